Source: an optimization exercise on an open RTL-to-GDS flow (aim: small area). Production flows keep margins and buffers that such runs may drop. RTL that was checked went through simulation tests only; none was proved equivalent to the original. Order is by start time. A run may have started before the one above it ended, and the first run may already hold edits. Some runs may be left out. An edit can pass the tests and still lose a function that they never use. Function not checked in runs 2 and 6 to 8: the RTL went through the layout flow alone. The clock port is modelled as an ideal driver; clocking choices that lean on that would not hold on a real chip.

==> flow/design.v <==
module dec2_7seg(display, num);
	input [3:0] num;
	output[6:0] display;
	assign display =
			num	== 0 ? 7'b1000000 :
			num	== 1 ? 7'b1111001 :
			num	== 2 ? 7'b0100100 :
			num	== 3 ? 7'b0110000 :
			num	== 4 ? 7'b0011001 :
			num	== 5 ? 7'b0010010 :
			num	== 6 ? 7'b0000010 :
			num	== 7 ? 7'b1111000 :
			num	== 8 ? 7'b0000000 :
			num	== 9 ? 7'b0010000 :
			7'b0010000;			 
endmodule
module nBit2InputMux(out, sel, in0, in1);
	parameter n = 8;
	input sel;
	input [(n - 1):0] in0, in1;
	output [(n - 1):0] out;
	reg [(n - 1):0] rOut;
	assign out = rOut;
	always@(*) begin
		if (sel) begin
			rOut = in1;
		end
		else begin
			rOut = in0;		
		end
	end 
endmodule
module divideClock(clk_in, clk_out, rst);
	parameter freq = 1'd1;	 
	input clk_in, rst;
	output clk_out;
	reg[31:0] ct;
	reg clk_out;
	always @(posedge clk_in) begin
		if (rst) begin
			clk_out <= 1'b0;
			ct <= 32'b0;
		end else begin
		clk_out <= 0;
		if (ct % (32'd100000000 / (freq * 2)) == 0) begin
			clk_out <= ~clk_out;
			ct <= 32'b0;
		end		
		ct <= ct + 1'd1;
		end
	end
endmodule
module TimerController(state, key, clk, finishBit);
	parameter [3:0]	RESET		= 4'b0100,	 
					SET_SEC 	= 4'b0000,	 
					SET_MIN		= 4'b0001,	 
					READY		= 4'b0011, 	 
					TIMER		= 4'b0010,	 
					FLASH		= 4'b0101,	 
					SEC_MIN 	= 4'b0111,	 
					READY_TIMER	= 4'b1001,
					TIMER_READY	= 4'b1011,
					MIN_READY	= 4'b1010;
	input [2:0] key;
	input clk, finishBit;
	output [3:0] state;
	reg [3:0] state;
	always@(posedge clk) begin
		case (state)
			FLASH:
				state <= FLASH;	 
			TIMER:
				if (~key[2])
					state <= TIMER_READY;
				else if (finishBit)
					state <= FLASH;   
			TIMER_READY:
				if (key[2])
					state <= READY;
			READY_TIMER:
				if (key[2])
					state <= TIMER;
			READY:
				if (~key[2])
					state <= READY_TIMER;
			MIN_READY:
				if (key[1])
					state <= READY;
			SET_MIN:
				if (~key[1])
					state <= MIN_READY;
			SEC_MIN:
				if (key[1])
					state <= SET_MIN;
			SET_SEC:
				if (~key[1])
					state <= SEC_MIN;
			RESET:
				if (key[0])
					state <= SET_SEC;
		endcase
		if (!key[0])	 
			state <= RESET;
	end
endmodule
module OnBoard(LEDR, HEX3, HEX2, HEX1, HEX0, SW, KEY, CLOCK_50);
	parameter [3:0]	RESET		= 4'b0100,	 
					SET_SEC 	= 4'b0000,	 
					SET_MIN		= 4'b0001,	 
					READY		= 4'b0011, 	 
					TIMER		= 4'b0010,	 
					FLASH		= 4'b0101,	 
					SEC_MIN 	= 4'b0111,	 
					READY_TIMER	= 4'b1001,
					TIMER_READY	= 4'b1011,
					MIN_READY	= 4'b1010;
	input [7:0] SW;
	input [2:0] KEY;
	input CLOCK_50;
	output [9:0] LEDR;
	output [6:0] HEX3, HEX2, HEX1, HEX0;
	wire timeoutBit, clk0;	
	wire [3:0] wSTATE;
	TimerController fsm(wSTATE, KEY, CLOCK_50, timeoutBit);	
	divideClock #(500000) dvd(CLOCK_50, clk0, ~KEY[0]);
	wire [3:0] out3, out2, out1, out0;
	dec2_7seg disp3(HEX3, out3);
	dec2_7seg disp2(HEX2, out2);
	dec2_7seg disp1(HEX1, out1);
	dec2_7seg disp0(HEX0, out0);
	reg [3:0] r0, r1, r2, r3;
	reg [15:0] timeStore;
	reg sel;
	nBit2InputMux #(4) mux3(out3, sel, timeStore[15:12], r3);
	nBit2InputMux #(4) mux2(out2, sel, timeStore[11:8], r2);
	nBit2InputMux #(4) mux1(out1, sel, timeStore[7:4], r1);
	nBit2InputMux #(4) mux0(out0, sel, timeStore[3:0], r0);
	assign timeoutBit = ({r3, r2, r1, r0} == 0) ? 1 : 0;
	reg [9:0] LEDR;
	wire CLK500ms;
	divideClock #(1000000) ledrclock(CLOCK_50, CLK500ms, ~KEY[0]);
	always@(posedge CLOCK_50) begin
		if (CLK500ms)
		case(wSTATE)		
			FLASH: begin
				LEDR[9:0] <= ~LEDR[9:0];
			end
			default: begin
				LEDR[9:0] <= 10'b0;
			end
		endcase
	end
	always @(posedge CLOCK_50) begin
		if (clk0)
		case(wSTATE)
			FLASH: begin end
			TIMER: begin
				r0 <= r0 - 1;
				if (r0 == 0) begin
					r0 <= 9;
					r1 <= r1 - 1;
					if (r1 == 0) begin
						r1 <= 5;
						r2 <= r2 - 1;
						if (r2 == 0) begin
							r2 <= 9;
							r3 <= r3 - 1;
						end
					end
				end
			end
			TIMER_READY: begin end
			READY_TIMER: begin end
			READY: begin end	
			default:
				{r3, r2, r1, r0} <= timeStore;	
		endcase
	end
	always@(posedge CLOCK_50) begin
		case(wSTATE)
			MIN_READY:
				sel <= 1;
			SET_MIN: begin
				timeStore[15:12] <= (SW[7:4] <= 4'd5) ? SW[7:4] : 4'd5;
				timeStore[11:8] <= (SW[3:0] <= 4'd9) ? SW[3:0] : 4'd9;
			end
			SEC_MIN: begin
				timeStore[7:4] <= (SW[7:4] <= 4'd5) ? SW[7:4] : 4'd5;
				timeStore[3:0] <= (SW[3:0] <= 4'd9) ? SW[3:0] : 4'd9;
			end
			SET_SEC: begin
				timeStore[7:4] <= (SW[7:4] <= 4'd5) ? SW[7:4] : 4'd5;
				timeStore[3:0] <= (SW[3:0] <= 4'd9) ? SW[3:0] : 4'd9;
			end
			RESET: begin
				sel <= 0;
				timeStore <= 16'b0;
			end
		endcase
	end
endmodule
==> flow/run.sh <==
#!/bin/bash
# synth_recipe.tcl (not shown) runs the flow's synth.tcl, then flattens the netlist and writes it again
# the make line also repeats each setting of config.mk as NAME=value (left out here)
make -C /OpenROAD-flow-scripts/flow DESIGN_CONFIG=/design/flow/config.mk WORK_HOME=/design/flow/orfs CLKGATE_MAP_FILE= SYNTH_SCRIPT=/design/flow/synth_recipe.tcl finish
==> flow/config.mk <==
export PLATFORM = sky130hd
export DESIGN_NAME = OnBoard
export DESIGN_NICKNAME = OnBoard
export VERILOG_FILES = /design/flow/design.v
export SDC_FILE = /design/flow/constraint.sdc
export NUM_CORES = 4
export LEC_CHECK = 0
export CAP_MARGIN = 20
export CORE_MARGIN = 2
export CORE_UTILIZATION = 40
export SLEW_MARGIN = 20
==> flow/constraint.sdc <==
create_clock -name core_clock -period 25.0 [get_ports {CLOCK_50}]
set_input_delay 5.0000 -clock core_clock [delete_from_list [all_inputs] [get_ports {CLOCK_50}]]
set_output_delay 5.0000 -clock core_clock [all_outputs]
set_load 0.01 [all_outputs]
==> results_dict.tcl, run 1 <==
set metrics [dict create \
    dieArea_mm2 0.0534 \
    yosysMostFrequentCell "nor2_1" \
    nets 2612 \
    hold_class "register to register" \
    synth.top_cell.area_share_pct 6.79 \
    grt_pass1_vias 19375 \
    synthMuxAreaShare_pct 4.18 \
    dr.pass1.iters 6 \
    fin_worst_skew_ns 0.0179 \
    ctsResizeCount 0 \
    seq_area_mm2 0.00269 \
    crit_required_ns 25.34 \
    cts-buffers-inserted 17 \
    post-cts-setup-buffer-count 0 \
    clk_latency_ns 0.45 \
    cts_tree "done" \
    cts_max_level 4 \
    setup-tns-final_ns 0 \
    rsz0062_at_grt "no" \
    critPathLaunchType "register" \
    clock.fmax_mhz 54.1 \
    layout-drive-gt1-share_pct 14.0 \
    die_h_um 231 \
    drv_slew 0 \
    syn_area_mm2 0.0206 \
    synth-main-ff-cell "dfxtp_1" \
    vias 20932 \
    slowest_stage "dfxtp_1" \
    syn-instance-count 2681 \
    syn_to_final_growth_pct 4.18 \
    ys_seq_elements 113 \
    place_hpwl_mm 40.5 \
    synth_async_sr_flop_share_pct 0 \
    synth_edf_count 43 \
    initial_core_util_pct 40.3 \
    end_kind "register" \
    hold_buffers 0 \
    synthDistinctLibCells 180 \
    drtIter0Drc 1483 \
    final_cells 3284 \
    grt_pass1_wl_mm 92.9 \
    syn_avg_cell_area_um2 7.70 \
    period_share_pct 73.9 \
    grt_use_met3_pct 1.86 \
    synthXorXnorAreaFrac_pct 5.36 \
    slew_headroom_pct 30.1 \
    finalHoldViolCount 0 \
    worst-path-buf-inv 1 \
    synth_area_leader_cell "dfxtp_1" \
    synth_top_family_by_area "compound AO/OA/AOI/OAI gates" \
    grt_max_degree 63 \
    crit_fanout 28 \
    criticalPathCategory "register to register" \
    status "no timing/DRC/antenna violations" \
    fin_crit_ns 18.48 \
    setup_viol 0 \
    path_delay_family "compound AO/OA/AOI/OAI gates" \
    gr-total-overflow 0 \
    met2_usage_pct 33.9 \
    fp.coreArea_mm2 0.0512 \
    n_antenna_cell 0 \
    max_stage_delay_ns 0.91 \
    viasPerCell 6.37 \
    drtAntennaViolNets 0 \
    grt-busiest-layer "met2" \
    use_met1_pct 26.6 \
    seq_area_frac_synth_pct 13.0 \
    yosys.area_share.simple_pct 27.4 \
    antenna_found_initial 0 \
    clock_sinks 113 \
    track_usage_pct 19.8 \
    wl_per_cell_um 16.7 \
    synth_compound_area_share_pct 41.8 \
    dpl.cell_count 3252 \
    cap_violations 0 \
    tightestPinTransition_ns 1.05 \
    multiInputGateArea_mm2 0.0165 \
    place_congestion 0.895 \
    die_w_um 231 \
    cp.arrival_ns 18.82 \
    clockBufferDepth 2 \
    n_fill_cell 5159 \
    ios 50 \
    fp-row-count 83 \
    synth-adder-area-share_pct 1.23 \
    port_buffers 49 \
    drc_errors 0 \
    synthTopCellsByArea "dfxtp_1 (6.8%), edfxtp_1 (6.3%), nor2_1 (4.3%), xnor2_1 (4.2%), a21oi_1 (4.1%)" \
    routed_wl_mm 54.9 \
    clkTransAtPathRegs_ns 0.06 \
    ys_warn_count 5 \
    root_buffer "clkbuf_16" \
    synthTopCellsByCount "nor2_1 (234), nand2_1 (197), a21oi_1 (168)" \
]
[worst paths after layout]
check | start | end | slack, ns | cells after the start
min reg2reg | dvd.ct[0] | dvd.ct[0] | 0.48 | 1
max | dvd.ct[31] | dvd.clk_out | 6.52 | 55
max reg2reg | dvd.ct[31] | dvd.clk_out | 6.52 | 55
min | dvd.ct[0] | dvd.ct[0] | 0.48 | 1
[state kept, by name (all words and copies together) (netlist names)]
signal and count:
dvd.ct 32, ledrclock.ct 32, timeStore 16, LEDR 10
fsm.state 4, r0 4, r1 4, r2 4
r3 4, dvd.clk_out 1, ledrclock.clk_out 1, sel 1
[through the flow]
step / util (%) / hold slack (ns) / setup slack [ns] / instance area (um2)
after global placement: 40.8 / 0.447 / 6.91 / 20900
after floorplan: - / 0.437 / 9.94 / 20600
final: 42.0 / 0.480 / 6.52 / 21500
after detailed placement: 40.8 / 0.468 / 6.84 / 20900
after CTS: 42.0 / 0.486 / 6.80 / 21500
after global routing: 42.0 / 0.530 / 4.98 / 21500
[cell usage in the layout, fill, tap and decap left out, types with 22 or more instances in the layout]
cell             count
o31ai_1             27
and3_1              25
o211ai_1            50
nor2_1             234
a31oi_1             38
nand2_1            197
o21ai_1             44
nand2b_1            22
mux2i_1             44
or3_1               42
nor3_1              95
a211oi_1            42
inv_1               71
clkdlybuf4s50_1     48
a21o_1              38
nor4_1              24
o2111ai_1           23
nand4_1             36
nand3_1            107
a21boi_0            27
and2_1              80
xnor2_1             98
a21oi_1            168
o21a_1              36
dfxtp_1             70
edfxtp_1            43
o21ai_0             97
[per-layer routing]
metal | vias to the layer above | routed length [um]
met5 | - | 0
met4 | 0 | 661
met3 | 73 | 2230
met2 | 611 | 26400
met1 | 9947 | 25700
li1 | 10301 | -
[worst register-to-register path, delay by kind of cell (launching register included)]
family / cells / cell delay, ns
muxes: 1 / 0.33
buffers and inverters: 1 / 0.37
xor gates and xnor gates: 3 / 0.75
and+or+nand+nor: 14 / 4.10
AOI/OAI and AO/OA: 36 / 11.95
DFF: 1 / 0.91
[cell type report]
| cell class | instances | area share, % |
|---|---|---|
| flip-flops and latches | 113 | 12.5 |
| multi-input cells | 2325 | 76.8 |
| repair buffers | 55 | 2.47 |
| clock buffers | 17 | 1.98 |
| well taps | 680 | 3.96 |
| clock inverters | 15 | 0.873 |
| inverters | 79 | 1.38 |
[logic make-up (layout without fill, tap and decap cells)]
group,Yosys count,in the layout
adders and majority gates,23,23
and+or+nand+nor,1050,1050
AOI/OAI and AO/OA,1058,1058
other,1,2
xor gates and xnor gates,116,116
buffers and inverters,244,166
DFF,113,113
muxes,76,76
Power of run 1 is not shown: the default activity estimate is doubtful for this run.
==> run 2: changes to the inputs <==
==> flow/design.v (replaced) <==
module OnBoard(LEDR, HEX3, HEX2, HEX1, HEX0, SW, KEY, CLOCK_50);
	input [7:0] SW;
	input [2:0] KEY;
	input CLOCK_50;
	output [9:0] LEDR;
	output [6:0] HEX3, HEX2, HEX1, HEX0;
	localparam [3:0] RESET=4'd4, SET_SEC=4'd0, SET_MIN=4'd1, READY=4'd3, TIMER=4'd2,
		FLASH=4'd5, SEC_MIN=4'd7, READY_TIMER=4'd9, TIMER_READY=4'd11, MIN_READY=4'd10,
		RESET1=4'd12, MIN_READY1=4'd14;
	reg [6:0] p;
	always @(posedge CLOCK_50)
		if (!KEY[0]) p <= 7'd0;
		else p <= (p == 7'd99) ? 7'd0 : p + 7'd1;
	wire tick = (p == 7'd1);
	wire tickL = (p == 7'd1) | (p == 7'd51);
	reg [3:0] st;
	reg [3:0] r0, r2, r3;
	reg [2:0] r1;
	reg [3:0] t0, t2;
	reg [2:0] t1, t3;
	reg led;
	wire zero = ({r3, r2, r1, r0} == 15'd0);
	wire sel = (st == READY) | (st == TIMER) | (st == FLASH) | (st == READY_TIMER) |
		(st == TIMER_READY) | (st == RESET1) | (st == MIN_READY1);
	always @(posedge CLOCK_50) begin
		case (st)
			FLASH: st <= FLASH;
			TIMER: if (~KEY[2]) st <= TIMER_READY; else if (zero) st <= FLASH;
			TIMER_READY: if (KEY[2]) st <= READY;
			READY_TIMER: if (KEY[2]) st <= TIMER;
			READY: if (~KEY[2]) st <= READY_TIMER;
			MIN_READY: st <= KEY[1] ? READY : MIN_READY1;
			MIN_READY1: if (KEY[1]) st <= READY;
			SET_MIN: if (~KEY[1]) st <= MIN_READY;
			SEC_MIN: if (KEY[1]) st <= SET_MIN;
			SET_SEC: if (~KEY[1]) st <= SEC_MIN;
			default: st <= SET_SEC;  
		endcase
		if (!KEY[0]) st <= (sel && st != RESET1 || st == MIN_READY) ? RESET1 : RESET;
	end
	wire [2:0] ct = (SW[7] | (SW[6] & SW[5] & SW[4]) | (SW[6] & SW[5])) ? 3'd5 : SW[6:4];
	wire [3:0] co = (SW[3] & (SW[2] | SW[1])) ? 4'd9 : SW[3:0];
	always @(posedge CLOCK_50) begin
		case (st)
			RESET, RESET1: begin t3 <= 0; t2 <= 0; t1 <= 0; t0 <= 0; end
			SET_SEC, SEC_MIN: begin t1 <= ct; t0 <= co; end
			SET_MIN: begin t3 <= ct; t2 <= co; end
			default: ;
		endcase
	end
	always @(posedge CLOCK_50) begin
		if (tick) case (st)
			TIMER: begin
				r0 <= (r0 == 0) ? 4'd9 : r0 - 4'd1;
				if (r0 == 0) begin
					r1 <= (r1 == 0) ? 3'd5 : r1 - 3'd1;
					if (r1 == 0) begin
						r2 <= (r2 == 0) ? 4'd9 : r2 - 4'd1;
						if (r2 == 0) r3 <= r3 - 4'd1;
					end
				end
			end
			READY, READY_TIMER, TIMER_READY, FLASH: ;
			default: begin r3 <= {1'b0, t3}; r2 <= t2; r1 <= t1; r0 <= t0; end
		endcase
	end
	always @(posedge CLOCK_50)
		if (tickL) led <= (st == FLASH) & ~led;
	assign LEDR = {10{led}};
	wire [3:0] d3 = sel ? r3 : {1'b0, t3};
	wire [3:0] d2 = sel ? r2 : t2;
	wire [2:0] d1 = sel ? r1 : t1;
	wire [3:0] d0 = sel ? r0 : t0;
	assign HEX3 = seg(d3);
	assign HEX2 = seg(d2);
	assign HEX1 = seg({1'b0, d1});
	assign HEX0 = seg(d0);
	function [6:0] seg(input [3:0] n);
		case (n)
			4'd0: seg = 7'b1000000;
			4'd1: seg = 7'b1111001;
			4'd2: seg = 7'b0100100;
			4'd3: seg = 7'b0110000;
			4'd4: seg = 7'b0011001;
			4'd5: seg = 7'b0010010;
			4'd6: seg = 7'b0000010;
			4'd7: seg = 7'b1111000;
			4'd8: seg = 7'b0000000;
			default: seg = 7'b0010000;
		endcase
	endfunction
endmodule
--- a/flow/config.mk
+++ b/flow/config.mk
@@ -6,4 +6,5 @@
 export NUM_CORES = 4
 export LEC_CHECK = 0
+export ABC_AREA = 1
 export CAP_MARGIN = 20
 export CORE_MARGIN = 2
==> run 2 against run 1 <==
Still clean on timing, DRC and antenna. First-iteration DRC count down 92%. Die area down 84%. Register-to-register slack better by 16 ns. Worst setup slack better by 10 ns. Count of clock-buffer cells in the layout down 11. Critical path type is now register to primary output. Largest cell class unchanged. Highest routed layer unchanged.
==> results_dict.tcl, run 2 <==
set metrics [dict create \
    status "no timing/DRC/antenna violations" \
    finalHoldViolCount 0 \
    stdcell_area_mm2 0.00366 \
    fin_ws_ns 16.76 \
    holdPathEnd "p[0]" \
    setup_viol 0 \
    cp.arrival_ns 3.24 \
    r2r_slack_ns 22.51 \
    largest_reg_flops 7 \
    top_register "p" \
    drtAntennaViolNets 0 \
    grt_pass1_wl_mm 10.6 \
    viasPerCell 4.75 \
    crit_required_ns 20.00 \
    syn_to_final_growth_pct 18.1 \
    seq_area_frac_synth_pct 37.5 \
    syn_area_mm2 0.00310 \
    layout-drive-gt1-share_pct 10.6 \
    grt_pass1_vias 2408 \
    placed_cell_area_mm2 0.00357 \
    fp-row-count 32 \
    ys_seq_elements 41 \
    layout_commonest_cell "nand2_1" \
    tightestPinTransition_ns 0.964 \
    gr-total-overflow 0 \
    clockBufferDepth 2 \
    min_from "p[0]" \
    drc_errors 0 \
    clk_latency_ns 0.29 \
    hold_buffers 0 \
    place_congestion 0.895 \
    ios 50 \
    synthDistinctLibCells 40 \
    syn_avg_cell_area_um2 7.46 \
    antenna_found_initial 0 \
    clock.fmax_mhz 121 \
    grt_max_degree 23 \
    die_w_um 92.0 \
    slew_headroom_pct 35.1 \
    drtIter0Drc 118 \
    initial_core_util_pct 40.7 \
    synth_edf_count 34 \
    track_usage_pct 15.3 \
    fin_worst_skew_ns 0.00365 \
    cts_max_level 2 \
    end_kind "primary output" \
    fp.coreArea_mm2 0.00761 \
    cap_violations 0 \
    vias 2641 \
    n_antenna_cell 0 \
    synth_async_sr_flop_share_pct 0 \
    ff2ff_path_depth 7 \
    grt_use_met3_pct 2.63 \
    drv_slew 0 \
    crit_fanout 22 \
    synthTopCellsByArea "edfxtp_1 (33%), nand2_1 (11%), nor2_1 (7.0%), inv_1 (6.9%), nand3_1 (5.2%)" \
    reg2reg_to "r3[3]" \
    clock_sinks 41 \
    grt-busiest-layer "met2" \
    ctsResizeCount 0 \
    dr.pass1.iters 4 \
    post-cts-setup-buffer-count 0 \
    nets 474 \
    port_buffers 49 \
    cts-buffers-inserted 5 \
    criticalPathCategory "register to primary output" \
    holdPathStages 1 \
    wl_per_cell_um 11.2 \
    met2_usage_pct 26.7 \
    pre_cts_ws_ns 17.08 \
    die_h_um 92.0 \
    layout_common_cells "nand2_1 (94), nor2_1 (58), inv_1 (57)" \
    synth.top_cell.area_share_pct 33.0 \
    ys_warn_count 1 \
    critPathLaunchType "register" \
    period_share_pct 33.0 \
    routed_wl_mm 6.25 \
    synthTopCellsByCount "nand2_1 (94), nor2_1 (58), inv_1 (57)" \
    dieArea_mm2 0.00846 \
    setup-tns-final_ns 0 \
    syn-instance-count 415 \
    hold_class "register to register" \
    clkTransAtPathRegs_ns 0.08 \
    use_met1_pct 20.1 \
    synth-main-ff-cell "edfxtp_1" \
    fin_crit_ns 8.24 \
    root_buffer "clkbuf_8" \
    cts_tree "done" \
    yosysMostFrequentCell "nand2_1" \
    place_hpwl_mm 5.01 \
    rsz0062_at_grt "no" \
    r2r-start "st[0]" \
    synth_area_leader_cell "edfxtp_1" \
]
==> run 2: changes by cell type after synthesis, moves of 63 or more <==
cell,delta
nand2_1,-103
nor2_1,-176
nor3_1,-91
dfxtp_1,-63
nand3_1,-75
o21ai_0,-69
a21oi_1,-162
and2_1,-78
xnor2_1,-97
==> run 2: worst max path at each step <==
stage | slack (ns) | to | start | depth (start not counted)
after floorplan | 18.15 | HEX0[0] | st[3] | 13
after global placement | 17.17 | HEX0[0] | st[0] | 14
after detailed placement | 17.08 | HEX0[0] | st[0] | 14
after CTS | 16.75 | HEX0[3] | st[0] | 14
after global routing | 16.47 | HEX0[3] | st[0] | 14
final | 16.76 | HEX0[0] | st[0] | 14
==> run 2: cells by family (layout without fill, tap and decap cells) <==
logic type / Yosys count / count (layout) / synth area share (%)
AO/OA/AOI/OAI: 51 / 51 / 9.66
XOR/XNOR: 4 / 4 / 1.13
adder cells (fa/ha/maj): 9 / 9 / 3.64
buffers and inverters: 84 / 123 / 12.9
flip-flops: 41 / 41 / 37.5
AND/OR/NAND/NOR: 226 / 226 / 35.2
==> run 2: worst max-delay path, cell delays in order (launching register included) <==
cell and delay [ns]:
edfxtp_1 0.53, nand2_1 0.13, clkinv_1 0.09, nand2_1 0.09
nand2_2 0.06, nor2_4 0.47, nand2_4 0.29, nand2_1 0.16
nand2_2 0.09, inv_1 0.08, ha_1 0.13, nand3b_1 0.10
nand2_1 0.09, a21oi_2 0.10, clkdlybuf4s50_1 0.54
==> run 2: final cells by class <==
| type | count | area [um2] |
|---|---|---|
| clock buffer | 6 | 72.6 |
| clock inverter | 2 | 12.5 |
| fill | 767 | 3950 |
| inverter | 66 | 250 |
| multi-input combinational | 290 | 1540 |
| sequential | 41 | 1160 |
| tap | 102 | 128 |
| timing repair buffer | 49 | 490 |
==> run 2: stage by stage <==
step           util [%]  hold slack, ns  instances
2_1_floorplan         -           0.433        415
3_3_place_gp       46.9           0.452        548
3_5_place_dp       47.0           0.461        548
4_1_cts            48.1           0.479        556
5_1_grt            48.1           0.494        556
6_report           48.1           0.471        556
==> run 2: per-layer routing <==
layer / routed length, um / part of all wire [%]
met1: 3010 / 48
met2: 2940 / 47
met3: 277 / 4.4
met4: 19 / 0.30
met5: 0 / 0
Power of run 2 is not shown: the default activity estimate is doubtful for this run.
==> run 3: changes to the inputs <==
==> flow/design.v (replaced) <==
module OnBoard(LEDR, HEX3, HEX2, HEX1, HEX0, SW, KEY, CLOCK_50);
	input [7:0] SW;
	input [2:0] KEY;
	input CLOCK_50;
	output [9:0] LEDR;
	output [6:0] HEX3, HEX2, HEX1, HEX0;
	localparam [3:0] RST=4'd0, SS=4'd1, SM=4'd2, SMIN=4'd3, MR0=4'd4, MR1=4'd5,
		RDY=4'd6, RT=4'd7, TMR=4'd8, TR=4'd9, FL=4'd10;
	reg [6:0] p;
	wire fb = ((p[0] & ~p[4]) ^ p[1]) ^ p[6];
	always @(posedge CLOCK_50)
		p <= KEY[0] ? {p[5:0], fb} : 7'd3;
	wire tick = ~p[0] & p[1] & p[2] & ~p[3] & ~p[6];
	wire tickL = ~p[0] & p[1] & ~p[3] & ~p[5] & ~p[6];
	reg [3:0] st;
	reg [3:0] d0, d2, d3;
	reg [2:0] d1;
	reg [3:0] o0, o2;
	reg [2:0] o1, o3;
	reg led;
	wire b0 = (d0 == 4'd0);
	wire b1 = b0 & (d1 == 3'd0);
	wire b2 = b1 & (d2 == 4'd0);
	wire zero = b2 & (d3 == 4'd0);
	always @(posedge CLOCK_50) begin
		case (st)
			SS: if (~KEY[1]) st <= SM;
			SM: if (KEY[1]) st <= SMIN;
			SMIN: if (~KEY[1]) st <= MR0;
			MR0: st <= KEY[1] ? RDY : MR1;
			MR1: if (KEY[1]) st <= RDY;
			RDY: if (~KEY[2]) st <= RT;
			RT: if (KEY[2]) st <= TMR;
			TMR: if (~KEY[2]) st <= TR; else if (zero) st <= FL;
			TR: if (KEY[2]) st <= RDY;
			FL: ;
			default: st <= SS;
		endcase
		if (!KEY[0]) st <= RST;
	end
	wire setting = (st == RST) | (st == SS) | (st == SM) | (st == SMIN);
	wire [2:0] ct = (SW[7] | (SW[6] & SW[5])) ? 3'd5 : SW[6:4];
	wire [3:0] co = (SW[3] & (SW[2] | SW[1])) ? 4'd9 : SW[3:0];
	always @(posedge CLOCK_50)
		if ((tick & st != MR1) | st == MR0) begin
			o3 <= d3[2:0]; o2 <= d2; o1 <= d1; o0 <= d0;
		end
	wire ldo = (st == MR0 & ~tick) | (st == MR1 & tick);
	wire dec = (st == TMR) & tick;
	always @(posedge CLOCK_50) begin
		if (st == RST) begin
			d3 <= 0; d2 <= 0; d1 <= 0; d0 <= 0;
		end else if (ldo) begin
			d3 <= {1'b0, o3}; d2 <= o2; d1 <= o1; d0 <= o0;
		end else begin
			if (st == SS | st == SM) begin d1 <= ct; d0 <= co; end
			if (st == SMIN) begin d3 <= {1'b0, ct}; d2 <= co; end
			if (dec) begin
				d0 <= b0 ? 4'd9 : d0 - 4'd1;
				if (b0) d1 <= (d1 == 3'd0) ? 3'd5 : d1 - 3'd1;
				if (b1) d2 <= (d2 == 4'd0) ? 4'd9 : d2 - 4'd1;
				if (b2) d3 <= d3 - 4'd1;
			end
		end
	end
	always @(posedge CLOCK_50)
		if (tickL) led <= (st == FL) & ~led;
	assign LEDR = {10{led}};
	assign HEX3 = seg(d3);
	assign HEX2 = seg(d2);
	assign HEX1 = seg({1'b0, d1});
	assign HEX0 = seg(d0);
	function [6:0] seg(input [3:0] n);
		seg = n == 4'd0 ? 7'b1000000 :
			n == 4'd1 ? 7'b1111001 :
			n == 4'd2 ? 7'b0100100 :
			n == 4'd3 ? 7'b0110000 :
			n == 4'd4 ? 7'b0011001 :
			n == 4'd5 ? 7'b0010010 :
			n == 4'd6 ? 7'b0000010 :
			n == 4'd7 ? 7'b1111000 :
			n == 4'd8 ? 7'b0000000 : 7'b0010000;
	endfunction
endmodule
==> run 3 against run 2 <==
Worst setup slack better by 0.84 ns. Cell count decreased by 5.2%. Global-route usage increased by 2.6 points.
==> results_dict.tcl, run 3 <==
set metrics [dict create \
    layout_common_cells "nand2_1 (115), inv_1 (58), nor2_1 (50)" \
    synthTopCellsByCount "nand2_1 (115), inv_1 (58), nor2_1 (50)" \
    place_congestion 0.894 \
    synth_async_sr_flop_share_pct 0 \
    cp_cell_sequence "inv_1 > ha_1 > o21ai_0 > nand2_1 > nor2_1 > nand2_1 > a41oi_1 > clkdlybuf4s50_1" \
    slowest_stage "clkdlybuf4s50_1" \
    finalHoldViolCount 0 \
    dieArea_mm2 0.00738 \
    ys_warn_count 1 \
    crit_fanout 6 \
    multiInputGateArea_mm2 0.00137 \
    cts_max_level 2 \
    fp.coreArea_mm2 0.00642 \
    fp-row-count 29 \
    cts_tree "done" \
    grt_max_degree 16 \
    clk_latency_ns 0.29 \
    ctsResizeCount 0 \
    setup-tns-final_ns 0 \
    hold_class "register to register" \
    die_w_um 85.9 \
    initial_core_util_pct 41.8 \
    antenna_found_initial 0 \
    cp_common_cell "nand2_1" \
    die_h_um 85.9 \
    critPathLaunchType "register" \
    vias 2530 \
    end_kind "primary output" \
    yosysMostFrequentCell "nand2_1" \
    synthTopCellsByArea "dfxtp_1 (19%), edfxtp_1 (17%), nand2_1 (16%), inv_1 (8.1%), nor2_1 (7.0%)" \
    max_stage_delay_ns 0.56 \
    port_buffers 49 \
    clockBufferDepth 2 \
    cts-buffers-inserted 5 \
    period_share_pct 29.6 \
    synth.top_cell.area_share_pct 19.4 \
    dr.pass1.iters 4 \
    drtAntennaViolNets 0 \
    grt_pass1_wl_mm 10.6 \
    synthDistinctLibCells 29 \
    routed_wl_mm 6.23 \
    drtIter0Drc 124 \
    root_buffer "clkbuf_8" \
    place_hpwl_mm 4.80 \
    nets 466 \
    syn_to_final_growth_pct 22.3 \
    fin_worst_skew_ns 0.00639 \
    slew_headroom_pct 51.0 \
    n_fill_cell 634 \
    setup_viol 0 \
    drv_slew 0 \
    hold_buffers 0 \
    seq_area_um2 971 \
    syn-instance-count 406 \
    criticalPathCategory "register to primary output" \
    n_antenna_cell 0 \
    track_usage_pct 17.9 \
    tightestPinTransition_ns 0.734 \
    drc_errors 0 \
    wl_per_cell_um 11.8 \
    clock_sinks 41 \
    ys_seq_elements 41 \
    fin_crit_ns 7.40 \
    post-cts-setup-buffer-count 0 \
    layout_commonest_cell "nand2_1" \
    cp.arrival_ns 2.40 \
    clkTransAtPathRegs_ns 0.08 \
    viasPerCell 4.80 \
    synth_area_leader_cell "dfxtp_1" \
    syn_avg_cell_area_um2 6.61 \
    top_register "p" \
    grt_pass1_vias 2328 \
    crit_required_ns 20.00 \
    layout-drive-gt1-share_pct 7.78 \
    clock.fmax_mhz 135 \
    ios 50 \
    rsz0062_at_grt "no" \
    synth_edf_count 15 \
    largest_reg_flops 7 \
    gr-total-overflow 0 \
    synth-main-ff-cell "dfxtp_1" \
    cap_violations 0 \
    syn_area_mm2 0.00268 \
    seq_area_frac_synth_pct 36.2 \
    status "no timing/DRC/antenna violations" \
]
run 3: worst max-delay path, delay by kind of cell, from the launching register on:
kind / cells / cell delay (ns)
AND/OR/NAND/NOR: 3 / 0.32
AO/OA/AOI/OAI: 2 / 0.41
flip-flops: 1 / 0.44
buffers and inverters: 2 / 0.68
adder cells (fa/ha/maj): 1 / 0.24
run 3: worst paths after layout:
path	to	start	cells past startpoint	slack (ns)
min	p[4]	p[3]	2	0.43
min reg2reg	p[4]	p[3]	2	0.43
max	HEX3[5]	d3[0]	8	17.60
max reg2reg	o1[2]	p[0]	5	23.21
run 3: layer usage:
layer	global-route usage, %	vias up	share of wire (%)
li1	-	1363	-
met1	25.2	1104	51
met2	27.8	57	45
met3	3.18	6	3.9
met4	5.77	0	0.98
met5	0	-	0
run 3: cell type report:
class                   count  share of cell area, %
inverters                  65                   7.43
clock inverters             2                   1.07
clock buffers               6                   2.21
repair buffers             49                   14.9
multi-input cells         287                   41.8
flip-flops and latches     41                   29.6
well taps                  77                   2.93
run 3: metrics by stage:
step / hold WS, ns / worst slack [ns] / std cells / cell area [um2] / util [%]
floorplan: 0.407 / 18.62 / 406 / 2680 / -
global placement: 0.414 / 18.06 / 519 / 3180 / 49.4
detailed placement: 0.419 / 17.97 / 519 / 3180 / 49.4
CTS: 0.432 / 17.64 / 527 / 3280 / 51.1
global route: 0.447 / 17.46 / 527 / 3280 / 51.1
finish: 0.429 / 17.60 / 527 / 3280 / 51.1
run 3: cells by family (layout without fill, tap and decap cells):
family	after synthesis	in the layout	share of synthesized area [%]
buf+inv	78	122	12.6
flops	41	41	36.2
fa+ha+maj	5	5	2.33
simple gates	220	220	35.2
xor+xnor	3	3	0.979
compound gates	59	59	12.6
Power of run 3 is not shown: the default activity estimate is doubtful for this run.
==> run 4: changes to the inputs <==
==> flow/flow/run.sh (new file) <==
#!/bin/bash
# Own layout flow: the standard ORFS flow (standard.sh, unchanged synthesis), with
# - one buf_1 per input/output port instead of the default port buffer,
# - combinational cells downsized to their smallest drive after floorplan (timing is loose),
# - CTS with small clock buffers and no dummy loads.
# Each step's full output goes to a log file in this folder; ORFS's own logs are under orfs/logs.
set -euo pipefail
HERE=$(pwd)
export BUFFER_PORTS_ARGS="-buffer_cell sky130_fd_sc_hd__buf_1"
export POST_FLOORPLAN_TCL="$HERE/flow/downsize.tcl"
export CTS_ARGS="-sink_clustering_enable -repair_clock_nets -buf_list sky130_fd_sc_hd__clkbuf_4 -dont_use_dummy_load"
bash standard.sh synth > "$HERE/log_synth.txt" 2>&1
bash standard.sh finish > "$HERE/log_layout.txt" 2>&1
==> flow/flow/downsize.tcl (new file) <==
# Swap every combinational cell to the smallest-area drive strength of the same function.
set db [ord::get_db]
set block [ord::get_db_block]
set n 0
foreach inst [$block getInsts] {
  set mname [[$inst getMaster] getName]
  if {![regexp {^(sky130_fd_sc_hd__[a-z0-9]+)_([0-9]+)$} $mname -> base drive]} { continue }
  if {[regexp {df|dl|tap|fill|decap|conb|clk} $base]} { continue }
  set best ""
  set barea 1e9
  foreach d {0 1 2 3 4 6 8 12 16} {
    set m [$db findMaster ${base}_$d]
    if {$m == "NULL"} { continue }
    if {[lsearch -exact $::env(DONT_USE_CELLS) ${base}_$d] >= 0} { continue }
    set a [expr {[$m getWidth] * [$m getHeight]}]
    if {$a < $barea} { set barea $a; set best ${base}_$d }
  }
  if {$best ne "" && $best ne $mname} {
    replace_cell [$inst getName] $best
    incr n
  }
}
puts "downsize: replaced $n cells"
==> flow/standard.sh (new file) <==
#!/bin/bash
# synth_recipe.tcl (not shown) runs the flow's synth.tcl, then flattens the netlist and writes it again
# the make line also repeats each setting of config.mk as NAME=value (left out here)
make -C /OpenROAD-flow-scripts/flow DESIGN_CONFIG=/design/flow/config.mk WORK_HOME=/design/flow/orfs CLKGATE_MAP_FILE= SYNTH_SCRIPT=/design/flow/synth_recipe.tcl "${@:-finish}"
removed: flow/run.sh
==> run 4 against run 3 <==
Area after synthesis stayed put. Register-to-register slack worse by 0.17 ns. First-iteration DRC count is 8.9% lower. Final area is 14% lower. Sequential share of layout area is 4.7 points higher. Critical path type unchanged.
==> results_dict.tcl, run 4 <==
set metrics [dict create \
    layout-drive-gt1-share_pct 1.12 \
    grt_pass1_wl_mm 10.4 \
    hold_buffers 0 \
    initial_core_util_pct 41.8 \
    clockBufferDepth 2 \
    synth-main-ff-cell "dfxtp_1" \
    min_from "p[3]" \
    layout_commonest_cell "nand2_1" \
    cp.arrival_ns 2.04 \
    synthTopCellsByCount "nand2_1 (115), inv_1 (58), nor2_1 (50)" \
    final_util_pct 44.1 \
    clock_sinks 41 \
    clk_latency_ns 0.35 \
    period_share_pct 28.1 \
    cts-buffers-inserted 5 \
    drc_errors 0 \
    dieArea_mm2 0.00738 \
    die_h_um 85.9 \
    ios 50 \
    place_congestion 0.895 \
    nets 466 \
    holdPathStages 2 \
    reg2reg_to "d1[1]" \
    drtAntennaViolNets 0 \
    grt_max_degree 16 \
    ff2ff_path_depth 9 \
    fin_crit_ns 7.04 \
    place_hpwl_mm 4.68 \
    setup-tns-final_ns 0 \
    fp-row-count 29 \
    fin_worst_skew_ns 0.0204 \
    layout_common_cells "nand2_1 (122), inv_1 (65), nor2_1 (62)" \
    wl_per_cell_um 11.7 \
    drtIter0Drc 113 \
    post-cts-setup-buffer-count 0 \
    holdPathEnd "p[4]" \
    largest_reg_flops 7 \
    synth.top_cell.area_share_pct 19.4 \
    n_antenna_cell 0 \
    r2r_slack_ns 23.04 \
    dr.pass1.iters 4 \
    synth_edf_count 15 \
    track_usage_pct 17.6 \
    seq_area_frac_synth_pct 36.2 \
    cp_cell_sequence "inv_1 > ha_1 > o21ai_0 > nand2_1 > nor2_1 > nand2_1 > a41oi_1 > buf_1" \
    slowest_stage "dfxtp_1" \
    cts_tree "done" \
    clkTransAtPathRegs_ns 0.11 \
    synth_async_sr_flop_share_pct 0 \
    r2r-start "st[2]" \
    status "no timing/DRC/antenna violations" \
    syn_area_mm2 0.00268 \
    hold_class "register to register" \
    ys_warn_count 1 \
    crit_fanout 6 \
    cp_common_cell "nand2_1" \
    root_buffer "clkbuf_4" \
    fp.coreArea_mm2 0.00642 \
    finalHoldViolCount 0 \
    top_register "p" \
    port_buffers 49 \
    clock.fmax_mhz 142 \
    cap_violations 0 \
    end_kind "primary output" \
    die_w_um 85.9 \
    routed_wl_mm 6.13 \
    ctsResizeCount 0 \
    rsz0062_at_grt "no" \
    viasPerCell 4.92 \
    ys_seq_elements 41 \
    max_stage_delay_ns 0.44 \
    drv_slew 0 \
    cts_max_level 2 \
    synthDistinctLibCells 29 \
    tightestPinTransition_ns 0.870 \
    syn-instance-count 406 \
    critPathLaunchType "register" \
    synth_area_leader_cell "dfxtp_1" \
    gr-total-overflow 0 \
    crit_required_ns 20.00 \
    synthTopCellsByArea "dfxtp_1 (19%), edfxtp_1 (17%), nand2_1 (16%), inv_1 (8.1%), nor2_1 (7.0%)" \
    syn_avg_cell_area_um2 6.61 \
    antenna_found_initial 0 \
    vias 2579 \
    setup_viol 0 \
    syn_to_final_growth_pct 5.64 \
    grt_pass1_vias 2333 \
    yosysMostFrequentCell "nand2_1" \
    slew_headroom_pct 41.8 \
    criticalPathCategory "register to primary output" \
]
-- run 4: cell counts after synthesis --
No cell type changed its count.
-- run 4: critical path, delay by kind of cell, from the launching register on --
family                   cells  cell delay [ns]
AO/OA/AOI/OAI                2             0.41
adder cells (fa/ha/maj)      1             0.24
buffers and inverters        2             0.29
flip-flops                   1             0.44
AND/OR/NAND/NOR              3             0.31
-- run 4: layer usage --
metal | track usage [%] | routed length (um) | up-vias
met5 | 0 | 0 | -
li1 | - | - | 1363
met2 | 28.3 | 2750 | 58
met1 | 24.1 | 2990 | 1148
met4 | 5.63 | 95 | 0
met3 | 3.08 | 298 | 10
-- run 4: kinds of logic (layout without fill, tap and decap cells) --
logic type	count (synthesis)	after routing	share of synthesized area [%]
AOI/OAI and AO/OA	59	59	12.6
xor gates and xnor gates	3	3	0.979
adders and majority gates	5	5	2.33
buffers and inverters	78	119	12.6
DFF	41	41	36.2
and+or+nand+nor	220	220	35.2
-- run 4: worst max-delay path by stage --
| stage | start | end | slack (ns) | cells past startpoint |
|---|---|---|---|---|
| floorplan | d3[0] | HEX3[5] | 18.62 | 7 |
| global placement | d3[0] | HEX3[5] | 18.44 | 8 |
| detailed placement | d3[0] | HEX3[5] | 18.38 | 8 |
| CTS | d3[0] | HEX3[5] | 17.97 | 8 |
| global route | d3[0] | HEX3[5] | 17.73 | 8 |
| finish | d3[0] | HEX3[5] | 17.96 | 8 |
-- run 4: area by class of cell --
cell class	count	area, um2
fill	673	3590
timing repair buffer	49	184
sequential	41	971
clock buffer	5	37.5
inverter	65	244
multi-input combinational	287	1300
tap	77	96.3
-- run 4: metrics by stage --
stage / hold slack [ns] / setup WS (ns) / std cells / area [um2]
after floorplan: 0.407 / 18.62 / 406 / 2680
after CTS: 0.438 / 17.97 / 524 / 2840
final: 0.434 / 17.96 / 524 / 2840
after detailed placement: 0.420 / 18.38 / 519 / 2800
after global placement: 0.411 / 18.44 / 519 / 2800
after global routing: 0.453 / 17.73 / 524 / 2840
Power of run 4 is not shown: the default activity estimate is doubtful for this run.
==> run 5: changes to the inputs <==
==> flow/design.v (replaced) <==
module OnBoard(LEDR, HEX3, HEX2, HEX1, HEX0, SW, KEY, CLOCK_50);
	input [7:0] SW;
	input [2:0] KEY;
	input CLOCK_50;
	output [9:0] LEDR;
	output [6:0] HEX3, HEX2, HEX1, HEX0;
	localparam [3:0] RST=4'd0, SS=4'd1, SM=4'd2, SMIN=4'd3, MR0=4'd4, MR1=4'd5,
		RDY=4'd6, RT=4'd7, TMR=4'd8, TR=4'd9, FL=4'd10;
	reg [6:0] p;
	wire fb = ((p[0] & ~p[4]) ^ p[1]) ^ p[6];
	always @(posedge CLOCK_50)
		p <= KEY[0] ? {p[5:0], fb} : 7'd3;
	wire tick = ~p[0] & p[1] & p[2] & ~p[3] & ~p[6];
	wire tickL = ~p[0] & p[1] & ~p[3] & ~p[5] & ~p[6];
	reg [3:0] st;
	reg [3:0] d0, d2, d3;
	reg [2:0] d1;
	reg [3:0] o0, o2;
	reg [2:0] o1, o3;
	reg led;
	wire z0 = ~(d0[0] | d0[1] | d0[2] | d0[3]);
	wire b1 = z0 & ~(d1[0] | d1[1] | d1[2]);
	wire b2 = b1 & ~(d2[0] | d2[1] | d2[2] | d2[3]);
	wire zero = b2 & ~(d3[0] | d3[1] | d3[2] | d3[3]);
	always @(posedge CLOCK_50) begin
		case (st)
			SS: if (~KEY[1]) st <= SM;
			SM: if (KEY[1]) st <= SMIN;
			SMIN: if (~KEY[1]) st <= MR0;
			MR0: st <= KEY[1] ? RDY : MR1;
			MR1: if (KEY[1]) st <= RDY;
			RDY: if (~KEY[2]) st <= RT;
			RT: if (KEY[2]) st <= TMR;
			TMR: if (~KEY[2]) st <= TR; else if (zero) st <= FL;
			TR: if (KEY[2]) st <= RDY;
			FL: ;
			default: st <= SS;
		endcase
		if (!KEY[0]) st <= RST;
	end
	wire sRST = (st == RST);
	wire sSEC = (st == SS) | (st == SM);
	wire sMIN = (st == SMIN);
	wire sMR0 = (st == MR0);
	wire sMR1 = (st == MR1);
	wire sTMR = (st == TMR);
	wire sFL = (st == FL);
	wire [2:0] ct = (SW[7] | (SW[6] & SW[5])) ? 3'd5 : SW[6:4];
	wire [3:0] co = (SW[3] & (SW[2] | SW[1])) ? 4'd9 : SW[3:0];
	always @(posedge CLOCK_50)
		if ((tick & ~sMR1) | sMR0) begin
			o3 <= d3[2:0]; o2 <= d2; o1 <= d1; o0 <= d0;
		end
	wire ldo = (sMR0 & ~tick) | (sMR1 & tick);
	wire mr = sMR0 | sMR1;
	wire tdec = sTMR & tick;
	wire en0 = sRST | sSEC | ldo | tdec;
	wire en1 = sRST | sSEC | ldo | (tdec & z0);
	wire en2 = sRST | sMIN | ldo | (tdec & b1);
	wire en3 = sRST | sMIN | ldo | (tdec & b2);
	wire [3:0] n0 = {d0[0] ? d0[3] : ~(d0[1] | d0[2] | d0[3]),
	                 d0[0] ? d0[2] : ((d0[2] & d0[1]) | d0[3]),
	                 d0[0] ? d0[1] : (~d0[1] & (d0[2] | d0[3])),
	                 ~d0[0]};
	wire [2:0] n1 = {d1[0] ? d1[2] : ~(d1[1] | d1[2]),
	                 d1[0] ? d1[1] : d1[2],
	                 ~d1[0]};
	wire [3:0] n2 = {d2[0] ? d2[3] : ~(d2[1] | d2[2] | d2[3]),
	                 d2[0] ? d2[2] : ((d2[2] & d2[1]) | d2[3]),
	                 d2[0] ? d2[1] : (~d2[1] & (d2[2] | d2[3])),
	                 ~d2[0]};
	wire [3:0] n3 = d3 - 4'd1;
	wire sset = sSEC | sMIN;
	wire [2:0] cts = {3{sset}} & ct;
	wire [3:0] cos = {4{sset}} & co;
	always @(posedge CLOCK_50) begin
		if (en0) d0 <= ({4{mr}} & o0) | ({4{sTMR}} & n0) | cos;
		if (en1) d1 <= ({3{mr}} & o1) | ({3{sTMR}} & n1) | cts;
		if (en2) d2 <= ({4{mr}} & o2) | ({4{sTMR}} & n2) | cos;
		if (en3) d3 <= ({4{mr}} & {1'b0, o3}) | ({4{sTMR}} & n3) | {1'b0, cts};
	end
	always @(posedge CLOCK_50)
		if (tickL) led <= sFL & ~led;
	assign LEDR = {10{led}};
	assign HEX3 = seg16(d3);
	assign HEX2 = seg10(d2);
	assign HEX1 = seg6(d1);
	assign HEX0 = seg10(d0);
	function [6:0] seg16(input [3:0] n);
		seg16 =
			n == 4'd0 ? 7'b1000000 :
			n == 4'd1 ? 7'b1111001 :
			n == 4'd2 ? 7'b0100100 :
			n == 4'd3 ? 7'b0110000 :
			n == 4'd4 ? 7'b0011001 :
			n == 4'd5 ? 7'b0010010 :
			n == 4'd6 ? 7'b0000010 :
			n == 4'd7 ? 7'b1111000 :
			n == 4'd8 ? 7'b0000000 :
			n == 4'd9 ? 7'b0010000 :
			n == 4'd10 ? 7'b0010000 :
			n == 4'd11 ? 7'b0010000 :
			n == 4'd12 ? 7'b0010000 :
			n == 4'd13 ? 7'b0010000 :
			n == 4'd14 ? 7'b0010000 :
			7'b0010000;
	endfunction
	function [6:0] seg10(input [3:0] n);
		seg10 =
			n == 4'd0 ? 7'b1000000 :
			n == 4'd1 ? 7'b1111001 :
			n == 4'd2 ? 7'b0100100 :
			n == 4'd3 ? 7'b0110000 :
			n == 4'd4 ? 7'b0011001 :
			n == 4'd5 ? 7'b0010010 :
			n == 4'd6 ? 7'b0000010 :
			n == 4'd7 ? 7'b1111000 :
			n == 4'd8 ? 7'b0000000 :
			n == 4'd9 ? 7'b0010000 :
			n == 4'd10 ? 7'b0010000 :
			n == 4'd11 ? 7'b0010000 :
			n == 4'd12 ? 7'b0010000 :
			n == 4'd13 ? 7'b0010000 :
			n == 4'd14 ? 7'b0010000 :
			7'b0010000;
	endfunction
	function [6:0] seg6(input [2:0] n);
		seg6 =
			n == 3'd0 ? 7'b1000000 :
			n == 3'd1 ? 7'b1111001 :
			n == 3'd2 ? 7'b0100100 :
			n == 3'd3 ? 7'b0110000 :
			n == 3'd4 ? 7'b0011001 :
			n == 3'd5 ? 7'b0010010 :
			n == 3'd6 ? 7'b0010000 :
			7'b0010000;
	endfunction
endmodule
==> flow/flow/run.sh (replaced) <==
#!/bin/bash
# Own layout flow: the standard ORFS flow (standard.sh) with these changes:
# - synthesis: flow/synth.tcl (synth_recipe.tcl with a stronger area script for abc),
# - one buf_1 per input/output port instead of the default port buffer,
# - combinational cells downsized to their smallest drive after floorplan (timing is loose),
# - CTS with small clock buffers and no dummy loads.
# Each step's full output goes to a log file in this folder; ORFS's own logs are under orfs/logs.
set -euo pipefail
HERE=$(pwd)
export FLOW_SYNTH_TCL="$HERE/synth_recipe.tcl"
export OWN_ABC_SCRIPT="$HERE/flow/abc_own.script"
export BUFFER_PORTS_ARGS="-buffer_cell sky130_fd_sc_hd__buf_1"
export POST_FLOORPLAN_TCL="$HERE/flow/downsize.tcl"
export CTS_ARGS="-sink_clustering_enable -repair_clock_nets -buf_list sky130_fd_sc_hd__clkbuf_4 -dont_use_dummy_load"
sed "s#SYNTH_SCRIPT=[^ ]*#SYNTH_SCRIPT=$HERE/flow/synth.tcl#" standard.sh > "$HERE/own.sh"
grep -q "SYNTH_SCRIPT=$HERE/flow/synth.tcl" "$HERE/own.sh"
bash "$HERE/own.sh" synth > "$HERE/log_synth.txt" 2>&1
bash "$HERE/own.sh" finish > "$HERE/log_layout.txt" 2>&1
==> flow/flow/abc_own.script (new file) <==
strash
&get -n
&deepsyn -T 20
&put
dch -f
map -a
==> flow/flow/synth.tcl (new file) <==
# The standard synthesis (synth_recipe.tcl, sourced unchanged), with one difference:
# the combinational mapping step (abc) runs flow/abc_own.script instead of ORFS's script.
# Flip-flops are mapped before abc, so the registers are the standard synthesis's.
proc abc {args} {
  set i [lsearch -exact $args -script]
  if {$i >= 0} { lset args [expr {$i + 1}] $::env(OWN_ABC_SCRIPT) }
  yosys abc {*}$args
}
source $::env(FLOW_SYNTH_TCL)
==> run 5 against run 4 <==
Wire length down 21%. Count of clock-buffer cells in the layout is the same. Critical endpoint is now HEX3[6]. Core utilization is 1.1 points higher. Sequential share of layout area increased by 11 points. Die area shrank 17%. Clock skew shrank 0.0087 ns.
==> results_dict.tcl, run 5 <==
set metrics [dict create \
    period_share_pct 28.0 \
    critPathLaunchType "register" \
    track_usage_pct 17.0 \
    n_antenna_cell 0 \
    ios 50 \
    slew_headroom_pct 42.9 \
    cts_tree "done" \
    gr-total-overflow 0 \
    ys_warn_count 1 \
    largest_reg_flops 7 \
    dr.pass1.iters 4 \
    setup-tns-final_ns 0 \
    syn_avg_cell_area_um2 8.41 \
    layout_common_cells "buf_1 (49), nor2_1 (48), clkinv_1 (40), nand2_1 (40), edfxtp_1 (30)" \
    hold_buffers 0 \
    cp.arrival_ns 2.00 \
    clock.fmax_mhz 143 \
    synth_async_sr_flop_share_pct 0 \
    status "no timing/DRC/antenna violations" \
    rsz0062_at_grt "no" \
    place_congestion 0.832 \
    fin_crit_ns 7.00 \
    cp_cell_sequence "clkinv_1 > ha_1 > nor2_1 > o31ai_1 > nor2_1 > nand2_1 > o21ai_0 > buf_1" \
    crit_required_ns 20.00 \
    clock_sinks 41 \
    drtAntennaViolNets 0 \
    grt-busiest-layer "met2" \
    routed_wl_mm 4.84 \
    criticalPathCategory "register to primary output" \
    die_w_um 78.4 \
    tightestPinTransition_ns 0.853 \
    cp_common_cell "nor2_1" \
    synth-main-ff-cell "edfxtp_1" \
    post-cts-setup-buffer-count 0 \
    fin_worst_skew_ns 0.0117 \
    setup_viol 0 \
    dieArea_mm2 0.00614 \
    synthTopCellsByCount "nor2_1 (48), clkinv_1 (40), nand2_1 (40)" \
    synth_area_leader_cell "edfxtp_1" \
    end_kind "primary output" \
    seq_area_frac_synth_pct 50.7 \
    clockBufferDepth 2 \
    finalHoldViolCount 0 \
    worst-path-buf-inv 2 \
    crit_fanout 6 \
    die_h_um 78.4 \
    clkTransAtPathRegs_ns 0.11 \
    drv_slew 0 \
    layout-drive-gt1-share_pct 2.60 \
    syn_area_mm2 0.00221 \
    ys_seq_elements 41 \
    synthDistinctLibCells 24 \
    hold_class "register to register" \
    drc_errors 0 \
    yosysMostFrequentCell "nor2_1" \
    cap_violations 0 \
    root_buffer "clkbuf_4" \
    nets 327 \
    use_met1_pct 22.7 \
    synthTopCellsByArea "edfxtp_1 (41%), dfxtp_1 (10%), nor2_1 (8.1%), clkinv_1 (6.8%), nand2_1 (6.8%)" \
    fp.coreArea_mm2 0.00544 \
    layout_commonest_cell "buf_1" \
    vias 1932 \
    place_hpwl_mm 3.63 \
    slowest_stage "edfxtp_1" \
    cp-startpoint "d3[0]" \
    ctsResizeCount 0 \
    viasPerCell 5.08 \
    syn_to_final_growth_pct 11.2 \
    r2r-start "st[3]" \
    initial_core_util_pct 40.7 \
    min_from "p[2]" \
    port_buffers 49 \
    grt_pass1_wl_mm 8.28 \
    clk_latency_ns 0.35 \
    grt_max_degree 18 \
    wl_per_cell_um 12.7 \
    met2_usage_pct 27.8 \
    synth_edf_count 30 \
    antenna_found_initial 0 \
    path_delay_family "flip-flops" \
    max_stage_delay_ns 0.45 \
    fp-row-count 27 \
    syn-instance-count 263 \
    drtIter0Drc 121 \
    n_fill_cell 549 \
    cts_max_level 2 \
    grt_pass1_vias 1816 \
    top_register "p" \
    grt_use_met3_pct 2.53 \
    synth.top_cell.area_share_pct 40.7 \
    cts-buffers-inserted 5 \
]
run 5: cell types whose count changed in the layout (fill, tap and decap cells not counted), moves of 7 or more:
cell | before | now
nand3_1 | 26 | 15
a22oi_1 | 0 | 7
nand2_1 | 122 | 40
edfxtp_1 | 15 | 30
o21ai_0 | 31 | 12
inv_1 | 65 | 0
nor2_1 | 62 | 48
dfxtp_1 | 26 | 11
clkinv_1 | 0 | 40
run 5: logic make-up (layout without fill, tap and decap cells):
logic type / Yosys count / count (layout) / synth area share, %
and+or+nand+nor: 122 / 122 / 23.1
adders and majority gates: 5 / 5 / 2.83
AOI/OAI and AO/OA: 43 / 43 / 12.5
xor gates and xnor gates: 1 / 1 / 0.396
buffers and inverters: 51 / 96 / 10.5
DFF: 41 / 41 / 50.7
run 5: metrics by stage:
step	area (um2)	util [%]	instances	hold WS, ns	worst slack (ns)
6_report	2460	45.2	380	0.427	18.00
5_1_grt	2460	45.2	380	0.456	17.75
4_1_cts	2450	45.1	380	0.430	18.00
3_5_place_dp	2420	44.4	375	0.417	18.37
3_3_place_gp	2420	44.4	375	0.408	18.45
2_1_floorplan	2210	-	263	0.403	18.52
run 5: path summary, 6_finish.rpt:
check | depth (start not counted) | slack (ns) | endpoint
worst min-delay path | 2 | 0.43 | p[3]
worst max-delay path | 8 | 18.00 | HEX3[6]
worst min register to register | 2 | 0.43 | p[3]
worst max register to register | 7 | 22.35 | d3[0]
run 5: area by class of cell:
type	count	area, um2	area share [%]
Sequential cell	41	1120	45.6
Inverter	40	150	6.10
Tap cell	72	90.1	3.66
Multi-Input combinational cell	171	862	35.0
Clock buffer	5	37.5	1.53
Timing Repair Buffer	51	199	8.09
run 5: worst min-delay path, delay by kind of cell, from the launching register on:
kind                   cells  cell delay (ns)
and+or+nand+nor            1             0.04
buffers and inverters      1             0.05
DFF                        1             0.32
run 5: per-layer routing:
metal / wire [um] / vias up
li1: - / 992
met1: 2290 / 891
met2: 2280 / 40
met3: 171 / 9
met4: 99 / 0
met5: 0 / -
Power of run 5 is not shown: the default activity estimate is doubtful for this run.
==> run 6: changes to the inputs <==
--- a/flow/design.v
+++ b/flow/design.v
@@ -7,10 +7,13 @@
 	localparam [3:0] RST=4'd0, SS=4'd1, SM=4'd2, SMIN=4'd3, MR0=4'd4, MR1=4'd5,
 		RDY=4'd6, RT=4'd7, TMR=4'd8, TR=4'd9, FL=4'd10;
-	reg [6:0] p;
-	wire fb = ((p[0] & ~p[4]) ^ p[1]) ^ p[6];
+	localparam [6:0] INV = 7'b0101010, RV = 7'b0000011;
+	wire k = KEY[0];
+	reg [6:0] q;
+	wire [6:0] s = q ^ INV;
+	wire fb = ((s[0] & ~s[4]) ^ s[1]) ^ s[6];
 	always @(posedge CLOCK_50)
-		p <= KEY[0] ? {p[5:0], fb} : 7'd3;
-	wire tick = ~p[0] & p[1] & p[2] & ~p[3] & ~p[6];
-	wire tickL = ~p[0] & p[1] & ~p[3] & ~p[5] & ~p[6];
+		q <= INV ^ (k ? {s[5:0], fb} : RV);
+	wire tick = ~s[0] & s[1] & s[2] & ~s[3] & ~s[6];
+	wire tickL = ~s[0] & s[1] & ~s[3] & ~s[5] & ~s[6];
 	reg [3:0] st;
 	reg [3:0] d0, d2, d3;
@@ -46,17 +49,28 @@
 	wire sTMR = (st == TMR);
 	wire sFL = (st == FL);
-	wire [2:0] ct = (SW[7] | (SW[6] & SW[5])) ? 3'd5 : SW[6:4];
-	wire [3:0] co = (SW[3] & (SW[2] | SW[1])) ? 4'd9 : SW[3:0];
-	always @(posedge CLOCK_50)
-		if ((tick & ~sMR1) | sMR0) begin
-			o3 <= d3[2:0]; o2 <= d2; o1 <= d1; o0 <= d0;
-		end
+	wire sset = sSEC | sMIN;
+	wire gt5 = SW[7] | (SW[6] & SW[5]);
+	wire gt9 = SW[3] & (SW[2] | SW[1]);
+	wire [2:0] cts = {3{sset}} & {SW[6] | gt5, SW[5] & ~gt5, SW[4] | gt5};
+	wire [3:0] cos = {4{sset}} & {SW[3], SW[2] & ~SW[3], SW[1] & ~SW[3], SW[0] | gt9};
+	wire oen = (tick & ~sMR1) | sMR0;
+	always @(posedge CLOCK_50) begin
+		o0 <= ({4{oen}} & d0) | ({4{~oen}} & o0);
+		o1 <= ({3{oen}} & d1) | ({3{~oen}} & o1);
+		o2 <= ({4{oen}} & d2) | ({4{~oen}} & o2);
+		o3 <= ({3{oen}} & d3[2:0]) | ({3{~oen}} & o3);
+	end
 	wire ldo = (sMR0 & ~tick) | (sMR1 & tick);
-	wire mr = sMR0 | sMR1;
 	wire tdec = sTMR & tick;
-	wire en0 = sRST | sSEC | ldo | tdec;
-	wire en1 = sRST | sSEC | ldo | (tdec & z0);
-	wire en2 = sRST | sMIN | ldo | (tdec & b1);
-	wire en3 = sRST | sMIN | ldo | (tdec & b2);
+	wire ldc0 = sRST | sSEC;
+	wire ldc2 = sRST | sMIN;
+	wire ln0 = tdec;
+	wire ln1 = tdec & z0;
+	wire ln2 = tdec & b1;
+	wire ln3 = tdec & b2;
+	wire h0 = ~(ldo | ln0 | ldc0);
+	wire h1 = ~(ldo | ln1 | ldc0);
+	wire h2 = ~(ldo | ln2 | ldc2);
+	wire h3 = ~(ldo | ln3 | ldc2);
 	wire [3:0] n0 = {d0[0] ? d0[3] : ~(d0[1] | d0[2] | d0[3]),
 	                 d0[0] ? d0[2] : ((d0[2] & d0[1]) | d0[3]),
@@ -70,16 +84,16 @@
 	                 d2[0] ? d2[1] : (~d2[1] & (d2[2] | d2[3])),
 	                 ~d2[0]};
-	wire [3:0] n3 = d3 - 4'd1;
-	wire sset = sSEC | sMIN;
-	wire [2:0] cts = {3{sset}} & ct;
-	wire [3:0] cos = {4{sset}} & co;
+	wire [3:0] n3 = {d3[3] ^ ~(d3[2] | d3[1] | d3[0]),
+	                 d3[2] ^ ~(d3[1] | d3[0]),
+	                 d3[1] ^ ~d3[0],
+	                 ~d3[0]};
 	always @(posedge CLOCK_50) begin
-		if (en0) d0 <= ({4{mr}} & o0) | ({4{sTMR}} & n0) | cos;
-		if (en1) d1 <= ({3{mr}} & o1) | ({3{sTMR}} & n1) | cts;
-		if (en2) d2 <= ({4{mr}} & o2) | ({4{sTMR}} & n2) | cos;
-		if (en3) d3 <= ({4{mr}} & {1'b0, o3}) | ({4{sTMR}} & n3) | {1'b0, cts};
+		d0 <= ({4{h0}} & d0) | ({4{ldo}} & o0) | ({4{ln0}} & n0) | ({4{ldc0}} & cos);
+		d1 <= ({3{h1}} & d1) | ({3{ldo}} & o1) | ({3{ln1}} & n1) | ({3{ldc0}} & cts);
+		d2 <= ({4{h2}} & d2) | ({4{ldo}} & o2) | ({4{ln2}} & n2) | ({4{ldc2}} & cos);
+		d3 <= ({4{h3}} & d3) | ({4{ldo}} & {1'b0, o3}) | ({4{ln3}} & n3) | ({4{ldc2}} & {1'b0, cts});
 	end
 	always @(posedge CLOCK_50)
-		if (tickL) led <= sFL & ~led;
+		led <= (tickL & sFL & ~led) | (~tickL & led);
 	assign LEDR = {10{led}};
 	assign HEX3 = seg16(d3);
==> run 6 against run 5 <==
Core utilization is 0.78 points higher. Non-clock buffer count is 2 lower. Register-to-register slack worse by 0.52 ns. Highest routed layer unchanged. Largest cell class unchanged. Final area is 4.5% lower. Synthesized cell count is 3.4% higher. Die area is 3.8% lower. Maximum frequency is 0.49% lower.
==> results_dict.tcl, run 6 <==
set metrics [dict create \
    layout_common_cells "buf_1 (49), nor2_1 (47), clkinv_1 (38)" \
    cts_max_level 2 \
    ys_seq_elements 41 \
    syn_area_mm2 0.00212 \
    drv_slew 0 \
    cts-buffers-inserted 5 \
    die_h_um 76.9 \
    synth.top_cell.area_share_pct 25.5 \
    clk_latency_ns 0.35 \
    track_usage_pct 17.5 \
    fin_worst_skew_ns 0.0276 \
    syn-instance-count 272 \
    fin_crit_ns 7.03 \
    final_util_pct 46.0 \
    r2r_slack_ns 21.83 \
    seq_area_frac_synth_pct 45.3 \
    synth-main-ff-cell "dfxtp_1" \
    critPathLaunchType "register" \
    status "no timing/DRC/antenna violations" \
    grt_pass1_vias 1805 \
    nets 334 \
    ios 50 \
    crit_required_ns 20.00 \
    end_kind "primary output" \
    slew_headroom_pct 43.0 \
    synth_area_leader_cell "dfxtp_1" \
    crit_fanout 6 \
    setup_viol 0 \
    vias 2010 \
    dieArea_mm2 0.00591 \
    drtAntennaViolNets 0 \
    cap_violations 0 \
    drtIter0Drc 135 \
    dr.pass1.iters 5 \
    synthTopCellsByArea "dfxtp_1 (25%), edfxtp_1 (20%), nor2_1 (8.3%), clkinv_1 (6.7%), nand2_1 (6.2%)" \
    n_fill_cell 524 \
    wl_per_cell_um 12.8 \
    routed_wl_mm 4.92 \
    synthDistinctLibCells 30 \
    r2r-start "q[1]" \
    clockBufferDepth 2 \
    n_antenna_cell 0 \
    yosysMostFrequentCell "nor2_1" \
    period_share_pct 28.1 \
    rsz0062_at_grt "no" \
    synth_edf_count 14 \
    place_congestion 0.766 \
    antenna_found_initial 0 \
    post-cts-setup-buffer-count 0 \
    tightestPinTransition_ns 0.854 \
    cp-startpoint "d3[0]" \
    grt_max_degree 18 \
    die_w_um 76.9 \
    port_buffers 49 \
    reg2reg_to "d1[0]" \
    syn_avg_cell_area_um2 7.81 \
    viasPerCell 5.22 \
    initial_core_util_pct 41.6 \
    clkTransAtPathRegs_ns 0.11 \
    syn_to_final_growth_pct 10.7 \
    fp.coreArea_mm2 0.00511 \
    criticalPathCategory "register to primary output" \
    synthTopCellsByCount "nor2_1 (47), clkinv_1 (38), nand2_1 (35)" \
    cts_tree "done" \
    setup-tns-final_ns 0 \
    hold_buffers 0 \
    root_buffer "clkbuf_4" \
    gr-total-overflow 0 \
    grt_pass1_wl_mm 8.29 \
    ctsResizeCount 0 \
    layout_commonest_cell "buf_1" \
    cp-endpoint "HEX3[3]" \
    fp-row-count 26 \
    synth_async_sr_flop_share_pct 0 \
    ff2ff_path_depth 11 \
    place_hpwl_mm 3.72 \
    clock.fmax_mhz 142 \
    hold_class "register to register" \
    finalHoldViolCount 0 \
    ys_warn_count 1 \
    drc_errors 0 \
    layout-drive-gt1-share_pct 1.90 \
    clock_sinks 41 \
    cp.arrival_ns 2.03 \
]
[run 6: critical path, stage by stage, from the launching register on]
cell and delay (ns):
dfxtp_1 0.44, clkinv_1 0.14, ha_1 0.29, nor2_1 0.21
o21ai_0 0.16, nor2_1 0.15, nand2_1 0.08, o31ai_1 0.07
buf_1 0.17
[run 6: how the worst min path moves through the flow]
stage	startpoint	end	slack, ns	cells past startpoint
2_1_floorplan	q[2]	q[3]	0.36	1
3_3_place_gp	q[2]	q[3]	0.38	1
3_5_place_dp	q[2]	q[3]	0.38	1
4_1_cts	q[2]	q[3]	0.41	1
5_1_grt	q[2]	q[3]	0.43	1
6_report	q[2]	q[3]	0.41	1
[run 6: per-layer routing]
layer	share of wire (%)	track usage (%)	vias to the layer above	wire, um
met5	0	0	-	0
met4	0.59	5.27	0	29
met3	4.9	4.00	4	243
met2	46	28.6	60	2260
met1	48	22.9	916	2380
li1	-	-	1030	-
[run 6: area by class of cell]
type / count / area [um2] / share of cell area, %
Inverter: 38 / 143 / 6.07
Timing Repair Buffer: 49 / 184 / 7.83
Multi-Input combinational cell: 182 / 937 / 39.9
Tap cell: 70 / 87.6 / 3.73
Clock buffer: 5 / 37.5 / 1.60
Sequential cell: 41 / 961 / 40.9
[run 6: cells by family after synthesis]
logic type               Yosys count  synth area share [%]
adder cells (fa/ha/maj)            5                  2.95
flip-flops                        41                  45.3
buffers and inverters             49                  10.6
AND/OR/NAND/NOR                  129                  26.5
AO/OA/AOI/OAI                     48                  14.7
[run 6: per-stage QoR]
step / worst slack, ns / area (um2) / instances / hold WS (ns)
finish: 17.97 / 2350 / 385 / 0.406
global route: 17.82 / 2350 / 385 / 0.427
CTS: 17.97 / 2350 / 385 / 0.406
detailed placement: 18.35 / 2310 / 380 / 0.378
global placement: 18.49 / 2310 / 380 / 0.376
floorplan: 18.56 / 2120 / 272 / 0.358
Power of run 6 is not shown: the default activity estimate is doubtful for this run.
==> run 7: changes to the inputs <==
--- a/flow/flow/run.sh
+++ b/flow/flow/run.sh
@@ -12,5 +12,5 @@
 export BUFFER_PORTS_ARGS="-buffer_cell sky130_fd_sc_hd__buf_1"
 export POST_FLOORPLAN_TCL="$HERE/flow/downsize.tcl"
-export CTS_ARGS="-sink_clustering_enable -repair_clock_nets -buf_list sky130_fd_sc_hd__clkbuf_4 -dont_use_dummy_load"
+export CTS_ARGS="-sink_clustering_enable -repair_clock_nets -buf_list sky130_fd_sc_hd__clkbuf_8 -sink_clustering_size 24 -dont_use_dummy_load"
 sed "s#SYNTH_SCRIPT=[^ ]*#SYNTH_SCRIPT=$HERE/flow/synth.tcl#" standard.sh > "$HERE/own.sh"
 grep -q "SYNTH_SCRIPT=$HERE/flow/synth.tcl" "$HERE/own.sh"
==> run 7 against run 6 <==
Worst setup slack improved by 0.061 ns. Highest routed layer unchanged. Still clean on timing, DRC and antenna. Count of clock-buffer cells in the layout did not move. Wire length rose by 0.92%. Non-clock buffer count did not move. Die area did not move. Via count fell by 2.0%.
==> results_dict.tcl, run 7 <==
set metrics [dict create \
    fin_ws_ns 18.03 \
    slew_headroom_pct 43.0 \
    n_fill_cell 519 \
    max_stage_delay_ns 0.43 \
    multiInputGateArea_um2 937 \
    synth_edf_count 14 \
    initial_core_util_pct 41.6 \
    drv_slew 0 \
    antenna_found_initial 0 \
    die_h_um 76.9 \
    cap_violations 0 \
    dieArea_mm2 0.00591 \
    layout_commonest_cell "buf_1" \
    gr-total-overflow 0 \
    clkTransAtPathRegs_ns 0.07 \
    clockBufferDepth 2 \
    synthDistinctLibCells 30 \
    cts-buffers-inserted 5 \
    drc_errors 0 \
    crit_fanout 6 \
    hold_buffers 0 \
    pre_cts_ws_ns 18.35 \
    ys_seq_elements 41 \
    tightestPinTransition_ns 0.855 \
    syn-instance-count 272 \
    routed_wl_mm 4.96 \
    syn_area_mm2 0.00212 \
    cp_cell_sequence "clkinv_1 > ha_1 > nor2_1 > o21ai_0 > nor2_1 > nand2_1 > o31ai_1 > buf_1" \
    stdcell_area_mm2 0.00238 \
    post-cts-setup-buffer-count 0 \
    cp.arrival_ns 1.97 \
    syn_to_final_growth_pct 12.1 \
    n_antenna_cell 0 \
    slowest_stage "dfxtp_1" \
    grt_pass1_wl_mm 8.34 \
    fp.coreArea_mm2 0.00511 \
    period_share_pct 27.9 \
    end_kind "primary output" \
    place_hpwl_mm 3.72 \
    nets 334 \
    setup-tns-final_ns 0 \
    fin_crit_ns 6.97 \
    synth_area_leader_cell "dfxtp_1" \
    setup_viol 0 \
    placed_cell_area_mm2 0.00231 \
    fin_worst_skew_ns 0.0151 \
    synth.top_cell.area_share_pct 25.5 \
    cp_common_cell "nor2_1" \
    critPathLaunchType "register" \
    clock_sinks 41 \
    final_cells 385 \
    grt_pass1_vias 1809 \
    status "no timing/DRC/antenna violations" \
    synthTopCellsByArea "dfxtp_1 (25%), edfxtp_1 (20%), nor2_1 (8.3%), clkinv_1 (6.7%), nand2_1 (6.2%)" \
    clock.fmax_mhz 143 \
    drtAntennaViolNets 0 \
    grt_max_degree 18 \
    viasPerCell 5.11 \
    seq_area_um2 961 \
    clk_latency_ns 0.30 \
    yosysMostFrequentCell "nor2_1" \
    ys_warn_count 1 \
    ios 50 \
    vias 1969 \
    dpl.cell_count 380 \
    root_buffer "clkbuf_8" \
    dr.pass1.iters 4 \
    cts_tree "done" \
    criticalPathCategory "register to primary output" \
    place_congestion 0.766 \
    synthTopCellsByCount "nor2_1 (47), clkinv_1 (38), nand2_1 (35)" \
    ctsResizeCount 0 \
    port_buffers 49 \
    finalHoldViolCount 0 \
    r2r_slack_ns 21.83 \
    rsz0062_at_grt "no" \
    fp-row-count 26 \
    synth_async_sr_flop_share_pct 0 \
    synth-main-ff-cell "dfxtp_1" \
    seq_area_frac_synth_pct 45.3 \
    hold_class "register to register" \
    track_usage_pct 17.6 \
    layout_common_cells "buf_1 (49), nor2_1 (47), clkinv_1 (38)" \
    cts_max_level 2 \
    syn_avg_cell_area_um2 7.81 \
    wl_per_cell_um 12.9 \
    crit_required_ns 20.00 \
    layout-drive-gt1-share_pct 1.90 \
    die_w_um 76.9 \
    drtIter0Drc 145 \
]
==> run 7: cell counts after synthesis <==
Identical to the previous run, type by type.
==> run 7: worst max-delay path, delay by kind of cell (launching register included) <==
| family | cells | cell delay (ns) |
|---|---|---|
| AO/OA/AOI/OAI | 2 | 0.21 |
| adder cells (fa/ha/maj) | 1 | 0.29 |
| buffers and inverters | 2 | 0.31 |
| flip-flops | 1 | 0.43 |
| AND/OR/NAND/NOR | 3 | 0.43 |
==> run 7: cell families after synthesis <==
logic type | after synthesis | share of synthesized area [%]
flops | 41 | 45.3
fa+ha+maj | 5 | 2.95
compound gates | 48 | 14.7
buf+inv | 49 | 10.6
simple gates | 129 | 26.5
==> run 7: final timing paths <==
| path | start | end | cells after the start |
|---|---|---|---|
| max | d3[0] | HEX3[3] | 8 |
| min | q[2] | q[3] | 1 |
| max reg2reg | q[1] | d1[0] | 11 |
| min reg2reg | q[2] | q[3] | 1 |
==> run 7: final cells by class <==
cell class | count | share of cell area, %
flip-flops and latches | 41 | 40.4
multi-input cells | 182 | 39.4
repair buffers | 49 | 7.72
inverters | 38 | 5.99
well taps | 70 | 3.68
clock buffers | 5 | 2.89
==> run 7: per-stage QoR <==
| stage | utilization, % | hold WS, ns |
|---|---|---|
| after floorplan | - | 0.358 |
| after global placement | 45.3 | 0.376 |
| after detailed placement | 45.3 | 0.378 |
| after CTS | 46.6 | 0.396 |
| after global routing | 46.6 | 0.416 |
| final | 46.6 | 0.396 |
==> run 7: per-layer routing <==
layer,global-route usage [%],up-vias,wire length (um)
li1,-,1025,-
met1,23.1,899,2410
met2,28.6,40,2290
met3,4.35,5,205
met4,5.27,0,60
met5,0,-,0
Power of run 7 is not shown: the default activity estimate is doubtful for this run.
==> run 8: changes to the inputs <==
--- a/flow/flow/run.sh
+++ b/flow/flow/run.sh
@@ -12,5 +12,5 @@
 export BUFFER_PORTS_ARGS="-buffer_cell sky130_fd_sc_hd__buf_1"
 export POST_FLOORPLAN_TCL="$HERE/flow/downsize.tcl"
-export CTS_ARGS="-sink_clustering_enable -repair_clock_nets -buf_list sky130_fd_sc_hd__clkbuf_8 -sink_clustering_size 24 -dont_use_dummy_load"
+export CTS_ARGS="-sink_clustering_enable -repair_clock_nets -buf_list \"sky130_fd_sc_hd__clkbuf_2 sky130_fd_sc_hd__clkbuf_4 sky130_fd_sc_hd__clkbuf_8\" -dont_use_dummy_load"
 sed "s#SYNTH_SCRIPT=[^ ]*#SYNTH_SCRIPT=$HERE/flow/synth.tcl#" standard.sh > "$HERE/own.sh"
 grep -q "SYNTH_SCRIPT=$HERE/flow/synth.tcl" "$HERE/own.sh"
==> run 8 against run 7 <==
Sequential cell count is the same. Critical path depth is the same. Maximum frequency unchanged. Synthesized cell count did not move. Clock skew unchanged. Hold slack unchanged. Count of clock-buffer cells in the layout unchanged. Sequential share of layout area is the same. Critical endpoint unchanged. Largest cell class unchanged. Wire length did not move. Die area unchanged. First-iteration DRC count unchanged.
==> results_dict.tcl, run 8 <==
set metrics [dict create \
    status "no timing/DRC/antenna violations" \
    synth_edf_count 14 \
    initial_core_util_pct 41.6 \
    die_h_um 76.9 \
    nets 334 \
    grt_max_degree 18 \
    period_share_pct 27.9 \
    wl_per_cell_um 12.9 \
    grt_pass1_wl_mm 8.34 \
    synthTopCellsByArea "dfxtp_1 (25%), edfxtp_1 (20%), nor2_1 (8.3%), clkinv_1 (6.7%), nand2_1 (6.2%)" \
    syn-instance-count 272 \
    n_antenna_cell 0 \
    yosysMostFrequentCell "nor2_1" \
    fin_worst_skew_ns 0.0151 \
    fp.coreArea_mm2 0.00511 \
    clockBufferDepth 2 \
    setup-tns-final_ns 0 \
    drc_errors 0 \
    layout_commonest_cell "buf_1" \
    antenna_found_initial 0 \
    clk_latency_ns 0.30 \
    die_w_um 76.9 \
    clock_sinks 41 \
    dieArea_mm2 0.00591 \
    ys_seq_elements 41 \
    layout_common_cells "buf_1 (49), nor2_1 (47), clkinv_1 (38)" \
    hold_buffers 0 \
    ctsResizeCount 0 \
    rsz0062_at_grt "no" \
    fp-row-count 26 \
    synthDistinctLibCells 30 \
    ios 50 \
    hold_class "register to register" \
    root_buffer "clkbuf_8" \
    cts_max_level 2 \
    track_usage_pct 17.6 \
    ys_warn_count 1 \
    crit_required_ns 20.00 \
    n_fill_cell 519 \
    place_congestion 0.766 \
    seq_area_frac_synth_pct 45.3 \
    port_buffers 49 \
    cap_violations 0 \
    setup_viol 0 \
    cts-buffers-inserted 5 \
    dr.pass1.iters 4 \
    finalHoldViolCount 0 \
    syn_avg_cell_area_um2 7.81 \
    clkTransAtPathRegs_ns 0.07 \
    crit_fanout 6 \
    critPathLaunchType "register" \
    fin_crit_ns 6.97 \
    drv_slew 0 \
    slew_headroom_pct 43.0 \
    post-cts-setup-buffer-count 0 \
    clock.fmax_mhz 143 \
    place_hpwl_mm 3.72 \
    synth-main-ff-cell "dfxtp_1" \
    routed_wl_mm 4.96 \
    synth_area_leader_cell "dfxtp_1" \
    grt_pass1_vias 1809 \
    syn_to_final_growth_pct 12.1 \
    synth.top_cell.area_share_pct 25.5 \
    synth_async_sr_flop_share_pct 0 \
    tightestPinTransition_ns 0.855 \
    criticalPathCategory "register to primary output" \
    vias 1969 \
    end_kind "primary output" \
    drtIter0Drc 145 \
    gr-total-overflow 0 \
    layout-drive-gt1-share_pct 1.90 \
    cts_tree "done" \
    drtAntennaViolNets 0 \
    syn_area_mm2 0.00212 \
    viasPerCell 5.11 \
    synthTopCellsByCount "nor2_1 (47), clkinv_1 (38), nand2_1 (35)" \
    cp.arrival_ns 1.97 \
]
==> run 8: area by class of cell <==
class                   instances  area (um2)  area share, %
flip-flops and latches         41         961           40.4
multi-input cells             182         937           39.4
repair buffers                 49         184           7.72
inverters                      38         143           5.99
well taps                      70        87.6           3.68
clock buffers                   5        68.8           2.89
==> run 8: worst max-delay path: stages, from the launching register on <==
cell      delay (ns)
dfxtp_1         0.43
clkinv_1        0.14
ha_1            0.29
nor2_1          0.21
o21ai_0         0.14
nor2_1          0.14
nand2_1         0.08
o31ai_1         0.07
buf_1           0.17
==> run 8: kinds of logic after synthesis <==
family | Yosys count | share of synthesized area (%)
adders and majority gates | 5 | 2.95
and+or+nand+nor | 129 | 26.5
AOI/OAI and AO/OA | 48 | 14.7
DFF | 41 | 45.3
buffers and inverters | 49 | 10.6
==> run 8: per-stage QoR <==
stage | hold WS [ns] | utilization [%] | area, um2 | setup WS [ns] | instances
after floorplan | 0.358 | - | 2120 | 18.56 | 272
after global placement | 0.376 | 45.3 | 2310 | 18.49 | 380
after detailed placement | 0.378 | 45.3 | 2310 | 18.35 | 380
after CTS | 0.396 | 46.6 | 2380 | 18.03 | 385
after global routing | 0.416 | 46.6 | 2380 | 17.89 | 385
final | 0.396 | 46.6 | 2380 | 18.03 | 385
==> run 8: path summary, 6_finish.rpt <==
kind / start / endpoint / slack, ns / depth (start not counted)
max: d3[0] / HEX3[3] / 18.03 / 8
min: q[2] / q[3] / 0.40 / 1
max reg2reg: q[1] / d1[0] / 21.83 / 11
min reg2reg: q[2] / q[3] / 0.40 / 1
==> run 8: routing by layer <==
metal	vias to the layer above	share of wire (%)	global-route usage, %
li1	1025	-	-
met1	899	48	23.1
met2	40	46	28.6
met3	5	4.1	4.35
met4	0	1.2	5.27
met5	-	0	0
Power of run 8 is not shown: the default activity estimate is doubtful for this run.
==> run 9: changes to the inputs <==
--- a/flow/design.v
+++ b/flow/design.v
@@ -5,6 +5,6 @@
 	output [9:0] LEDR;
 	output [6:0] HEX3, HEX2, HEX1, HEX0;
-	localparam [3:0] RST=4'd0, SS=4'd1, SM=4'd2, SMIN=4'd3, MR0=4'd4, MR1=4'd5,
-		RDY=4'd6, RT=4'd7, TMR=4'd8, TR=4'd9, FL=4'd10;
+	localparam [3:0] RST=4'd10, SS=4'd9, SM=4'd15, SMIN=4'd14, MR0=4'd0, MR1=4'd8,
+		RDY=4'd5, RT=4'd7, TMR=4'd1, TR=4'd3, FL=4'd12;
 	localparam [6:0] INV = 7'b0101010, RV = 7'b0000011;
 	wire k = KEY[0];
@@ -55,10 +55,8 @@
 	wire [3:0] cos = {4{sset}} & {SW[3], SW[2] & ~SW[3], SW[1] & ~SW[3], SW[0] | gt9};
 	wire oen = (tick & ~sMR1) | sMR0;
-	always @(posedge CLOCK_50) begin
-		o0 <= ({4{oen}} & d0) | ({4{~oen}} & o0);
-		o1 <= ({3{oen}} & d1) | ({3{~oen}} & o1);
-		o2 <= ({4{oen}} & d2) | ({4{~oen}} & o2);
-		o3 <= ({3{oen}} & d3[2:0]) | ({3{~oen}} & o3);
-	end
+	always @(posedge CLOCK_50)
+		if (oen) begin
+			o3 <= d3[2:0]; o2 <= d2; o1 <= d1; o0 <= d0;
+		end
 	wire ldo = (sMR0 & ~tick) | (sMR1 & tick);
 	wire tdec = sTMR & tick;
--- a/flow/flow/run.sh
+++ b/flow/flow/run.sh
@@ -12,5 +12,5 @@
 export BUFFER_PORTS_ARGS="-buffer_cell sky130_fd_sc_hd__buf_1"
 export POST_FLOORPLAN_TCL="$HERE/flow/downsize.tcl"
-export CTS_ARGS="-sink_clustering_enable -repair_clock_nets -buf_list \"sky130_fd_sc_hd__clkbuf_2 sky130_fd_sc_hd__clkbuf_4 sky130_fd_sc_hd__clkbuf_8\" -dont_use_dummy_load"
+export CTS_ARGS="-sink_clustering_enable -repair_clock_nets -buf_list sky130_fd_sc_hd__clkbuf_4 -dont_use_dummy_load"
 sed "s#SYNTH_SCRIPT=[^ ]*#SYNTH_SCRIPT=$HERE/flow/synth.tcl#" standard.sh > "$HERE/own.sh"
 grep -q "SYNTH_SCRIPT=$HERE/flow/synth.tcl" "$HERE/own.sh"
==> flow/flow/abc_own.script (replaced) <==
strash
&get -n
&deepsyn -T 20
&put
dch -f
&get -n
&nf -R 1000
&put
==> flow/flow/synth.tcl (replaced) <==
# The standard synthesis (synth_recipe.tcl, sourced unchanged), with two differences:
# the combinational mapping step (abc) runs flow/abc_own.script instead of ORFS's script.
# Yosys's half/full-adder extraction is skipped (abc maps that logic instead).
# Flip-flops are mapped before abc, so the registers are the standard synthesis's.
proc abc {args} {
  set i [lsearch -exact $args -script]
  if {$i >= 0} { lset args [expr {$i + 1}] $::env(OWN_ABC_SCRIPT) }
  yosys abc {*}$args
}
proc extract_fa {args} {}
source $::env(FLOW_SYNTH_TCL)
--- a/flow/config.mk
+++ b/flow/config.mk
@@ -9,4 +9,4 @@
 export CAP_MARGIN = 20
 export CORE_MARGIN = 2
-export CORE_UTILIZATION = 40
+export CORE_UTILIZATION = 75
 export SLEW_MARGIN = 20
==> run 9 against run 8 <==
Still clean. Core utilization rose by 42 points. Final area fell by 5.8%. Global-route usage rose by 14 points. Cell count fell by 22%. Synthesized cell count fell by 17%. Non-clock buffer count rose by 2. Hold slack improved by 0.0015 ns. Maximum frequency rose by 4.9%. Count of clock-buffer cells in the layout did not move. Sequential share of layout area rose by 2.5 points. First-iteration DRC count rose by 9.7%.
==> results_dict.tcl, run 9 <==
set metrics [dict create \
    status "no timing/DRC/antenna violations" \
    tightestPinTransition_ns 0.660 \
    cts-buffers-inserted 5 \
    drtAntennaViolNets 0 \
    rsz0062_at_grt "no" \
    crit_required_ns 20.00 \
    synth_async_sr_flop_share_pct 0 \
    viasPerCell 6.32 \
    fp-row-count 18 \
    dieArea_mm2 0.00317 \
    synth-main-ff-cell "dfxtp_1" \
    cp.arrival_ns 1.64 \
    track_usage_pct 31.2 \
    worst-path-buf-inv 1 \
    max_stage_delay_ns 0.54 \
    syn_area_mm2 0.00205 \
    grt_pass1_vias 1664 \
    gr-total-overflow 0 \
    yosysMostFrequentCell "nor2_1" \
    critPathLaunchType "register" \
    fp.coreArea_mm2 0.00254 \
    clkTransAtPathRegs_ns 0.10 \
    die_h_um 56.3 \
    seq_area_frac_synth_pct 46.8 \
    hold_class "register to register" \
    cp_cell_sequence "xnor2_1 > a22o_1 > nor2b_1 > buf_1" \
    layout_commonest_cell "buf_1" \
    criticalPathCategory "register to primary output" \
    setup_viol 0 \
    clk_latency_ns 0.35 \
    place_hpwl_mm 3.31 \
    synthDistinctLibCells 42 \
    grt_pass1_wl_mm 7.77 \
    clock.fmax_mhz 151 \
    grt_use_met3_pct 6.91 \
    layout_common_cells "buf_1 (49), nor2_1 (33), dfxtp_1 (27)" \
    grt-busiest-layer "met2" \
    path_delay_family "flip-flops" \
    drv_slew 0 \
    fin_crit_ns 6.64 \
    use_met1_pct 43.8 \
    grt_max_degree 16 \
    cts_max_level 2 \
    synth.top_cell.area_share_pct 26.3 \
    syn_to_final_growth_pct 9.33 \
    syn-instance-count 227 \
    place_congestion 0.848 \
    n_antenna_cell 0 \
    largest_reg_flops 7 \
    antenna_found_initial 0 \
    finalHoldViolCount 0 \
    drtIter0Drc 159 \
    cts_tree "done" \
    syn_avg_cell_area_um2 9.04 \
    synthTopCellsByArea "dfxtp_1 (26%), edfxtp_1 (20%), nor2_1 (6.0%), nor2b_1 (5.5%), nand2_1 (4.8%)" \
    synth_edf_count 14 \
    crit_fanout 10 \
    hold_buffers 0 \
    die_w_um 56.3 \
    top_register "q" \
    end_kind "primary output" \
    ys_warn_count 1 \
    initial_core_util_pct 80.6 \
    wl_per_cell_um 15.2 \
    clock_sinks 41 \
    layout-drive-gt1-share_pct 2.57 \
    drc_errors 0 \
    ctsResizeCount 0 \
    fin_worst_skew_ns 0.00459 \
    routed_wl_mm 4.60 \
    met2_usage_pct 47.1 \
    root_buffer "clkbuf_4" \
    ys_seq_elements 41 \
    ios 50 \
    period_share_pct 26.6 \
    port_buffers 49 \
    dr.pass1.iters 6 \
    post-cts-setup-buffer-count 0 \
    synthTopCellsByCount "nor2_1 (33), dfxtp_1 (27), nand2_1 (26)" \
    clockBufferDepth 2 \
    vias 1910 \
    nets 286 \
    slowest_stage "dfxtp_1" \
    synth_area_leader_cell "dfxtp_1" \
    cap_violations 0 \
    setup-tns-final_ns 0 \
    slew_headroom_pct 55.9 \
]
run 9: cell count changes after synthesis, moves of 5 or more:
cell / change
nand2b_1: +5
nor2_1: -14
ha_1: -5
nand3_1: -11
nand2_1: -9
clkinv_1: -34
a21oi_1: -9
xnor2_1: +5
o21ai_0: -5
nor2b_1: +18
a222oi_1: +5
run 9: area by class of cell:
cell class	instances	area (um2)
clock buffer	5	37.5
fill	142	302
inverter	4	15.0
multi-input combinational	171	993
sequential	41	961
tap	30	37.5
timing repair buffer	51	199
run 9: worst register-to-register path, cell delays in order (launching register included):
cell     delay, ns
dfxtp_1       0.35
nor4b_1       0.38
nand2_1       0.14
nand2_1       0.07
o21ai_0       0.12
o311a_1       0.17
nor2_1        0.18
nand3_1       0.17
nor2_1        0.33
nand3_1       0.19
nor2_1        0.22
nand3_1       0.16
nor2_1        0.15
xnor2_1       0.12
run 9: cell families (layout without fill, tap and decap cells):
| logic type | count (synthesis) | count (layout) | synth area share (%) |
|---|---|---|---|
| and+or+nand+nor | 124 | 124 | 29.6 |
| xor gates and xnor gates | 5 | 5 | 2.13 |
| muxes | 3 | 3 | 1.52 |
| buffers and inverters | 15 | 60 | 4.76 |
| DFF | 41 | 41 | 46.8 |
| AOI/OAI and AO/OA | 39 | 39 | 15.2 |
run 9: metal layers:
metal / routed length [um] / vias to the layer above
li1: - / 919
met1: 1840 / 850
met2: 2130 / 127
met3: 528 / 14
met4: 93 / 0
met5: 0 / -
run 9: worst paths after layout:
kind | cells after the start | endpoint | from | slack [ns]
max | 4 | HEX0[0] | d0[0] | 18.36
min reg2reg | 1 | q[3] | q[2] | 0.40
max reg2reg | 13 | d3[3] | q[1] | 22.20
min | 1 | q[3] | q[2] | 0.40
run 9: through the flow:
step	setup slack (ns)	util (%)	instance area (um2)	hold slack [ns]	cells
2_1_floorplan	18.91	-	2050	0.358	227
3_3_place_gp	18.84	86.7	2210	0.365	297
3_5_place_dp	18.77	86.7	2210	0.368	297
4_1_cts	18.37	88.2	2240	0.401	302
5_1_grt	18.21	88.2	2240	0.429	302
6_report	18.36	88.2	2240	0.398	302
Power of run 9 is not shown: the default activity estimate is doubtful for this run.
==> run 10: changes to the inputs <==
--- a/flow/flow/run.sh
+++ b/flow/flow/run.sh
@@ -4,5 +4,5 @@
 # - one buf_1 per input/output port instead of the default port buffer,
 # - combinational cells downsized to their smallest drive after floorplan (timing is loose),
-# - CTS with small clock buffers and no dummy loads.
+# - CTS with small clock buffers and no dummy loads; buffers driving 11+ sinks are upsized.
 # Each step's full output goes to a log file in this folder; ORFS's own logs are under orfs/logs.
 set -euo pipefail
@@ -12,4 +12,5 @@
 export BUFFER_PORTS_ARGS="-buffer_cell sky130_fd_sc_hd__buf_1"
 export POST_FLOORPLAN_TCL="$HERE/flow/downsize.tcl"
+export POST_CTS_TCL="$HERE/flow/post_cts.tcl"
 export CTS_ARGS="-sink_clustering_enable -repair_clock_nets -buf_list sky130_fd_sc_hd__clkbuf_4 -dont_use_dummy_load"
 sed "s#SYNTH_SCRIPT=[^ ]*#SYNTH_SCRIPT=$HERE/flow/synth.tcl#" standard.sh > "$HERE/own.sh"
==> flow/flow/post_cts.tcl (new file) <==
set block [ord::get_db_block]
set n 0
foreach inst [$block getInsts] {
  if {[[$inst getMaster] getName] ne "sky130_fd_sc_hd__clkbuf_4"} { continue }
  set net [[$inst findITerm X] getNet]
  if {$net == "NULL"} { continue }
  set fo 0
  foreach it [$net getITerms] { if {[$it isInputSignal]} { incr fo } }
  if {$fo >= 11} {
    replace_cell [$inst getName] sky130_fd_sc_hd__clkbuf_8
    incr n
  }
}
puts "post_cts: upsized $n clock buffers"
if {$n > 0} {
  detailed_placement
  check_placement -verbose
}
==> run 10 against run 9 <==
Worst setup slack got worse by 0.0095 ns. Still clean. Sequential share of layout area shrank 0.12 points. Via count grew 0.37%. First-iteration DRC count rose by 23%. Hold slack got worse by 0.0034 ns. Count of clock-buffer cells in the layout unchanged.
==> results_dict.tcl, run 10 <==
set metrics [dict create \
    status "no timing/DRC/antenna violations" \
    crit_required_ns 20.00 \
    seq_area_um2 961 \
    holdPathStages 1 \
    antenna_found_initial 0 \
    wl_per_cell_um 15.3 \
    slew_headroom_pct 57.0 \
    fp-row-count 18 \
    n_fill_cell 140 \
    cap_violations 0 \
    clock_sinks 41 \
    synth_area_leader_cell "dfxtp_1" \
    clock.fmax_mhz 150 \
    top_register "q" \
    drtIter0Drc 196 \
    n_antenna_cell 0 \
    fp.coreArea_mm2 0.00254 \
    synth_async_sr_flop_share_pct 0 \
    die_w_um 56.3 \
    synthTopCellsByArea "dfxtp_1 (26%), edfxtp_1 (20%), nor2_1 (6.0%), nor2b_1 (5.5%), nand2_1 (4.8%)" \
    cts_tree "done" \
    gr-total-overflow 0 \
    grt_pass1_vias 1678 \
    seq_area_frac_synth_pct 46.8 \
    cp.arrival_ns 1.65 \
    track_usage_pct 31.4 \
    yosys.area_share.simple_pct 29.6 \
    rsz0062_at_grt "no" \
    setup_viol 0 \
    synth-main-ff-cell "dfxtp_1" \
    die_h_um 56.3 \
    fin_worst_skew_ns 0.0340 \
    fin_crit_ns 6.65 \
    layout-drive-gt1-share_pct 2.57 \
    layout_commonest_cell "buf_1" \
    synth.top_cell.area_share_pct 26.3 \
    grt_pass1_wl_mm 7.85 \
    drv_slew 0 \
    ys_warn_count 1 \
    synth_edf_count 14 \
    synth-adder-area-share_pct 0 \
    syn_avg_cell_area_um2 9.04 \
    layout_common_cells "buf_1 (49), nor2_1 (33), dfxtp_1 (27)" \
    synth_compound_area_share_pct 15.2 \
    yosysMostFrequentCell "nor2_1" \
    routed_wl_mm 4.63 \
    synthXorXnorAreaFrac_pct 2.13 \
    tightestPinTransition_ns 0.644 \
    clk_latency_ns 0.35 \
    syn_to_final_growth_pct 9.63 \
    viasPerCell 6.35 \
    period_share_pct 26.6 \
    finalHoldViolCount 0 \
    synth_top_family_by_area "simple AND/OR/NAND/NOR gates" \
    nets 286 \
    ys_seq_elements 41 \
    synthDistinctLibCells 42 \
    end_kind "primary output" \
    syn-instance-count 227 \
    dieArea_mm2 0.00317 \
    crit_fanout 10 \
    ff2ff_path_depth 13 \
    place_hpwl_mm 3.31 \
    criticalPathCategory "register to primary output" \
    multiInputGateArea_um2 993 \
    vias 1917 \
    critPathLaunchType "register" \
    hold_class "register to register" \
    drtAntennaViolNets 0 \
    largest_reg_flops 7 \
    syn_area_mm2 0.00205 \
    place_congestion 0.848 \
    initial_core_util_pct 80.6 \
    ios 50 \
    synthMuxAreaShare_pct 1.52 \
    dr.pass1.iters 5 \
    setup-tns-final_ns 0 \
    clkTransAtPathRegs_ns 0.10 \
    grt_max_degree 16 \
    drc_errors 0 \
    port_buffers 49 \
    synthTopCellsByCount "nor2_1 (33), dfxtp_1 (27), nand2_1 (26)" \
]
-- run 10: cell types whose count changed in the layout (fill, tap and decap cells not counted) --
cell	change
clkbuf_4	-1
clkbuf_8	+1
-- run 10: through the flow --
stage          utilization (%)  setup slack, ns  cell area, um2  hold WS [ns]  instances
2_1_floorplan                -            18.91            2050         0.358        227
3_3_place_gp              86.7            18.84            2210         0.365        297
3_5_place_dp              86.7            18.77            2210         0.368        297
5_1_grt                   88.4            18.21            2250         0.419        302
6_report                  88.4            18.35            2250         0.395        302
-- run 10: logic make-up after synthesis --
group                  Yosys count
multiplexers                     3
buffers and inverters           15
XOR/XNOR                         5
flip-flops                      41
AND/OR/NAND/NOR                124
AO/OA/AOI/OAI                   39
-- run 10: final cells by class --
type	count	area share, %
multi-input combinational	171	44.2
clock buffer	5	1.95
tap	30	1.67
inverter	4	0.667
timing repair buffer	51	8.84
sequential	41	42.7
-- run 10: per-layer routing --
layer | vias up | routed length [um] | track usage [%]
met2 | 118 | 2170 | 48.4
met5 | - | 0 | 0
met4 | 0 | 108 | 11.2
met3 | 17 | 448 | 6.91
met1 | 863 | 1900 | 43.8
li1 | 919 | - | -
-- run 10: path summary, 6_finish.rpt --
kind / end / slack, ns / start
max: HEX0[0] / 18.35 / d0[0]
min: q[3] / 0.39 / q[2]
max reg2reg: d3[3] / 22.21 / q[1]
min reg2reg: q[3] / 0.39 / q[2]
-- run 10: critical path: stages, from the launching register on --
cell     delay (ns)
dfxtp_1        0.55
xnor2_1        0.19
a22o_1         0.20
nor2b_1        0.18
buf_1          0.18
Power of run 10 is not shown: the default activity estimate is doubtful for this run.
==> run 11: changes to the inputs <==
--- a/flow/design.v
+++ b/flow/design.v
@@ -5,6 +5,6 @@
 	output [9:0] LEDR;
 	output [6:0] HEX3, HEX2, HEX1, HEX0;
-	localparam [3:0] RST=4'd10, SS=4'd9, SM=4'd15, SMIN=4'd14, MR0=4'd0, MR1=4'd8,
-		RDY=4'd5, RT=4'd7, TMR=4'd1, TR=4'd3, FL=4'd12;
+	localparam [3:0] RST=4'd3, SS=4'd7, SM=4'd5, SMIN=4'd6, MR0=4'd9, MR1=4'd11,
+		RDY=4'd12, RT=4'd4, TMR=4'd14, TR=4'd15, FL=4'd13;
 	localparam [6:0] INV = 7'b0101010, RV = 7'b0000011;
 	wire k = KEY[0];
--- a/flow/flow/run.sh
+++ b/flow/flow/run.sh
@@ -1,5 +1,5 @@
 #!/bin/bash
 # Own layout flow: the standard ORFS flow (standard.sh) with these changes:
-# - synthesis: flow/synth.tcl (synth_recipe.tcl with a stronger area script for abc),
+# - synthesis: flow/synth.tcl (synth_recipe.tcl with a stronger area script for abc and no adder extraction),
 # - one buf_1 per input/output port instead of the default port buffer,
 # - combinational cells downsized to their smallest drive after floorplan (timing is loose),
--- a/flow/config.mk
+++ b/flow/config.mk
@@ -9,4 +9,4 @@
 export CAP_MARGIN = 20
 export CORE_MARGIN = 2
-export CORE_UTILIZATION = 75
+export CORE_UTILIZATION = 40
 export SLEW_MARGIN = 20
==> run 11 against run 10 <==
Sequential share of layout area is 0.26 points lower. Hold slack worse by 0.0076 ns. Wire length is 3.3% lower. Sequential cell count stayed put. Critical endpoint is now HEX2[5]. Highest routed layer unchanged.
==> results_dict.tcl, run 11 <==
set metrics [dict create \
    worst-path-buf-inv 1 \
    max_stage_delay_ns 0.50 \
    syn-instance-count 229 \
    path_delay_family "simple AND/OR/NAND/NOR gates" \
    cp.arrival_ns 1.77 \
    initial_core_util_pct 42.1 \
    clkTransAtPathRegs_ns 0.08 \
    rsz0062_at_grt "no" \
    vias 1780 \
    setup_viol 0 \
    tightestPinTransition_ns 0.951 \
    synthDistinctLibCells 40 \
    grt_pass1_wl_mm 7.09 \
    top_register "q" \
    final_cells 341 \
    fp-row-count 25 \
    fin_crit_ns 6.77 \
    drv_slew 0 \
    critPathLaunchType "register" \
    cts_tree "done" \
    period_share_pct 27.1 \
    drtAntennaViolNets 0 \
    clock_sinks 41 \
    ys_seq_elements 41 \
    syn_avg_cell_area_um2 8.79 \
    nets 288 \
    hold_ws_ns 0.387 \
    dieArea_mm2 0.00562 \
    fin_ws_ns 18.23 \
    wl_per_cell_um 13.1 \
    crit_fanout 9 \
    synthTopCellsByCount "nand2_1 (31), dfxtp_1 (27), nor2_1 (25)" \
    synth-main-ff-cell "dfxtp_1" \
    synth.top_cell.area_share_pct 26.8 \
    layout_common_cells "buf_1 (49), nand2_1 (31), dfxtp_1 (27)" \
    layout_commonest_cell "buf_1" \
    track_usage_pct 16.8 \
    die_w_um 74.9 \
    n_antenna_cell 0 \
    setup-tns-final_ns 0 \
    largest_reg_flops 7 \
    synthTopCellsByArea "dfxtp_1 (27%), edfxtp_1 (21%), nand2_1 (5.8%), nor2_1 (4.7%), nand3_1 (4.5%)" \
    ios 50 \
    drc_errors 0 \
    place_hpwl_mm 3.27 \
    synth_edf_count 14 \
    yosysMostFrequentCell "nand2_1" \
    crit_required_ns 20.00 \
    cp_cell_sequence "nor2_1 > nor2b_1 > nand3_1 > o31ai_1 > nor3b_1 > nor3_1 > buf_1" \
    cap_violations 0 \
    criticalPathCategory "register to primary output" \
    syn_area_mm2 0.00201 \
    grt_pass1_vias 1520 \
    slowest_stage "dfxtp_1" \
    fin_worst_skew_ns 0.0212 \
    syn_to_final_growth_pct 12.4 \
    routed_wl_mm 4.47 \
    gr-total-overflow 0 \
    drtIter0Drc 70 \
    dpl.cell_count 336 \
    fp.coreArea_mm2 0.00479 \
    die_h_um 74.9 \
    synth_area_leader_cell "dfxtp_1" \
    status "no timing/DRC/antenna violations" \
    layout-drive-gt1-share_pct 2.55 \
    hold_class "register to register" \
    seq_area_frac_synth_pct 47.7 \
    pre_cts_ws_ns 18.58 \
    slew_headroom_pct 36.3 \
    dr.pass1.iters 4 \
    synth_async_sr_flop_share_pct 0 \
    place_congestion 0.768 \
    clk_latency_ns 0.34 \
    viasPerCell 5.22 \
    grt_max_degree 16 \
    ys_warn_count 1 \
    end_kind "primary output" \
    antenna_found_initial 0 \
    clock.fmax_mhz 148 \
    finalHoldViolCount 0 \
    port_buffers 49 \
]
[run 11: cell count changes in the layout (fill, tap and decap cells not counted), sizes merged, moves of 5 or more]
cell / before / now
nor3: 13 / 6
nand2: 26 / 31
nor2: 33 / 25
nand3: 12 / 18
[run 11: per-stage QoR]
step,util (%),area (um2)
finish,47.3,2260
global route,47.3,2260
detailed placement,46.2,2210
global placement,46.2,2210
floorplan,-,2010
[run 11: routing by layer]
| metal | track usage [%] | routed length, um |
|---|---|---|
| met5 | 0 | 0 |
| met4 | 4.76 | 53 |
| met3 | 4.82 | 237 |
| met2 | 25.4 | 2010 |
| met1 | 23.6 | 2180 |
[run 11: worst paths after layout]
check	from	endpoint	slack [ns]	cells after the start
worst max register to register	q[1]	d3[3]	21.52	13
worst max-delay path	d2[3]	HEX2[5]	18.23	7
worst min register to register	q[2]	q[3]	0.39	1
worst min-delay path	q[2]	q[3]	0.39	1
[run 11: cell families after synthesis]
| group | after synthesis | synth area share [%] |
|---|---|---|
| AOI/OAI and AO/OA | 42 | 14.2 |
| xor gates and xnor gates | 3 | 1.31 |
| buffers and inverters | 17 | 5.22 |
| DFF | 41 | 47.7 |
| muxes | 1 | 0.497 |
| and+or+nand+nor | 125 | 31.0 |
[run 11: area by class of cell]
type                    count  area [um2]
well taps                  67        83.8
flip-flops and latches     41         961
inverters                   6        22.5
multi-input cells         171         947
repair buffers             51         199
fillers                   474        2520
clock buffers               5        50.0
Power of run 11 is not shown: the default activity estimate is doubtful for this run.
==> run 12: changes to the inputs <==
--- a/flow/config.mk
+++ b/flow/config.mk
@@ -10,3 +10,4 @@
 export CORE_MARGIN = 2
 export CORE_UTILIZATION = 40
+export GPL_TIMING_DRIVEN = 0
 export SLEW_MARGIN = 20
==> run 12 against run 11 <==
Clock skew rose by 0.012 ns. Final area rose by 1.7%. Global-route usage rose by 0.64 points. Critical path depth did not move.
==> results_dict.tcl, run 12 <==
set metrics [dict create \
    status "no timing/DRC/antenna violations" \
    min_from "q[2]" \
    drv_slew 0 \
    top_register "q" \
    end_kind "primary output" \
    synth.top_cell.area_share_pct 26.8 \
    fp.coreArea_mm2 0.00479 \
    place_hpwl_mm 3.40 \
    synth_async_sr_flop_share_pct 0 \
    max_stage_delay_ns 0.53 \
    ys_warn_count 1 \
    ff2ff_path_depth 13 \
    port_buffers 49 \
    slowest_stage "dfxtp_1" \
    routed_wl_mm 4.46 \
    clk_latency_ns 0.34 \
    tightestPinTransition_ns 0.875 \
    clkTransAtPathRegs_ns 0.10 \
    r2r-start "q[1]" \
    grt_pass1_vias 1515 \
    fin_crit_ns 6.86 \
    stdcell_area_mm2 0.00230 \
    fin_worst_skew_ns 0.0332 \
    cts_tree "done" \
    syn_area_mm2 0.00201 \
    wl_per_cell_um 12.7 \
    slew_headroom_pct 41.4 \
    period_share_pct 27.4 \
    critPathLaunchType "register" \
    viasPerCell 5.11 \
    ys_seq_elements 41 \
    drc_errors 0 \
    drtIter0Drc 131 \
    initial_core_util_pct 42.1 \
    fp-row-count 25 \
    r2r_slack_ns 21.45 \
    synthDistinctLibCells 40 \
    layout_common_cells "buf_1 (60), nand2_1 (31), dfxtp_1 (27)" \
    setup-tns-final_ns 0 \
    grt_pass1_wl_mm 7.31 \
    finalHoldViolCount 0 \
    setup_viol 0 \
    crit_required_ns 20.00 \
    dieArea_mm2 0.00562 \
    clock.fmax_mhz 146 \
    layout-drive-gt1-share_pct 2.82 \
    syn-instance-count 229 \
    holdPathEnd "q[3]" \
    synth-main-ff-cell "dfxtp_1" \
    ios 50 \
    hold_class "register to register" \
    drtAntennaViolNets 0 \
    clock_sinks 41 \
    holdPathStages 1 \
    synth_edf_count 14 \
    layout_commonest_cell "buf_1" \
    placed_cell_area_mm2 0.00226 \
    criticalPathCategory "register to primary output" \
    synthTopCellsByArea "dfxtp_1 (27%), edfxtp_1 (21%), nand2_1 (5.8%), nor2_1 (4.7%), nand3_1 (4.5%)" \
    n_antenna_cell 0 \
    place_congestion 0.774 \
    die_h_um 74.9 \
    vias 1795 \
    nets 298 \
    cp_cell_sequence "nor2_1 > nor2b_1 > nand3_1 > o31ai_1 > nor3b_1 > nor3_1 > buf_1" \
    antenna_found_initial 0 \
    reg2reg_to "d3[3]" \
    yosysMostFrequentCell "nand2_1" \
    syn_avg_cell_area_um2 8.79 \
    largest_reg_flops 7 \
    grt_max_degree 16 \
    rsz0062_at_grt "no" \
    synthTopCellsByCount "nand2_1 (31), dfxtp_1 (27), nor2_1 (25)" \
    cap_violations 0 \
    seq_area_frac_synth_pct 47.7 \
    synth_area_leader_cell "dfxtp_1" \
    crit_fanout 9 \
    track_usage_pct 17.5 \
    syn_to_final_growth_pct 14.4 \
    gr-total-overflow 0 \
    cp.arrival_ns 1.86 \
    die_w_um 74.9 \
    dr.pass1.iters 4 \
]
## run 12: cell counts after synthesis
Identical to the previous run, type by type.
## run 12: metal layers
metal | wire [um] | up-vias | share of wire (%) | track usage [%]
met5 | 0 | - | 0 | 0
met4 | 27 | 0 | 0.60 | 4.76
met3 | 225 | 2 | 5.0 | 4.42
met2 | 1990 | 41 | 44 | 26.6
met1 | 2230 | 809 | 50 | 24.7
li1 | - | 943 | - | -
## run 12: kinds of logic (layout without fill, tap and decap cells)
| logic type | Yosys count | in the layout | synth area share (%) |
|---|---|---|---|
| and+or+nand+nor | 125 | 125 | 31.0 |
| buffers and inverters | 17 | 72 | 5.22 |
| DFF | 41 | 41 | 47.7 |
| AOI/OAI and AO/OA | 42 | 42 | 14.2 |
| xor gates and xnor gates | 3 | 3 | 1.31 |
| muxes | 1 | 1 | 0.497 |
## run 12: area by class of cell
class / instances / area (um2)
Buffer: 11 / 41.3
Clock buffer: 5 / 43.8
Fill cell: 473 / 2480
Inverter: 6 / 22.5
Multi-Input combinational cell: 171 / 955
Sequential cell: 41 / 961
Tap cell: 67 / 83.8
Timing Repair Buffer: 50 / 195
## run 12: how the worst max path moves through the flow
stage	from	end	slack, ns	cells after the start
finish	d2[3]	HEX2[5]	18.14	7
floorplan	d2[3]	HEX2[5]	18.52	5
detailed placement	d2[3]	HEX2[5]	18.52	7
global route	d2[3]	HEX2[5]	17.85	7
global placement	d2[3]	HEX2[5]	18.56	7
## run 12: worst max-delay path: cells and delay by family (launching register included)
kind / cells / cell delay [ns]
AO/OA/AOI/OAI: 1 / 0.12
buffers and inverters: 1 / 0.17
flip-flops: 1 / 0.53
AND/OR/NAND/NOR: 5 / 0.72
## run 12: per-stage QoR
stage               cells  util, %  setup WS, ns  hold WS, ns
floorplan             229        -         18.52        0.358
global placement      345     46.8         18.56        0.367
detailed placement    346     47.2         18.52        0.372
global route          351     48.1         17.85        0.411
finish                351     48.1         18.14        0.390
Power of run 12 is not shown: the default activity estimate is doubtful for this run.
==> run 13: changes to the inputs <==
--- a/flow/config.mk
+++ b/flow/config.mk
@@ -7,7 +7,7 @@
 export LEC_CHECK = 0
 export ABC_AREA = 1
-export CAP_MARGIN = 20
+export CAP_MARGIN = 5
 export CORE_MARGIN = 2
 export CORE_UTILIZATION = 40
 export GPL_TIMING_DRIVEN = 0
-export SLEW_MARGIN = 20
+export SLEW_MARGIN = 5
==> run 13 against run 12 <==
Global-route usage grew 0.14 points. Critical endpoint unchanged. First-iteration DRC count rose by 0.76%. Still clean on timing, DRC and antenna. Register-to-register slack better by 0.06 ns. Final area barely moved. Worst setup slack better by 0.014 ns.
==> results_dict.tcl, run 13 <==
set metrics [dict create \
    r2r_slack_ns 21.51 \
    dr.pass1.iters 4 \
    die_w_um 74.9 \
    synth-main-ff-cell "dfxtp_1" \
    clkTransAtPathRegs_ns 0.09 \
    ios 50 \
    setup_viol 0 \
    synth_area_leader_cell "dfxtp_1" \
    n_antenna_cell 0 \
    fp.coreArea_mm2 0.00479 \
    layout_common_cells "buf_1 (60), nand2_1 (31), dfxtp_1 (27)" \
    routed_wl_mm 4.54 \
    holdPathEnd "q[3]" \
    track_usage_pct 17.6 \
    drc_errors 0 \
    ff2ff_path_depth 13 \
    status "no timing/DRC/antenna violations" \
    place_congestion 0.774 \
    criticalPathCategory "register to primary output" \
    worst-path-buf-inv 1 \
    gr-total-overflow 0 \
    nets 298 \
    slew_headroom_pct 20.1 \
    rsz0062_at_grt "no" \
    grt_max_degree 16 \
    fp-row-count 25 \
    grt_pass1_wl_mm 7.41 \
    cap_violations 0 \
    cp.arrival_ns 1.85 \
    die_h_um 74.9 \
    r2r-start "q[1]" \
    dieArea_mm2 0.00562 \
    n_fill_cell 494 \
    final_cells 351 \
    largest_reg_flops 7 \
    seq_area_frac_synth_pct 47.7 \
    cts_tree "done" \
    place_hpwl_mm 3.40 \
    clock.fmax_mhz 146 \
    synthDistinctLibCells 40 \
    cp_cell_sequence "nor2_1 > nor2b_1 > nand3_1 > o31ai_1 > nor3b_1 > nor3_1 > buf_1" \
    initial_core_util_pct 42.1 \
    grt_pass1_vias 1552 \
    synthTopCellsByCount "nand2_1 (31), dfxtp_1 (27), nor2_1 (25)" \
    critPathLaunchType "register" \
    drtIter0Drc 132 \
    clk_latency_ns 0.35 \
    syn_area_mm2 0.00201 \
    drtAntennaViolNets 0 \
    hold_ws_ns 0.385 \
    antenna_found_initial 0 \
    viasPerCell 5.24 \
    wl_per_cell_um 12.9 \
    cp-startpoint "d2[3]" \
    synth_edf_count 14 \
    hold_class "register to register" \
    vias 1838 \
    period_share_pct 27.4 \
    layout-drive-gt1-share_pct 2.11 \
    synth.top_cell.area_share_pct 26.8 \
    layout_commonest_cell "buf_1" \
    setup-tns-final_ns 0 \
    finalHoldViolCount 0 \
    port_buffers 49 \
    clock_sinks 41 \
    ys_seq_elements 41 \
    path_delay_family "simple AND/OR/NAND/NOR gates" \
    crit_required_ns 20.00 \
    reg2reg_to "d3[3]" \
    end_kind "primary output" \
    max_stage_delay_ns 0.52 \
    top_register "q" \
    holdPathStages 1 \
    crit_fanout 9 \
    syn-instance-count 229 \
    synthTopCellsByArea "dfxtp_1 (27%), edfxtp_1 (21%), nand2_1 (5.8%), nor2_1 (4.7%), nand3_1 (4.5%)" \
    tightestPinTransition_ns 1.20 \
    syn_avg_cell_area_um2 8.79 \
    syn_to_final_growth_pct 14.3 \
    yosysMostFrequentCell "nand2_1" \
    fin_worst_skew_ns 0.0258 \
    drv_slew 0 \
    ys_warn_count 1 \
    synth_async_sr_flop_share_pct 0 \
    min_from "q[2]" \
    slowest_stage "dfxtp_1" \
    dpl.cell_count 346 \
    fin_crit_ns 6.85 \
]
==> run 13: cell counts after synthesis <==
No cell type changed its count.
==> run 13: logic make-up (layout without fill, tap and decap cells) <==
group	count (synthesis)	after routing	synth area share [%]
multiplexers	1	1	0.497
AO/OA/AOI/OAI	42	42	14.2
buffers and inverters	17	72	5.22
AND/OR/NAND/NOR	125	125	31.0
flip-flops	41	41	47.7
XOR/XNOR	3	3	1.31
==> run 13: worst reg2reg max path, cell delays in order, from the launching register on <==
cell,delay [ns]
dfxtp_1,0.34
nor4b_1,0.41
nand2_1,0.19
clkinv_1,0.07
nand4_1,0.21
or3_1,0.46
or2_0,0.30
nand2b_1,0.22
or2_0,0.33
nor2_1,0.16
nand2_1,0.13
nor3_1,0.33
nand2_1,0.11
xor2_1,0.16
==> run 13: layer usage <==
layer,vias up,track usage (%),share of wire [%]
met5,-,0,0
met4,0,5.36,1.6
met3,7,4.02,5.3
met2,54,27.1,46
met1,835,24.7,47
li1,942,-,-
==> run 13: worst max-delay path by stage <==
| stage | slack, ns | cells after the start | end |
|---|---|---|---|
| 2_1_floorplan | 18.52 | 5 | HEX2[5] |
| 3_3_place_gp | 18.56 | 7 | HEX2[5] |
| 3_5_place_dp | 18.52 | 7 | HEX2[5] |
| 5_1_grt | 17.89 | 7 | HEX2[5] |
| 6_report | 18.15 | 7 | HEX2[5] |
==> run 13: through the flow <==
stage               setup slack (ns)  cell area [um2]  utilization, %
floorplan                      18.52             2010               -
global placement               18.56             2240            46.8
detailed placement             18.52             2250            47.0
global route                   17.89             2300            48.1
finish                         18.15             2300            48.1
==> run 13: final cells by class <==
| cell class | count | area, um2 | share of cell area [%] |
|---|---|---|---|
| sequential | 41 | 961 | 41.8 |
| inverter | 6 | 22.5 | 0.979 |
| buffer | 11 | 41.3 | 1.79 |
| clock buffer | 5 | 50.0 | 2.18 |
| tap | 67 | 83.8 | 3.64 |
| timing repair buffer | 50 | 195 | 8.48 |
| multi-input combinational | 171 | 947 | 41.2 |
Power of run 13 is not shown: the default activity estimate is doubtful for this run.
==> run 14: changes to the inputs <==
--- a/flow/design.v
+++ b/flow/design.v
@@ -5,6 +5,6 @@
 	output [9:0] LEDR;
 	output [6:0] HEX3, HEX2, HEX1, HEX0;
-	localparam [3:0] RST=4'd3, SS=4'd7, SM=4'd5, SMIN=4'd6, MR0=4'd9, MR1=4'd11,
-		RDY=4'd12, RT=4'd4, TMR=4'd14, TR=4'd15, FL=4'd13;
+	localparam [3:0] RST=4'd3, SS=4'd7, SM=4'd5, SMIN=4'd6, MR0=4'd15, MR1=4'd11,
+		RDY=4'd12, RT=4'd4, TMR=4'd14, TR=4'd9, FL=4'd13;
 	localparam [6:0] INV = 7'b0101010, RV = 7'b0000011;
 	wire k = KEY[0];
--- a/flow/config.mk
+++ b/flow/config.mk
@@ -7,7 +7,6 @@
 export LEC_CHECK = 0
 export ABC_AREA = 1
-export CAP_MARGIN = 5
+export CAP_MARGIN = 20
 export CORE_MARGIN = 2
 export CORE_UTILIZATION = 40
-export GPL_TIMING_DRIVEN = 0
-export SLEW_MARGIN = 5
+export SLEW_MARGIN = 20
==> run 14 against run 13 <==
Still clean on timing, DRC and antenna. Non-clock buffer count shrank 11. Count of clock-buffer cells in the layout is the same. Final area shrank 1.0%. Register-to-register slack gained 0.23 ns. Hold slack lost 0.0010 ns. Wire length shrank 1.4%. Critical path depth shrank 2. Synthesized cell count shrank 2.2%. Global-route usage shrank 0.36 points. Sequential cell count is the same. Core utilization shrank 0.81 points.
==> results_dict.tcl, run 14 <==
set metrics [dict create \
    clk_latency_ns 0.35 \
    synth.top_cell.area_share_pct 26.6 \
    synthTopCellsByCount "nand2_1 (31), dfxtp_1 (27), nor2_1 (23)" \
    fp.coreArea_mm2 0.00482 \
    setup-tns-final_ns 0 \
    dr.pass1.iters 4 \
    track_usage_pct 17.2 \
    port_buffers 49 \
    layout_commonest_cell "buf_1" \
    wl_met1_mm 2.31 \
    n_antenna_cell 0 \
    ys_warn_count 1 \
    seq_area_frac_synth_pct 47.2 \
    clock_sinks 41 \
    grt_pass1_vias 1571 \
    drc_errors 0 \
    fin_worst_skew_ns 0.0407 \
    period_share_pct 27.6 \
    synthDistinctLibCells 44 \
    layout-drive-gt1-share_pct 2.24 \
    rsz0062_at_grt "no" \
    grt_max_degree 17 \
    critPathLaunchType "register" \
    vias 1803 \
    layout_common_cells "buf_1 (49), nand2_1 (31), dfxtp_1 (27)" \
    syn_area_mm2 0.00203 \
    wl_met3_um 219 \
    grt_pass1_wl_mm 7.48 \
    drtAntennaViolNets 0 \
    crit_fanout 13 \
    criticalPathCategory "register to primary output" \
    drtIter0Drc 155 \
    syn_to_final_growth_pct 11.9 \
    clock.fmax_mhz 145 \
    end_kind "primary output" \
    nets 282 \
    top_register "q" \
    fin_crit_ns 6.90 \
    crit_required_ns 20.00 \
    die_h_um 75.3 \
    hold_class "register to register" \
    antenna_found_initial 0 \
    finalHoldViolCount 0 \
    initial_core_util_pct 42.2 \
    wl_met2_mm 1.87 \
    dieArea_mm2 0.00567 \
    cap_violations 0 \
    largest_reg_flops 7 \
    cp.arrival_ns 1.90 \
    syn-instance-count 224 \
    routed_wl_mm 4.47 \
    ios 50 \
    cts_tree "done" \
    place_congestion 0.768 \
    setup_viol 0 \
    ys_seq_elements 41 \
    n_fill_cell 518 \
    clkTransAtPathRegs_ns 0.11 \
    place_hpwl_mm 3.24 \
    syn_avg_cell_area_um2 9.08 \
    tightestPinTransition_ns 0.652 \
    fp-row-count 25 \
    status "no timing/DRC/antenna violations" \
    slew_headroom_pct 56.4 \
    drv_slew 0 \
    gr-total-overflow 0 \
    synth_async_sr_flop_share_pct 0 \
    synthTopCellsByArea "dfxtp_1 (27%), edfxtp_1 (21%), nand2_1 (5.7%), nor2_1 (4.2%), buf_4 (4.1%)" \
    wl_per_cell_um 13.3 \
    yosysMostFrequentCell "nand2_1" \
    die_w_um 75.3 \
    synth_area_leader_cell "dfxtp_1" \
    synth-main-ff-cell "dfxtp_1" \
    maxUsedRoutingLayer "met4" \
    synth_edf_count 14 \
    viasPerCell 5.38 \
]
-- run 14: changes by cell type after synthesis, moves of 3 or more --
cell and change:
o21ai_0 -3, or2_0 -3, a31oi_1 -3, nand3_1 -6
nor3_1 +5, nor2b_1 -3, or3_1 -3, a211oi_1 +4
a21o_1 +3, a222oi_1 +3
-- run 14: path summary, 6_finish.rpt --
path,start,to,slack [ns],cells after the start
setup / recovery,d2[0],HEX2[5],18.10,5
hold / removal,q[3],q[4],0.38,1
setup reg to reg,q[1],d2[1],21.74,11
hold reg to reg,q[3],q[4],0.38,1
-- run 14: metal layers --
metal | GRT usage, % | up-vias
li1 | - | 919
met1 | 25.6 | 826
met2 | 24.9 | 52
met3 | 3.17 | 6
met4 | 6.43 | 0
met5 | 0 | -
-- run 14: critical path, cell delays in order, from the launching register on --
cell	delay (ns)
dfxtp_1	0.42
and2_0	0.25
nor4_1	0.37
a21oi_1	0.13
a211oi_1	0.25
buf_1	0.17
-- run 14: cell families after synthesis --
| kind of cell | count (synthesis) | synth area share (%) |
|---|---|---|
| buffers and inverters | 15 | 4.80 |
| flip-flops | 41 | 47.2 |
| AO/OA/AOI/OAI | 45 | 16.7 |
| multiplexers | 1 | 0.492 |
| XOR/XNOR | 4 | 1.72 |
| AND/OR/NAND/NOR | 118 | 29.0 |
-- run 14: through the flow --
step	area (um2)	setup slack [ns]	hold WS [ns]	utilization (%)	cells
global route	2280	17.91	0.392	47.3	335
finish	2280	18.10	0.384	47.3	335
floorplan	2030	18.39	0.360	-	224
global placement	2230	18.55	0.373	46.2	330
detailed placement	2230	18.45	0.372	46.2	330
-- run 14: layout make-up --
| type | count | area, um2 | share of cell area [%] |
|---|---|---|---|
| Tap cell | 67 | 83.8 | 3.68 |
| Inverter | 4 | 15.0 | 0.659 |
| Clock buffer | 5 | 50.0 | 2.20 |
| Multi-Input combinational cell | 168 | 976 | 42.9 |
| Timing Repair Buffer | 50 | 191 | 8.41 |
| Sequential cell | 41 | 961 | 42.2 |
Power of run 14 is not shown: the default activity estimate is doubtful for this run.
==> run 15: changes to the inputs <==
--- a/flow/design.v
+++ b/flow/design.v
@@ -5,6 +5,6 @@
 	output [9:0] LEDR;
 	output [6:0] HEX3, HEX2, HEX1, HEX0;
-	localparam [3:0] RST=4'd3, SS=4'd7, SM=4'd5, SMIN=4'd6, MR0=4'd15, MR1=4'd11,
-		RDY=4'd12, RT=4'd4, TMR=4'd14, TR=4'd9, FL=4'd13;
+	localparam [3:0] RST=4'd11, SS=4'd4, SM=4'd5, SMIN=4'd6, MR0=4'd0, MR1=4'd3,
+		RDY=4'd12, RT=4'd7, TMR=4'd14, TR=4'd15, FL=4'd13;
 	localparam [6:0] INV = 7'b0101010, RV = 7'b0000011;
 	wire k = KEY[0];
==> run 15 against run 14 <==
Wire length is 2.7% lower. Cell count is 0.30% higher. Sequential share of layout area is 0.97 points higher. Highest routed layer unchanged. Register-to-register slack better by 0.11 ns. Critical endpoint is now HEX0[5].
==> results_dict.tcl, run 15 <==
set metrics [dict create \
    tightestPinTransition_ns 0.667 \
    clk_latency_ns 0.35 \
    cp.arrival_ns 1.80 \
    syn-instance-count 225 \
    grt_max_degree 15 \
    drv_slew 0 \
    seq_area_frac_synth_pct 48.5 \
    grt_pass1_wl_mm 7.10 \
    initial_core_util_pct 41.7 \
    layout-drive-gt1-share_pct 2.23 \
    path_delay_family "simple AND/OR/NAND/NOR gates" \
    setup-tns-final_ns 0 \
    fin_crit_ns 6.80 \
    place_hpwl_mm 3.25 \
    port_buffers 49 \
    cap_violations 0 \
    fp-row-count 25 \
    synth-main-ff-cell "dfxtp_1" \
    top_register "q" \
    syn_to_final_growth_pct 12.2 \
    cts_tree "done" \
    worst-path-buf-inv 1 \
    synthTopCellsByCount "nand2_1 (34), nor2_1 (31), dfxtp_1 (27)" \
    fp.coreArea_mm2 0.00475 \
    slowest_stage "dfxtp_1" \
    crit_required_ns 20.00 \
    synthTopCellsByArea "dfxtp_1 (27%), edfxtp_1 (21%), nand2_1 (6.4%), nor2_1 (5.9%), buf_4 (4.2%)" \
    die_w_um 74.4 \
    r2r-start "q[1]" \
    antenna_found_initial 0 \
    wl_per_cell_um 12.9 \
    synthDistinctLibCells 37 \
    grt_pass1_vias 1469 \
    clkTransAtPathRegs_ns 0.10 \
    gr-total-overflow 0 \
    ys_seq_elements 41 \
    place_congestion 0.819 \
    ios 50 \
    nets 283 \
    dr.pass1.iters 5 \
    syn_avg_cell_area_um2 8.81 \
    end_kind "primary output" \
    fin_ws_ns 18.20 \
    drtIter0Drc 148 \
    clock.fmax_mhz 147 \
    crit_fanout 10 \
    die_h_um 74.4 \
    drtAntennaViolNets 0 \
    critPathLaunchType "register" \
    criticalPathCategory "register to primary output" \
    vias 1734 \
    dieArea_mm2 0.00554 \
    slew_headroom_pct 55.4 \
    layout_commonest_cell "buf_1" \
    period_share_pct 27.2 \
    ys_warn_count 1 \
    fin_worst_skew_ns 0.0239 \
    status "no timing/DRC/antenna violations" \
    setup_viol 0 \
    track_usage_pct 16.8 \
    hold_ws_ns 0.406 \
    yosysMostFrequentCell "nand2_1" \
    largest_reg_flops 7 \
    viasPerCell 5.16 \
    placed_cell_area_mm2 0.00218 \
    clock_sinks 41 \
    synth_area_leader_cell "dfxtp_1" \
    cp-startpoint "d0[0]" \
    syn_area_mm2 0.00198 \
    stdcell_area_mm2 0.00223 \
    min_from "q[4]" \
    hold_class "register to register" \
    finalHoldViolCount 0 \
    drc_errors 0 \
    synth_edf_count 14 \
    n_antenna_cell 0 \
    cp_cell_sequence "nor3_1 > nor4b_1 > nor2_1 > a211oi_1 > buf_1" \
    max_stage_delay_ns 0.49 \
    routed_wl_mm 4.35 \
    pre_cts_ws_ns 18.56 \
    layout_common_cells "buf_1 (49), nand2_1 (34), nor2_1 (31)" \
    synth.top_cell.area_share_pct 27.3 \
    rsz0062_at_grt "no" \
    synth_async_sr_flop_share_pct 0 \
]
==> run 15: path summary, 6_finish.rpt <==
kind | endpoint | slack, ns | cells past startpoint
max reg2reg | d3[3] | 21.85 | 11
min reg2reg | q[5] | 0.41 | 1
max | HEX0[5] | 18.20 | 5
min | q[5] | 0.41 | 1
==> run 15: layout make-up <==
class / instances / area [um2]
Timing Repair Buffer: 50 / 191
Tap cell: 67 / 83.8
Fill cell: 496 / 2530
Sequential cell: 41 / 961
Multi-Input combinational cell: 167 / 917
Inverter: 6 / 22.5
Clock buffer: 5 / 50.0
==> run 15: cells by family (layout without fill, tap and decap cells) <==
logic type	Yosys count	in the layout	synth area share, %
AND/OR/NAND/NOR	114	114	26.9
buffers and inverters	17	61	5.30
flip-flops	41	41	48.5
AO/OA/AOI/OAI	51	51	18.5
XOR/XNOR	2	2	0.883
==> run 15: per-stage QoR <==
stage	utilization (%)	instances
after floorplan	-	225
after global placement	45.8	331
after detailed placement	45.8	331
after global routing	46.8	336
final	46.8	336
==> run 15: layer usage <==
layer  track usage [%]  up-vias  part of all wire (%)
li1                  -      901                     -
met1              23.8      770                    50
met2              24.7       60                    43
met3              5.01        3                   6.6
met4              5.36        0                  0.64
met5                 0        -                     0
Power of run 15 is not shown: the default activity estimate is doubtful for this run.

static timing again, ports no longer ideal:
The results above use ideal ports. As a check the final layouts listed here were re-extracted and re-timed, cells and wires unchanged.
Step 1 sets driving cells, clkbuf_16 on the clock port and buf_2 on the other inputs (assumed; they add their load-dependent delay and slew).
Step 2 also shifts input and output timing later by t, the mid clock arrival at the registers, as if the neighbouring blocks saw the same clock.
Three values: ideal ports, drivers, drivers and shift; two values: the first two.
| run | shift t [ns] | setup slack, ns | hold slack, ns | worst data-port slew with drivers (ns) |
|---|---|---|---|---|
| run 1 | 0.488 | 6.518 / 6.518 / 6.518 | 0.480 / 0.480 / 0.480 | 0.04 |
| run 2 | 0.312 | 16.755 / 16.729 / 17.041 | 0.471 / 0.471 / 0.471 | 0.03 |
| run 3 | 0.318 | 17.599 / 17.570 / 17.888 | 0.429 / 0.429 / 0.429 | 0.04 |
| run 4 | 0.367 | 17.963 / 17.937 / 18.304 | 0.434 / 0.434 / 0.434 | 0.04 |
| run 5 | 0.365 | 18.004 / 17.980 / 18.345 | 0.427 / 0.427 / 0.427 | 0.03 |
| run 6 | 0.357 | 17.970 / 17.945 / 18.301 | 0.406 / 0.406 / 0.406 | 0.04 |
| run 7 | 0.318 | 18.031 / 18.003 / 18.320 | 0.396 / 0.396 / 0.396 | 0.04 |
| run 8 | 0.318 | 18.031 / 18.003 / 18.320 | 0.396 / 0.396 / 0.396 | 0.04 |
| run 9 | 0.372 | 18.359 / 18.337 / 18.709 | 0.398 / 0.398 / 0.398 | 0.03 |
| run 10 | 0.358 | 18.350 / 18.327 / 18.685 | 0.395 / 0.395 / 0.395 | 0.03 |
| run 11 | 0.354 | 18.233 / 18.209 / 18.564 | 0.387 / 0.387 / 0.387 | 0.03 |
| run 12 | 0.344 | 18.139 / 18.115 / 18.459 | 0.390 / 0.390 / 0.390 | 0.03 |
| run 13 | 0.359 | 18.153 / 18.129 / 18.488 | 0.385 / 0.385 / 0.385 | 0.03 |
| run 14 | 0.351 | 18.098 / 18.073 / 18.423 | 0.384 / 0.384 / 0.384 | 0.03 |
| run 15 | 0.354 | 18.199 / 18.178 / 18.532 | 0.406 / 0.406 / 0.406 | 0.04 |
After both steps setup and hold are still met in every run listed.
